Background: an optimization exercise with open tools, aiming at small area, a short achievable clock period and few clock cycles. Do not read the settings as production practice. RTL that was checked went through simulation tests only; none was proved equivalent to the original. Runs are listed by start time; runs that overlapped did not see each other's results, and the first one shown may already differ from the original design. Not every run is shown, and edits may drop behaviour that the tests do not exercise. No functional check of the RTL was part of runs 3 and 4. Power figures rest on the tool's default switching activity, not on a simulated workload.

<file path="design/flow/run.sh">
#!/bin/bash
# synth_recipe.tcl (not shown) runs the flow's synth.tcl, then flattens the netlist and writes it again
# the make line also repeats each setting of config.mk as NAME=value (left out here)
make -C /OpenROAD-flow-scripts/flow DESIGN_CONFIG=/design/flow/config.mk WORK_HOME=/design/flow/orfs CLKGATE_MAP_FILE= SYNTH_SCRIPT=/design/flow/synth_recipe.tcl finish
</file>
<file path="design/flow/config.mk">
export PLATFORM = sky130hd
export DESIGN_NAME = FemtoRV32
export DESIGN_NICKNAME = FemtoRV32
export VERILOG_FILES = /design/flow/design.v
export SDC_FILE = /design/flow/constraint.sdc
export NUM_CORES = 4
export LEC_CHECK = 0
export CAP_MARGIN = 20
export CORE_MARGIN = 2
export CORE_UTILIZATION = 30
export PLACE_DENSITY = 0.5
export SLEW_MARGIN = 20
</file>
<file path="design/flow/constraint.sdc">
create_clock -name core_clock -period 10.0 [get_ports {clk}]
set_input_delay 2.0000 -clock core_clock [delete_from_list [all_inputs] [get_ports {clk}]]
set_output_delay 2.0000 -clock core_clock [all_outputs]
set_load 0.01 [all_outputs]
</file>
<file path="design/flow/design.v">
module FemtoRV32(
   input 	 clk,
   output [31:0] mem_addr,   
   output [31:0] mem_wdata,  
   output [3:0]  mem_wmask,  
   input [31:0]  mem_rdata,  
   output 	 mem_rstrb,  
   input 	 mem_rbusy,  
   input 	 mem_wbusy,  
   input 	 reset       
);
   parameter RESET_ADDR       = 32'h00000000;
   parameter ADDR_WIDTH       = 32;
 wire [4:0] rdId = instr[11:7];
 (* onehot *)
 wire [7:0] funct3Is = 8'b00000001 << instr[14:12];
 wire [31:0] Uimm = {    instr[31],   instr[30:12], {12{1'b0}}};
 wire [31:0] Iimm = {{21{instr[31]}}, instr[30:20]};
 /*verilator lint_off UNUSED*/  
 wire [31:0] Simm = {{21{instr[31]}}, instr[30:25],instr[11:7]};
 wire [31:0] Bimm = {{20{instr[31]}}, instr[7],instr[30:25],instr[11:8],1'b0};
 wire [31:0] Jimm = {{12{instr[31]}}, instr[19:12],instr[20],instr[30:21],1'b0};
 /*verilator lint_on UNUSED*/
   wire isLoad    =  (instr[6:2] == 5'b00000);  
   wire isALUimm  =  (instr[6:2] == 5'b00100);  
   wire isStore   =  (instr[6:2] == 5'b01000);  
   wire isALUreg  =  (instr[6:2] == 5'b01100);  
   wire isSYSTEM  =  (instr[6:2] == 5'b11100);  
   wire isJAL     =  instr[3];  
   wire isJALR    =  (instr[6:2] == 5'b11001);  
   wire isLUI     =  (instr[6:2] == 5'b01101);  
   wire isAUIPC   =  (instr[6:2] == 5'b00101);  
   wire isBranch  =  (instr[6:2] == 5'b11000);  
   wire isALU = isALUimm | isALUreg;
   reg [31:0] rs1;
   reg [31:0] rs2;
   (* no_rw_check *)
   reg [31:0] registerFile [31:0];
   always @(posedge clk) begin
     if (writeBack)
       if (rdId != 0)
         registerFile[rdId] <= writeBackData;
   end
   wire [31:0] aluIn1 = rs1;
   wire [31:0] aluIn2 = isALUreg | isBranch ? rs2 : Iimm;
   reg  [31:0] aluReg;        
   reg  [4:0]  aluShamt;      
   wire aluBusy = |aluShamt;  
   wire aluWr;                
   wire [31:0] aluPlus = aluIn1 + aluIn2;
   wire [32:0] aluMinus = {1'b1, ~aluIn2} + {1'b0,aluIn1} + 33'b1;
   wire        LT  = (aluIn1[31] ^ aluIn2[31]) ? aluIn1[31] : aluMinus[32];
   wire        LTU = aluMinus[32];
   wire        EQ  = (aluMinus[31:0] == 0);
   wire [31:0] aluOut =
     (funct3Is[0]  ? instr[30] & instr[5] ? aluMinus[31:0] : aluPlus : 32'b0) |
     (funct3Is[2]  ? {31'b0, LT}                                     : 32'b0) |
     (funct3Is[3]  ? {31'b0, LTU}                                    : 32'b0) |
     (funct3Is[4]  ? aluIn1 ^ aluIn2                                 : 32'b0) |
     (funct3Is[6]  ? aluIn1 | aluIn2                                 : 32'b0) |
     (funct3Is[7]  ? aluIn1 & aluIn2                                 : 32'b0) |
     (funct3IsShift ? aluReg                                         : 32'b0) ;
   wire funct3IsShift = funct3Is[1] | funct3Is[5];
   always @(posedge clk) begin
      if(aluWr) begin
         if (funct3IsShift) begin   
	    aluReg <= aluIn1;
	    aluShamt <= aluIn2[4:0];
	 end
      end
      if (|aluShamt) begin
         aluShamt <= aluShamt - 1;
	 aluReg <= funct3Is[1] ? aluReg << 1 :               
		   {instr[30] & aluReg[31], aluReg[31:1]};   
      end
      if(!reset) aluShamt <= 5'b0;
   end
   wire predicate =
        funct3Is[0] &  EQ  |  
        funct3Is[1] & !EQ  |  
        funct3Is[4] &  LT  |  
        funct3Is[5] & !LT  |  
        funct3Is[6] &  LTU |  
        funct3Is[7] & !LTU ;  
   reg  [ADDR_WIDTH-1:0] PC;  
   reg  [31:2] instr;         
   wire [ADDR_WIDTH-1:0] PCplus4 = PC + 4;
   wire [ADDR_WIDTH-1:0] PCplusImm = PC + ( instr[3] ? Jimm[ADDR_WIDTH-1:0] :
					    instr[4] ? Uimm[ADDR_WIDTH-1:0] :
					               Bimm[ADDR_WIDTH-1:0] );
   wire [ADDR_WIDTH-1:0] loadstore_addr = rs1[ADDR_WIDTH-1:0] +
		   (instr[5] ? Simm[ADDR_WIDTH-1:0] : Iimm[ADDR_WIDTH-1:0]);
   /*verilator lint_off WIDTH*/
   assign mem_addr = state[WAIT_INSTR_bit] | state[FETCH_INSTR_bit] ?
		     PC : loadstore_addr ;
   wire [31:0] writeBackData  =
      (isSYSTEM            ? cycles     : 32'b0) |   
      (isLUI               ? Uimm       : 32'b0) |   
      (isALU               ? aluOut     : 32'b0) |   
      (isAUIPC             ? PCplusImm  : 32'b0) |   
      (isJALR   | isJAL    ? PCplus4    : 32'b0) |   
      (isLoad              ? LOAD_data  : 32'b0) ;   
   /*verilator lint_on WIDTH*/
   wire mem_byteAccess     = instr[13:12] == 2'b00;  
   wire mem_halfwordAccess = instr[13:12] == 2'b01;  
   wire LOAD_sign =
	!instr[14] & (mem_byteAccess ? LOAD_byte[7] : LOAD_halfword[15]);
   wire [31:0] LOAD_data =
         mem_byteAccess ? {{24{LOAD_sign}},     LOAD_byte} :
     mem_halfwordAccess ? {{16{LOAD_sign}}, LOAD_halfword} :
                          mem_rdata ;
   wire [15:0] LOAD_halfword =
	       loadstore_addr[1] ? mem_rdata[31:16] : mem_rdata[15:0];
   wire  [7:0] LOAD_byte =
	       loadstore_addr[0] ? LOAD_halfword[15:8] : LOAD_halfword[7:0];
   assign mem_wdata[ 7: 0] = rs2[7:0];
   assign mem_wdata[15: 8] = loadstore_addr[0] ? rs2[7:0]  : rs2[15: 8];
   assign mem_wdata[23:16] = loadstore_addr[1] ? rs2[7:0]  : rs2[23:16];
   assign mem_wdata[31:24] = loadstore_addr[0] ? rs2[7:0]  :
			     loadstore_addr[1] ? rs2[15:8] : rs2[31:24];
   wire [3:0] STORE_wmask =
	      mem_byteAccess      ?
	            (loadstore_addr[1] ?
		          (loadstore_addr[0] ? 4'b1000 : 4'b0100) :
		          (loadstore_addr[0] ? 4'b0010 : 4'b0001)
                    ) :
	      mem_halfwordAccess ?
	            (loadstore_addr[1] ? 4'b1100 : 4'b0011) :
              4'b1111;
   localparam FETCH_INSTR_bit     = 0;
   localparam WAIT_INSTR_bit      = 1;
   localparam EXECUTE_bit         = 2;
   localparam WAIT_ALU_OR_MEM_bit = 3;
   localparam NB_STATES           = 4;
   localparam FETCH_INSTR     = 1 << FETCH_INSTR_bit;
   localparam WAIT_INSTR      = 1 << WAIT_INSTR_bit;
   localparam EXECUTE         = 1 << EXECUTE_bit;
   localparam WAIT_ALU_OR_MEM = 1 << WAIT_ALU_OR_MEM_bit;
   (* onehot *)
   reg [NB_STATES-1:0] state;
   wire writeBack = ~(isBranch | isStore ) &
	            (state[EXECUTE_bit] | state[WAIT_ALU_OR_MEM_bit]);
   assign mem_rstrb = state[EXECUTE_bit] & isLoad | state[FETCH_INSTR_bit];
   assign mem_wmask = {4{state[EXECUTE_bit] & isStore}} & STORE_wmask;
   assign aluWr = state[EXECUTE_bit] & isALU;
   wire jumpToPCplusImm = isJAL | (isBranch & predicate);
   wire needToWait = isLoad | isStore | isALU & funct3IsShift;
   always @(posedge clk) begin
      if(!reset) begin
         state      <= WAIT_ALU_OR_MEM;  
         PC         <= RESET_ADDR[ADDR_WIDTH-1:0];
      end else
      case(1'b1)
        state[WAIT_INSTR_bit]: begin
           if(!mem_rbusy) begin  
              rs1 <= (mem_rdata[19:15] == 5'd0) ? 32'b0 : registerFile[mem_rdata[19:15]];
              rs2 <= (mem_rdata[24:20] == 5'd0) ? 32'b0 : registerFile[mem_rdata[24:20]];
              instr <= mem_rdata[31:2];  
              state <= EXECUTE;          
           end
        end
        state[EXECUTE_bit]: begin
           PC <= isJALR          ? {aluPlus[ADDR_WIDTH-1:1],1'b0} :
                 jumpToPCplusImm ? PCplusImm :
                 PCplus4;
	   state <= needToWait ? WAIT_ALU_OR_MEM : FETCH_INSTR;
        end
        state[WAIT_ALU_OR_MEM_bit]: begin
           if(!aluBusy & !mem_rbusy & !mem_wbusy) state <= FETCH_INSTR;
        end
        default: begin  
          state <= WAIT_INSTR;
        end
      endcase
   end
   reg [31:0]  cycles;
   always @(posedge clk) cycles <= !reset ? 0 : cycles + 1;
endmodule
</file>
==> results of run 1 <==
-- critical path: cells and delay by family (launching register included) --
family	cells	cell delay (ns)
compound gates	11	3.14
simple gates	1	0.11
flops	1	0.78
mux	1	0.41
buf+inv	1	0.57
fa+ha+maj	2	0.59
xor+xnor	1	0.08
-- layout make-up --
class                           count  area (um2)
Sequential cell                  1222       36000
Multi-Input combinational cell   2798       29400
Tap cell                         2958        3700
Clock buffer                      182        3700
Inverter                          116         435
Antenna cell                        2        5.00
Fill cell                       21263      144000
Clock inverter                     63         614
Timing Repair Buffer              221        2020
-- path summary, 6_finish.rpt --
check / from / slack [ns] / to / depth (start not counted)
worst min register to register: aluShamt[0] / 0.50 / aluShamt[0] / 1
worst max-delay path: instr[5] / 1.49 / mem_addr[26] / 17
worst max register to register: instr[5] / 2.60 / PC[11] / 20
worst min-delay path: aluShamt[0] / 0.50 / aluShamt[0] / 1
-- Yosys cell counts, types with 18 or more instances --
cell type | count | share of area [%]
a21oi_1 | 135 | 1.0
edfxtp_1 | 1150 | 52
nand4_1 | 23 | 0.22
mux2i_1 | 107 | 1.6
buf_1 | 71 | 0.40
and2_1 | 56 | 0.53
xor2_1 | 49 | 0.65
o21bai_1 | 20 | 0.23
a211oi_1 | 18 | 0.20
nand3_1 | 47 | 0.35
nand2b_1 | 27 | 0.25
a31oi_1 | 47 | 0.44
o21ai_0 | 178 | 1.3
inv_1 | 112 | 0.63
mux4_2 | 641 | 22
clkbuf_1 | 206 | 1.2
ha_1 | 160 | 3.0
dfxtp_1 | 72 | 2.2
a221oi_1 | 29 | 0.38
nor2b_1 | 25 | 0.24
nand2_1 | 290 | 1.6
nor2_1 | 284 | 1.6
xnor2_1 | 131 | 1.7
a221o_1 | 25 | 0.38
a21o_1 | 89 | 1.0
o221ai_1 | 26 | 0.34
o211ai_1 | 18 | 0.20
nor3_1 | 41 | 0.31
mux2_2 | 38 | 0.64
a22oi_1 | 24 | 0.27
-- metrics by stage --
| stage | utilization (%) | power, mW | cells | hold slack, ns |
|---|---|---|---|---|
| finish | 34.5 | 12.7 | 7562 | 0.497 |
| global route | 34.5 | 13.1 | 7560 | 0.509 |
| CTS | 34.5 | 12.8 | 7560 | 0.491 |
| detailed placement | 32.5 | 7.85 | 7315 | 0.478 |
| global placement | 32.5 | 7.84 | 7315 | 0.467 |
| floorplan | - | 7.10 | 4441 | 0.444 |
-- flip-flops by register name (all words and copies together), names as in the netlist --
signal,flops
rs2,32
aluReg,32
cycles,32
instr,30
registerFile,1024
PC,31
state,4
rs1,32
aluShamt,5
-- metal layers --
metal  vias to the layer above  wire length [um]  GRT usage [%]  share of wire [%]
li1                      17959                 -              -                  -
met5                         -                27              0              0.011
met2                      1826            114000           34.3                 46
met4                         2             10700           8.63                4.3
met3                       361             17200           3.06                7.0
met1                     22904            104000           29.8                 42
-- cell families (layout without fill, tap and decap cells) --
family                     after synthesis  after routing  synth area share [%]
other                                    1             34               0.00565
DFF                                   1222           1222                  54.2
buffers and inverters                  421            582                  2.55
AOI/OAI and AO/OA                      759            759                  7.72
muxes                                  787            787                  24.0
and+or+nand+nor                        876            876                  6.05
xor gates and xnor gates               180            180                  2.37
adders and majority gates              164            164                  3.13
-- where the power goes --
group,internal (mW),leakage (nW),switching [mW],total (mW)
Clock,2.80,2.08,2.16,4.97
Combinational,0.715,12.0,1.09,1.81
Sequential,5.79,11.3,0.150,5.94
Total,9.31,25.3,3.40,12.7
==> flow_summary.json, run 1 <==
{
  "fin_crit_ns": 8.51,
  "drt_drc_violations_left": 0,
  "core_um2": 220000,
  "critPathLaunchType": "register",
  "clkLatencyLatePin_ns": 0.82,
  "start_util_pct": 30.2,
  "dp_slack_ns": 2.33,
  "firstDrtPassIters": 6,
  "drt-total-wl_um": 246000,
  "ioPinCount": 105,
  "grt.total_usage_pct": 21.6,
  "crit_fanout": 19,
  "run_status": "complete, no violations",
  "tns_ns": 0,
  "finClkSkew_ns": 0.0409,
  "yosysWarnings": 1,
  "cts_buffer_depth": 3,
  "postLayoutSetupSlackWorst_ns": 1.49,
  "ys_ff_latch": 1222,
  "post-cts-setup-buffers": 0,
  "gr-total-overflow": 0,
  "vias": 43052,
  "placementRows": 172,
  "antenna_found_initial": 7,
  "grt_pass1_vias": 42947,
  "io_buffers": 104,
  "power_density_nw_per_um2": 168,
  "netlist_area_um2": 66400,
  "async_flop_share_pct": 0,
  "finalInstanceArea_um2": 75800,
  "synth_seq_area_share_pct": 54.2,
  "cts_root_buf": "clkbuf_16",
  "cp.required_ns": 8.00,
  "clock.fmax_ghz": 0.118,
  "cts_buffers": 140,
  "clkTransAtPathRegs_ns": 0.06,
  "hpwl_um": 157000,
  "critical_path.max_stage_delay_ns": 0.78,
  "crit_top_cell": "a21o_1",
  "p_leak_nw": 25.3,
  "final_nets": 4699,
  "crit_chain": "mux2_2, ha_1, fa_2, a21o_1, a21o_1, a2111oi_0, o21bai_1, a41oi_1, o21ai_0, a21oi_1, nor2_1, o41a_1, a21o_1, a21oi_1, xor2_1, o21ai_0, clkdlybuf4s50_1",
  "synth_ff_type": "edfxtp_1",
  "netlist_instances": 4410,
  "die_h_um": 475,
  "rsz0062_at_grt": "false",
  "synth.distinct_cells": 96,
  "dieArea_um2": 225000,
  "slew_violations": 0,
  "drt_iter0_drc": 4908,
  "post_dp_cell_area_um2": 71500,
  "htreeDepth": 4,
  "cp_slowest_cell": "edfxtp_1",
  "cts-resized-gates": 0,
  "peakVddDrop_mv": 0.125,
  "final_common_cell": "edfxtp_1",
  "vias_per_cell": 5.69,
  "hp-class": "register to register",
  "cp.arrival_ns": 6.51,
  "wire_per_inst_um": 32.5,
  "synth_edf_count": 1150,
  "critical_path_class": "register to output pin",
  "finalSetupViolations": 0,
  "fin_crit_sh_pct": 85.1,
  "grt_max_degree": 108,
  "cts.sinks": 1222,
  "holdBufCountCts": 0,
  "max_cap_viol_count": 0,
  "area_growth_pct": 14.1,
  "layout-drive-gt1-share_pct": 24.0,
  "cts_tree": "done",
  "endpoint_kind": "output pin",
  "ant_nets": 0,
  "gp_routability_congestion": 0.990,
  "die_x_um": 475,
  "hold_viol": 0,
  "tightest_slew_ns": 1.20,
  "avgSynthCellArea_um2": 15.1,
  "grt_first_pass_wirelength_um": 343000,
  "worst_slew_margin_rel_pct": 19.8,
  "final_cell_mix": "edfxtp_1, mux4_2, nand2_1"
}
Testbench counts, summed over its fixed seeds: cycles 269,672.
==> run 2, diff against run 1 <==
==> design/flow/design.v (replaced) <==
module FemtoRV32(
   input         clk,
   output [31:0] mem_addr,   
   output [31:0] mem_wdata,  
   output [3:0]  mem_wmask,  
   input  [31:0] mem_rdata,  
   output        mem_rstrb,  
   input         mem_rbusy,  
   input         mem_wbusy,  
   input         reset       
);
   wire stall = mem_rbusy | mem_wbusy;
   reg        D_valid;       
   reg [31:0] PC_D;          
   reg        E_valid;
   reg [31:0] E_rs1;         
   reg [31:0] E_op2;         
   reg [31:0] E_aux;         
   reg [4:0]  E_rd;
   reg [4:0]  E_rs1id;       
   reg [4:0]  E_rs2id;
   reg [2:0]  E_f3;
   reg        E_wr;          
   reg        E_isLoad, E_isStore, E_isBranch, E_isJAL, E_isJALR;
   reg        E_sub, E_arith;
   reg        E_selAdd, E_selSlt, E_selSltu, E_selXor, E_selOr, E_selAnd;
   reg        E_selShift, E_selLink, E_selCyc;
   reg        W_valid;       
   reg        W_wr;          
   reg [4:0]  W_rd;
   reg [2:0]  W_f3;
   reg [1:0]  W_a;
   reg [31:0] cycles;
   reg [31:0] registerFile [1:31];
   wire        rf_we;
   wire [4:0]  rf_wa;
   wire [31:0] rf_wd;
   always @(posedge clk) begin
      if (rf_we)
         registerFile[rf_wa] <= rf_wd;
   end
   wire [31:0] I = mem_rdata;
   wire [4:0] D_rs1 = I[19:15];
   wire [4:0] D_rs2 = I[24:20];
   wire [4:0] D_rd  = I[11:7];
   wire D_isLoad   = (I[6:2] == 5'b00000);
   wire D_isALUimm = (I[6:2] == 5'b00100);
   wire D_isAUIPC  = (I[6:2] == 5'b00101);
   wire D_isStore  = (I[6:2] == 5'b01000);
   wire D_isALUreg = (I[6:2] == 5'b01100);
   wire D_isLUI    = (I[6:2] == 5'b01101);
   wire D_isBranch = (I[6:2] == 5'b11000);
   wire D_isJALR   = (I[6:2] == 5'b11001);
   wire D_isJAL    = (I[6:2] == 5'b11011);
   wire D_isSYSTEM = (I[6:2] == 5'b11100);
   wire [31:0] Iimm = {{21{I[31]}}, I[30:20]};
   wire [31:0] Simm = {{21{I[31]}}, I[30:25], I[11:7]};
   wire [31:0] Bimm = {{20{I[31]}}, I[7], I[30:25], I[11:8], 1'b0};
   wire [31:0] Uimm = {I[31:12], 12'b0};
   wire [31:0] Jimm = {{12{I[31]}}, I[19:12], I[20], I[30:21], 1'b0};
   wire D_usesRs1 = !(D_isLUI | D_isAUIPC | D_isJAL);
   wire D_usesRs2 = D_isALUreg | D_isBranch | D_isStore;
   wire D_isALU   = D_isALUimm | D_isALUreg;
   wire [2:0] D_f3 = I[14:12];
   wire        E_fwd;
   wire [31:0] E_result;
   wire [31:0] rf_r1 = (D_rs1 == 5'd0) ? 32'b0 : registerFile[D_rs1];
   wire [31:0] rf_r2 = (D_rs2 == 5'd0) ? 32'b0 : registerFile[D_rs2];
   wire [31:0] D_r1 = (E_fwd && E_rd == D_rs1) ? E_result : rf_r1;
   wire [31:0] D_r2 = (E_fwd && E_rd == D_rs2) ? E_result : rf_r2;
   wire [31:0] D_imm = D_isStore           ? Simm :
                       (D_isLUI|D_isAUIPC) ? Uimm :
                       D_isJAL             ? Jimm :
                                             Iimm;
   wire [31:0] D_target = PC_D + Bimm;
   wire Eexec = E_valid & !W_valid;
   wire [31:0] op2x = E_sub ? ~E_op2 : E_op2;
   wire [32:0] X = {1'b0, E_rs1} + {1'b0, op2x} + {32'b0, E_sub};
   wire        LTU = !X[32];
   wire        LT  = (E_rs1[31] ^ E_op2[31]) ? E_rs1[31] : X[31];
   wire        EQ  = (E_rs1 == E_op2);
   wire taken = (E_f3[2:1] == 2'b00) ? (EQ  ^ E_f3[0]) :
                (E_f3[2:1] == 2'b10) ? (LT  ^ E_f3[0]) :
                                       (LTU ^ E_f3[0]);
   wire        shLeft = !E_f3[2];
   wire [31:0] rs1rev;
   genvar gi;
   generate
      for (gi = 0; gi < 32; gi = gi + 1) begin : rev1
         assign rs1rev[gi] = E_rs1[31-gi];
      end
   endgenerate
   wire [31:0] shIn = shLeft ? rs1rev : E_rs1;
   wire        shFill = E_arith & E_rs1[31];
   wire [63:0] shExt = {{32{shFill}}, shIn} >> E_op2[4:0];
   wire [31:0] shR = shExt[31:0];
   wire [31:0] shRrev;
   generate
      for (gi = 0; gi < 32; gi = gi + 1) begin : rev2
         assign shRrev[gi] = shR[31-gi];
      end
   endgenerate
   wire [31:0] shOut = shLeft ? shRrev : shR;
   wire [31:0] incPC = PC_D + 32'd4;
   wire [31:0] link  = D_valid ? PC_D : incPC;
   assign E_result =
      (E_selAdd   ? X[31:0]         : 32'b0) |
      (E_selSlt   ? {31'b0, LT}     : 32'b0) |
      (E_selSltu  ? {31'b0, LTU}    : 32'b0) |
      (E_selXor   ? E_rs1 ^ E_op2   : 32'b0) |
      (E_selOr    ? E_rs1 | E_op2   : 32'b0) |
      (E_selAnd   ? E_rs1 & E_op2   : 32'b0) |
      (E_selShift ? shOut           : 32'b0) |
      (E_selLink  ? link            : 32'b0) |
      (E_selCyc   ? cycles          : 32'b0);
   assign E_fwd = E_valid & E_wr;
   wire E_ld = Eexec & E_isLoad;
   wire E_st = Eexec & E_isStore;
   wire E_useX = Eexec & (E_isLoad | E_isStore | E_isJAL | E_isJALR);
   wire E_br   = Eexec & E_isBranch & taken;
   wire E_redirect = Eexec & (E_isJAL | E_isJALR | (E_isBranch & taken));
   wire fetch = !(E_ld | E_st);
   assign mem_addr = E_useX ? {X[31:1], X[0] & !E_isJALR} :
                     E_br   ? E_aux :
                              incPC;
   assign mem_rstrb = !stall & !E_st;
   wire [3:0] st_mask =
      E_f3[1] ? 4'b1111 :
      E_f3[0] ? (X[1] ? 4'b1100 : 4'b0011) :
                (4'b0001 << X[1:0]);
   assign mem_wmask = (!stall & E_st) ? st_mask : 4'b0000;
   assign mem_wdata = E_f3[1] ? E_aux :
                      E_f3[0] ? {2{E_aux[15:0]}} :
                                {4{E_aux[7:0]}};
   wire [15:0] ld_half = W_a[1] ? mem_rdata[31:16] : mem_rdata[15:0];
   wire  [7:0] ld_byte = W_a[0] ? ld_half[15:8] : ld_half[7:0];
   wire        ld_sign = !W_f3[2] & (W_f3[0] ? ld_half[15] : ld_byte[7]);
   wire [31:0] ld_data = W_f3[1] ? mem_rdata :
                         W_f3[0] ? {{16{ld_sign}}, ld_half} :
                                   {{24{ld_sign}}, ld_byte};
   assign rf_we = !stall & ((Eexec & E_wr) | (W_valid & W_wr));
   assign rf_wa = W_valid ? W_rd : E_rd;
   assign rf_wd = W_valid ? ld_data : E_result;
   always @(posedge clk) begin
      if (!reset) begin
         D_valid <= 1'b0;
         E_valid <= 1'b0;
         W_valid <= 1'b0;
         PC_D    <= 32'hFFFFFFFC;
      end else if (!stall) begin
         D_valid <= fetch;
         if (fetch) PC_D <= mem_addr;
         W_valid <= E_ld;
         if (!W_valid) E_valid <= D_valid & !E_redirect;
      end
   end
   always @(posedge clk) begin
      if (!stall) begin
         if (W_valid) begin
            if (W_wr && E_rs1id == W_rd) E_rs1 <= ld_data;
            if (W_wr && E_rs2id == W_rd) begin
               if (E_isStore) E_aux <= ld_data;
               else           E_op2 <= ld_data;
            end
         end else begin
            E_rs1   <= (D_isAUIPC | D_isJAL) ? PC_D : D_isLUI ? 32'b0 : D_r1;
            E_op2   <= (D_isALUreg | D_isBranch) ? D_r2 : D_imm;
            E_aux   <= D_isStore ? D_r2 : D_target;
            E_rd    <= D_rd;
            E_rs1id <= D_usesRs1 ? D_rs1 : 5'd0;
            E_rs2id <= D_usesRs2 ? D_rs2 : 5'd0;
            E_f3    <= D_f3;
            E_wr    <= !(D_isBranch | D_isStore | D_isLoad) & (D_rd != 5'd0);
            E_isLoad   <= D_isLoad;
            E_isStore  <= D_isStore;
            E_isBranch <= D_isBranch;
            E_isJAL    <= D_isJAL;
            E_isJALR   <= D_isJALR;
            E_sub      <= D_isBranch | (D_isALU & (D_f3 == 3'b010 | D_f3 == 3'b011)) |
                          (D_isALUreg & D_f3 == 3'b000 & I[30]);
            E_arith    <= I[30];
            E_selAdd   <= (D_isALU & D_f3 == 3'b000) | D_isLUI | D_isAUIPC;
            E_selSlt   <= D_isALU & D_f3 == 3'b010;
            E_selSltu  <= D_isALU & D_f3 == 3'b011;
            E_selXor   <= D_isALU & D_f3 == 3'b100;
            E_selOr    <= D_isALU & D_f3 == 3'b110;
            E_selAnd   <= D_isALU & D_f3 == 3'b111;
            E_selShift <= D_isALU & D_f3[1:0] == 2'b01;
            E_selLink  <= D_isJAL | D_isJALR;
            E_selCyc   <= D_isSYSTEM;
         end
         if (E_ld) begin
            W_wr  <= E_rd != 5'd0;
            W_rd  <= E_rd;
            W_f3  <= E_f3;
            W_a   <= X[1:0];
         end
      end
   end
   always @(posedge clk) cycles <= !reset ? 32'b0 : cycles + 1;
endmodule
==> run 2 against run 1 <==
Worst hold slack gained 0.023 ns; design area grew 0.77%; global-route usage grew 1.9 points; final cell count grew 3.2%; worst setup slack gained 0.41 ns; combinational power grew 54%; total power grew 5.8%; synthesized area grew 0.96%; largest power group unchanged; sequential power shrank 2%; still clean.
==> flow_summary.json, run 2 <==
{
  "crit_fanout": 39,
  "clock.fmax_ghz": 0.123,
  "die_x_um": 477,
  "grt_max_degree": 102,
  "die_h_um": 477,
  "cts_root_buf": "clkbuf_16",
  "fin_crit_sh_pct": 81.0,
  "final_cell_mix": "edfxtp_1, mux4_2, nand2_1",
  "crit_family": "compound AO/OA/AOI/OAI gates",
  "synth.distinct_cells": 88,
  "finalInstanceArea_um2": 76400,
  "r2r_slack_ns": 4.42,
  "worst_slew_margin_rel_pct": 14.2,
  "peakVddDrop_mv": 0.132,
  "cts_buffer_depth": 3,
  "r2r_cells": 14,
  "firstDrtPassIters": 6,
  "drt_drc_violations_left": 0,
  "synth_most_common_cell": "edfxtp_1",
  "postLayoutSetupSlackWorst_ns": 1.90,
  "core_um2": 222000,
  "crit_cells": 15,
  "run_status": "complete, no violations",
  "io_buffers": 104,
  "finalSetupViolations": 0,
  "max_cap_viol_count": 0,
  "final_common_cell": "edfxtp_1",
  "hpwl_um": 182000,
  "grt.total_usage_pct": 23.5,
  "finClkSkew_ns": 0.0365,
  "hold_viol": 0,
  "path_buf_inv": 3,
  "dieArea_um2": 227000,
  "synth_seq_area_share_pct": 52.8,
  "post-cts-setup-buffers": 0,
  "clkTransAtPathRegs_ns": 0.06,
  "vias_per_cell": 6.06,
  "p_total_mw": 13.4,
  "ioPinCount": 105,
  "largest_reg_flops": 992,
  "hp-class": "register to register",
  "p_leak_nw": 26.1,
  "drt_iter0_drc": 6745,
  "dp_slack_ns": 2.85,
  "fin_crit_ns": 8.10,
  "rr_startpoint": "E_op2[2]",
  "critical_path.max_stage_delay_ns": 0.67,
  "wire_per_inst_um": 35.2,
  "critPathLaunch": "E_op2[2]",
  "vias": 47249,
  "area_growth_pct": 13.9,
  "placementRows": 173,
  "antenna_found_initial": 28,
  "cp.arrival_ns": 6.10,
  "cp_slowest_cell": "edfxtp_1",
  "yosysWarnings": 1,
  "endpoint_kind": "output pin",
  "gr-total-overflow": 0,
  "crit_chain": "buf_4, xor2_1, ha_1, a211oi_1, o21ai_1, o2111ai_1, nand3_1, a211oi_1, o32ai_1, o21a_1, o211ai_1, buf_4, mux2i_1, o21ai_1, clkdlybuf4s50_1",
  "endpoint": "mem_addr[25]",
  "avgSynthCellArea_um2": 14.3,
  "tns_ns": 0,
  "synth_commonest_cells": "edfxtp_1, mux4_2, nand2_1",
  "synth_top_area_share_pct": 50.8,
  "grt_first_pass_wirelength_um": 376000,
  "holdBufCountCts": 0,
  "async_flop_share_pct": 0,
  "rr_endpoint": "E_aux[31]",
  "synth_edf_count": 1134,
  "netlist_area_um2": 67100,
  "yosysTopAreaCell": "edfxtp_1",
  "critPathLaunchType": "register",
  "htreeDepth": 4,
  "drt-total-wl_um": 274000,
  "grt_pass1_vias": 45368,
  "cts-resized-gates": 0,
  "top_register": "registerFile",
  "start_util_pct": 30.2,
  "ant_nets": 0,
  "ys_top_cells_by_area": "edfxtp_1, mux4_2, mux2i_1",
  "cts.sinks": 1201,
  "cts_buffers": 133,
  "post_dp_cell_area_um2": 72100,
  "final_nets": 4877,
  "rsz0062_at_grt": "false",
  "cts_tree": "done",
  "cp.required_ns": 8.00,
  "ys_ff_latch": 1201,
  "netlist_instances": 4674,
  "power_density_nw_per_um2": 176,
  "slew_violations": 0,
  "critical_path_class": "register to output pin",
  "clkLatencyLatePin_ns": 0.81,
  "gp_routability_congestion": 1.04,
  "tightest_slew_ns": 1.27,
  "layout-drive-gt1-share_pct": 23.7,
  "synth_ff_type": "edfxtp_1"
}
run 2: cell types whose count changed in the layout (fill, tap and decap cells not counted), sizes merged, moves of 31 or more:
cell / previous run / this run
a21o: 89 / 29
a21oi: 139 / 249
a31oi: 47 / 16
buf: 127 / 165
conb: 32 / 0
ha: 160 / 127
mux2: 38 / 86
mux2i: 108 / 199
mux4: 641 / 602
o21ai: 197 / 229
xnor2: 131 / 69
xor2: 49 / 123
run 2: layout make-up:
type                            count  area, um2
Timing Repair Buffer              259       2270
Antenna cell                        6       15.0
Clock buffer                      169       3530
Sequential cell                  1201      35400
Fill cell                       21448     146000
Tap cell                         2975       3720
Clock inverter                     75        674
Multi-Input combinational cell   3008      30400
Inverter                          109        409
run 2: logic make-up (layout without fill, tap and decap cells):
group	after synthesis	in the layout	share of synthesized area, %
multiplexers	887	887	24.6
buffers and inverters	465	612	2.78
XOR/XNOR	192	192	2.51
AO/OA/AOI/OAI	912	912	8.89
flip-flops	1201	1201	52.8
other	0	6	0
AND/OR/NAND/NOR	888	888	5.99
adder cells (fa/ha/maj)	129	129	2.43
run 2: worst min path at each step:
stage	from	depth (start not counted)	to	slack, ns
finish	E_f3[0]	0	W_f3[0]	0.52
global route	E_f3[0]	0	W_f3[0]	0.53
CTS	E_f3[0]	0	W_f3[0]	0.52
detailed placement	E_f3[0]	0	W_f3[0]	0.51
global placement	E_f3[0]	0	W_f3[0]	0.50
floorplan	E_f3[0]	0	W_f3[0]	0.42
run 2: where the power goes:
part | switching (mW) | internal, mW
Clock | 2.17 | 2.69
Sequential | 0.153 | 5.65
Combinational | 1.79 | 0.999
run 2: per-layer routing:
layer	GRT usage (%)	wire length, um
met1	32.5	113000
met5	0	63
met3	4.84	25200
met2	35.3	121000
met4	11.1	15000
run 2: worst reg2reg max path, cell delays in order, from the launching register on:
cell and delay (ns):
edfxtp_1 0.67, buf_4 0.48, xor2_1 0.13, ha_1 0.38
and3_1 0.21, and3_1 0.21, o211ai_1 0.40, o21ai_1 0.29
a31oi_1 0.26, xnor2_1 0.18, buf_4 0.23, a2111oi_1 0.99
nor2_1 0.13, o31ai_1 0.64, a31oi_1 0.10
run 2: stage by stage:
| step | std cells | util (%) | hold WS [ns] |
|---|---|---|---|
| floorplan | 4674 | - | 0.424 |
| finish | 7802 | 34.4 | 0.520 |
| global route | 7800 | 34.4 | 0.534 |
| global placement | 7550 | 32.4 | 0.501 |
| detailed placement | 7551 | 32.4 | 0.509 |
| CTS | 7795 | 34.3 | 0.524 |
Testbench counts for the RTL of run 2, summed over its fixed seeds: cycles 87,634.
==> run 3, diff against run 2 <==
==> design/flow/design.v (replaced) <==
module FemtoRV32(
   input         clk,
   output [31:0] mem_addr,   
   output [31:0] mem_wdata,  
   output [3:0]  mem_wmask,  
   input  [31:0] mem_rdata,  
   output        mem_rstrb,  
   input         mem_rbusy,  
   input         mem_wbusy,  
   input         reset       
);
   wire stall = mem_rbusy | mem_wbusy;
   reg [31:0] B_addr;
   reg [31:0] B_wdata;
   reg [3:0]  B_wmask;
   reg        B_rd;          
   reg        B_fetch;       
   reg        pend;          
   reg        D_valid;       
   reg [31:0] PC_D;          
   reg        E_valid;
   reg [31:0] E_rs1;         
   reg [31:0] E_op2;         
   reg [31:0] E_aux;         
   reg [4:0]  E_rd;
   reg [4:0]  E_rs1id;       
   reg [4:0]  E_rs2id;
   reg [2:0]  E_f3;
   reg        E_wr;          
   reg        E_isLoad, E_isStore, E_isBranch, E_isJALR, E_pred;
   reg        E_sub, E_arith;
   reg        E_selAdd, E_selSlt, E_selSltu, E_selXor, E_selOr, E_selAnd;
   reg        E_selShift, E_selAux, E_selCyc;
   reg        M_valid;       
   reg        M_isLoad;
   reg        M_wr;
   reg [4:0]  M_rd;
   reg [2:0]  M_f3;
   reg [1:0]  M_a;
   reg        W_valid;       
   reg        W_wr;
   reg [4:0]  W_rd;
   reg [2:0]  W_f3;
   reg [1:0]  W_a;
   reg [31:0] cycles;
   assign mem_addr  = B_addr;
   assign mem_wdata = B_wdata;
   assign mem_wmask = stall ? 4'b0000 : B_wmask;
   assign mem_rstrb = B_rd & !stall;
   reg [31:0] registerFile [1:31];
   wire        rf_we;
   wire [4:0]  rf_wa;
   wire [31:0] rf_wd;
   always @(posedge clk) begin
      if (rf_we)
         registerFile[rf_wa] <= rf_wd;
   end
   wire [31:0] I = mem_rdata;
   wire [4:0] D_rs1 = I[19:15];
   wire [4:0] D_rs2 = I[24:20];
   wire [4:0] D_rd  = I[11:7];
   wire [2:0] D_f3  = I[14:12];
   wire D_isLoad   = (I[6:2] == 5'b00000);
   wire D_isALUimm = (I[6:2] == 5'b00100);
   wire D_isAUIPC  = (I[6:2] == 5'b00101);
   wire D_isStore  = (I[6:2] == 5'b01000);
   wire D_isALUreg = (I[6:2] == 5'b01100);
   wire D_isLUI    = (I[6:2] == 5'b01101);
   wire D_isBranch = (I[6:2] == 5'b11000);
   wire D_isJALR   = (I[6:2] == 5'b11001);
   wire D_isJAL    = (I[6:2] == 5'b11011);
   wire D_isSYSTEM = (I[6:2] == 5'b11100);
   wire [31:0] Iimm = {{21{I[31]}}, I[30:20]};
   wire [31:0] Simm = {{21{I[31]}}, I[30:25], I[11:7]};
   wire [31:0] Bimm = {{20{I[31]}}, I[7], I[30:25], I[11:8], 1'b0};
   wire [31:0] Uimm = {I[31:12], 12'b0};
   wire [31:0] Jimm = {{12{I[31]}}, I[19:12], I[20], I[30:21], 1'b0};
   wire D_usesRs1 = !(D_isLUI | D_isAUIPC | D_isJAL);
   wire D_usesRs2 = D_isALUreg | D_isBranch | D_isStore;
   wire D_isALU   = D_isALUimm | D_isALUreg;
   wire D_pred    = D_isJAL | (D_isBranch & I[31]);    
   reg [31:0] rf_r1, rf_r2;
   integer ri;
   always @(*) begin
      rf_r1 = 32'b0;
      rf_r2 = 32'b0;
      for (ri = 1; ri < 32; ri = ri + 1) begin
         rf_r1 = rf_r1 | ({32{D_rs1 == ri}} & registerFile[ri]);
         rf_r2 = rf_r2 | ({32{D_rs2 == ri}} & registerFile[ri]);
      end
   end
   wire        E_fwd = E_valid & E_wr;
   wire [31:0] E_result;
   wire [31:0] D_r1 = (E_fwd && E_rd == D_rs1) ? E_result : rf_r1;
   wire [31:0] D_r2 = (E_fwd && E_rd == D_rs2) ? E_result : rf_r2;
   wire [31:0] D_imm = D_isStore           ? Simm :
                       (D_isLUI|D_isAUIPC) ? Uimm :
                                             Iimm;
   wire D_sub = D_isBranch | (D_isALU & (D_f3 == 3'b010 | D_f3 == 3'b011)) |
                (D_isALUreg & D_f3 == 3'b000 & I[30]);
   wire [31:0] D_op2 = (D_isALUreg | D_isBranch) ? D_r2 : D_imm;
   wire [31:0] D_target = PC_D + (I[3] ? Jimm : Bimm);    
   wire [31:0] D_pc4    = PC_D + 32'd4;
   wire E_stall = E_valid & (W_valid |
                  (M_valid & M_isLoad & M_wr &
                   (M_rd == E_rs1id | M_rd == E_rs2id | (E_wr & M_rd == E_rd))));
   wire E_exec  = E_valid & !E_stall;
   wire [32:0] X = {1'b0, E_rs1} + {1'b0, E_op2} + {32'b0, E_sub};
   wire        LTU = !X[32];
   wire        LT  = (E_rs1[31] ^ !E_op2[31]) ? E_rs1[31] : X[31];
   wire        EQ  = &(E_rs1 ^ E_op2);
   wire taken = (E_f3[2:1] == 2'b00) ? (EQ  ^ E_f3[0]) :
                (E_f3[2:1] == 2'b10) ? (LT  ^ E_f3[0]) :
                                       (LTU ^ E_f3[0]);
   wire        shLeft = !E_f3[2];
   wire [31:0] rs1rev;
   genvar gi;
   generate
      for (gi = 0; gi < 32; gi = gi + 1) begin : rev1
         assign rs1rev[gi] = E_rs1[31-gi];
      end
   endgenerate
   wire [31:0] shIn = shLeft ? rs1rev : E_rs1;
   wire        shFill = E_arith & E_rs1[31];
   wire [63:0] shExt = {{32{shFill}}, shIn} >> E_op2[4:0];
   wire [31:0] shR = shExt[31:0];
   wire [31:0] shRrev;
   generate
      for (gi = 0; gi < 32; gi = gi + 1) begin : rev2
         assign shRrev[gi] = shR[31-gi];
      end
   endgenerate
   wire [31:0] shOut = shLeft ? shRrev : shR;
   assign E_result =
      (E_selAdd   ? X[31:0]         : 32'b0) |
      (E_selSlt   ? {31'b0, LT}     : 32'b0) |
      (E_selSltu  ? {31'b0, LTU}    : 32'b0) |
      (E_selXor   ? E_rs1 ^ E_op2   : 32'b0) |
      (E_selOr    ? E_rs1 | E_op2   : 32'b0) |
      (E_selAnd   ? E_rs1 & E_op2   : 32'b0) |
      (E_selShift ? shOut           : 32'b0) |
      (E_selAux   ? E_aux           : 32'b0) |
      (E_selCyc   ? cycles_inc      : 32'b0);
   wire        E_redirect = E_exec & (E_isJALR | (E_isBranch & (taken ^ E_pred)));
   wire [31:0] E_newpc    = E_isJALR ? {X[31:1], 1'b0} : E_aux;
   wire        E_mem      = E_exec & (E_isLoad | E_isStore);
   wire [3:0] st_mask =
      E_f3[1] ? 4'b1111 :
      E_f3[0] ? (X[1] ? 4'b1100 : 4'b0011) :
                (4'b0001 << X[1:0]);
   wire [31:0] st_data = E_f3[1] ? E_aux :
                         E_f3[0] ? {2{E_aux[15:0]}} :
                                   {4{E_aux[7:0]}};
   wire D_enter    = D_valid & !E_stall & !E_redirect;
   wire D_refetch  = D_valid & E_stall;
   wire D_redirect = D_enter & D_pred;
   wire [15:0] ld_half = W_a[1] ? mem_rdata[31:16] : mem_rdata[15:0];
   wire  [7:0] ld_byte = W_a[0] ? ld_half[15:8] : ld_half[7:0];
   wire        ld_sign = !W_f3[2] & (W_f3[0] ? ld_half[15] : ld_byte[7]);
   wire [31:0] ld_data = W_f3[1] ? mem_rdata :
                         W_f3[0] ? {{16{ld_sign}}, ld_half} :
                                   {{24{ld_sign}}, ld_byte};
   assign rf_we = !stall & ((E_exec & E_wr) | (W_valid & W_wr));
   assign rf_wa = W_valid ? W_rd : E_rd;
   assign rf_wd = W_valid ? ld_data : E_result;
   wire [31:0] seq = pend ? PC_D : (B_fetch ? B_addr : PC_D) + 32'd4;
   always @(posedge clk) begin
      if (!reset) begin
         B_addr  <= 32'b0;
         B_rd    <= 1'b1;
         B_fetch <= 1'b1;
         B_wmask <= 4'b0000;
         pend    <= 1'b0;
         D_valid <= 1'b0;
         E_valid <= 1'b0;
         M_valid <= 1'b0;
         W_valid <= 1'b0;
      end else if (!stall) begin
         B_wmask <= 4'b0000;
         B_fetch <= !E_mem;
         B_rd    <= !(E_exec & E_isStore);
         if (E_mem) begin
            B_addr <= X[31:0];
            if (E_isStore) B_wmask <= st_mask;
            if (D_redirect) pend <= 1'b1;
         end else begin
            pend <= 1'b0;
            if (E_redirect)      B_addr <= E_newpc;
            else if (D_refetch)  B_addr <= PC_D;
            else if (D_redirect) B_addr <= D_target;
            else                 B_addr <= seq;
         end
         D_valid <= B_fetch & !E_redirect & !D_redirect & !D_refetch;
         if (!E_stall) E_valid <= D_enter;
         M_valid <= E_mem;
         W_valid <= M_valid & M_isLoad;
      end
   end
   always @(posedge clk) begin
      if (!stall) begin
         if (E_mem & D_redirect) PC_D <= D_target;
         else if (B_fetch)       PC_D <= B_addr;
         if (E_exec & E_isStore) B_wdata <= st_data;
         if (E_stall) begin
            if (W_valid & W_wr & E_rs1id == W_rd) E_rs1 <= ld_data;
            if (W_valid & W_wr & E_rs2id == W_rd) begin
               if (E_isStore) E_aux <= ld_data;
               else           E_op2 <= E_sub ? ~ld_data : ld_data;
            end
         end else begin
            E_rs1   <= (D_isAUIPC) ? PC_D : D_isLUI ? 32'b0 : D_r1;
            E_op2   <= D_sub ? ~D_op2 : D_op2;
            E_aux   <= D_isStore ? D_r2 :
                       (D_isBranch & !I[31]) ? D_target : D_pc4;
            E_rd    <= D_rd;
            E_rs1id <= D_usesRs1 ? D_rs1 : 5'd0;
            E_rs2id <= D_usesRs2 ? D_rs2 : 5'd0;
            E_f3    <= D_f3;
            E_wr    <= !(D_isBranch | D_isStore | D_isLoad) & (D_rd != 5'd0);
            E_isLoad   <= D_isLoad;
            E_isStore  <= D_isStore;
            E_isBranch <= D_isBranch;
            E_isJALR   <= D_isJALR;
            E_pred     <= I[31];
            E_sub      <= D_sub;
            E_arith    <= I[30];
            E_selAdd   <= (D_isALU & D_f3 == 3'b000) | D_isLUI | D_isAUIPC;
            E_selSlt   <= D_isALU & D_f3 == 3'b010;
            E_selSltu  <= D_isALU & D_f3 == 3'b011;
            E_selXor   <= D_isALU & D_f3 == 3'b100;
            E_selOr    <= D_isALU & D_f3 == 3'b110;
            E_selAnd   <= D_isALU & D_f3 == 3'b111;
            E_selShift <= D_isALU & D_f3[1:0] == 2'b01;
            E_selAux   <= D_isJAL | D_isJALR;
            E_selCyc   <= D_isSYSTEM;
         end
         if (E_mem) begin
            M_isLoad <= E_isLoad;
            M_wr  <= E_rd != 5'd0;
            M_rd  <= E_rd;
            M_f3  <= E_f3;
            M_a   <= X[1:0];
         end
         W_wr  <= M_wr;
         W_rd  <= M_rd;
         W_f3  <= M_f3;
         W_a   <= M_a;
      end
   end
   wire [31:0] cycles_inc = cycles + 1;
   always @(posedge clk) cycles <= !reset ? 32'b0 : cycles_inc;
endmodule
--- a/design/flow/config.mk
+++ b/design/flow/config.mk
@@ -9,4 +9,5 @@
 export CORE_MARGIN = 2
 export CORE_UTILIZATION = 30
 export PLACE_DENSITY = 0.5
+export SETUP_SLACK_MARGIN = 5
 export SLEW_MARGIN = 20
==> run 3 against run 2 <==
The layout now fails its checks (capacitance limit, slew limit); clock power increased by 13%; maximum frequency increased by 55%; register-to-register slack improved by 0.35 ns; die area increased by 2.5%; worst setup slack improved by 2.9 ns; utilization increased by 2.2 points; clock skew increased by 0.039 ns; combinational power decreased by 32%; highest routed layer unchanged.
==> flow_summary.json, run 3 <==
{
  "crit_fanout": 6,
  "dieArea_um2": 233000,
  "htreeDepth": 4,
  "largest_reg_flops": 992,
  "final_common_cell": "edfxtp_1",
  "drt-total-wl_um": 389000,
  "drt-met1-wl_um": 136000,
  "gr-total-overflow": 0,
  "holdBufCountCts": 0,
  "post_dp_cell_area_um2": 74500,
  "cts_buffers": 141,
  "r2r_cells": 20,
  "yosysTopAreaCell": "edfxtp_1",
  "hold_ws_ns": 0.423,
  "route.met3.wl_um": 60900,
  "antenna_found_initial": 31,
  "hpwl_um": 236000,
  "grt_first_pass_wirelength_um": 513000,
  "top_layer": "met5",
  "cts_buffer_depth": 3,
  "cts_root_buf": "clkbuf_16",
  "fin_crit_sh_pct": 52.3,
  "synth_ff_type": "edfxtp_1",
  "wire_per_inst_um": 41.6,
  "hold_depth": 0,
  "hold_end": "W_f3[2]",
  "die_x_um": 483,
  "synth_top_area_share_pct": 52.9,
  "layout-drive-gt1-share_pct": 18.5,
  "clkLatencyLatePin_ns": 0.86,
  "finalInstanceArea_um2": 83100,
  "hold_viol": 0,
  "r2r_slack_ns": 4.77,
  "peakVddDrop_mv": 0.132,
  "cts.sinks": 1285,
  "synth_commonest_cells": "edfxtp_1, a22oi_1, nand2_1",
  "synth.distinct_cells": 100,
  "yosysWarnings": 1,
  "vias": 64729,
  "wl_met2_um": 159000,
  "netlist_area_um2": 68700,
  "max_cap_viol_count": 1,
  "tns_ns": 0,
  "ant_nets": 0,
  "vias_per_cell": 6.93,
  "firstDrtPassIters": 13,
  "synth_seq_area_share_pct": 55.0,
  "finalSetupViolations": 0,
  "cp.required_ns": 10.70,
  "placementRows": 175,
  "final_nets": 6336,
  "ys_ff_latch": 1285,
  "worst_slew_margin_rel_pct": -5.23,
  "grt_max_degree": 75,
  "synth_most_common_cell": "edfxtp_1",
  "clock.fmax_ghz": 0.191,
  "grt_pass1_vias": 59301,
  "tightest_slew_ns": 1.58,
  "hp-class": "register to register",
  "avgSynthCellArea_um2": 11.5,
  "rr_startpoint": "E_rs1[0]",
  "core_um2": 227000,
  "run_status": "finished with violations",
  "clkTransAtPathRegs_ns": 0.07,
  "cts_tree": "done",
  "drt_iter0_drc": 14598,
  "ioPinCount": 105,
  "start_util_pct": 30.2,
  "netlist_instances": 5960,
  "async_flop_share_pct": 0,
  "endpoint_kind": "register",
  "hp-start": "M_f3[2]",
  "power_density_nw_per_um2": 162,
  "final_cell_mix": "edfxtp_1, a22oi_1, nand2_1",
  "critPathLaunchType": "register",
  "top_register": "registerFile",
  "gp_routability_congestion": 0.993,
  "slew_violations": 6,
  "finClkSkew_ns": 0.0755,
  "area_growth_pct": 20.9,
  "rr_endpoint": "B_addr[24]",
  "io_buffers": 104,
  "violations": "capacitance limit, slew limit",
  "p_leak_nw": 28.2,
  "drt_drc_violations_left": 0,
  "ys_top_cells_by_area": "edfxtp_1, a22oi_1, nand2_1",
  "grt.total_usage_pct": 31.9,
  "synth_edf_count": 1210,
  "die_h_um": 483,
  "rsz0062_at_grt": "true",
  "fin_crit_ns": 5.23,
  "cp.arrival_ns": 5.93,
  "critical_path_class": "register to register"
}
run 3: layout make-up:
class	count	area (um2)
multi-input cells	4086	30800
diodes	16	40.0
fillers	21969	144000
clock inverters	81	1090
repair buffers	554	5340
clock buffers	173	3670
inverters	129	533
repair inverters	2	16.3
well taps	3009	3760
flip-flops and latches	1285	37800
run 3: per-stage QoR:
step	worst slack, ns	instances	utilization [%]	power, mW
floorplan	4.83	5960	-	7.02
global placement	2.91	8834	32.7	7.77
detailed placement	2.90	8836	32.8	7.78
CTS	4.85	9258	36.0	13.3
global route	4.68	9325	36.5	13.7
finish	4.77	9335	36.5	13.5
run 3: how the worst max path moves through the flow:
stage / start / end / slack [ns] / cells past startpoint
finish: E_rs1[0] / B_addr[24] / 4.77 / 20
global route: E_rs1[0] / PC_D[30] / 4.68 / 21
CTS: E_rs1[0] / B_addr[6] / 4.85 / 21
detailed placement: mem_rdata[24] / E_op2[3] / 2.90 / 13
global placement: mem_rdata[20] / E_op2[3] / 2.91 / 13
floorplan: E_op2[2] / PC_D[14] / 4.83 / 24
run 3: report_power, final:
group	leakage (nW)	internal [mW]	switching, mW
sequential	11.7	5.96	0.0988
combinational	14.2	0.604	1.29
clock	2.29	3.06	2.45
run 3: layer usage:
metal	vias up	track usage [%]
li1	24395	-
met1	31675	39.4
met2	6802	45.7
met3	1833	12.9
met4	24	20.8
met5	-	0.960
run 3: kinds of logic after synthesis:
group	count (synthesis)	share of synthesized area (%)
mux	263	5.16
flops	1285	55.0
xor+xnor	209	2.66
simple gates	1512	10.6
fa+ha+maj	101	1.88
buf+inv	593	3.38
compound gates	1997	21.3
run 3: timing repair:
action / 4_1_cts / 5_1_grt
pin swaps: 87 / 76
buffers inserted: 160 / 51
gates cloned: 8 / 10
resized for setup: 250 / 169
endpoints found under the setup margin: 430 / 257
run 3: worst max-delay path, cell delays in order, from the launching register on:
cell      delay (ns)
edfxtp_1        0.53
fa_2            0.52
a211oi_2        0.26
o21ai_1         0.09
o211ai_1        0.19
a21oi_2         0.14
o2111a_1        0.29
or4_4           0.43
and3_4          0.19
o21ai_2         0.11
nand2b_1        0.10
fa_2            0.38
nor3_2          0.14
a31oi_2         0.09
mux2i_1         0.21
o21ai_2         0.11
o41a_1          0.46
buf_12          0.20
o211ai_1        0.30
o211a_1         0.26
o32ai_2         0.10
==> run 4, diff against run 3 <==
--- a/design/flow/config.mk
+++ b/design/flow/config.mk
@@ -9,5 +9,5 @@
 export CORE_MARGIN = 2
 export CORE_UTILIZATION = 30
 export PLACE_DENSITY = 0.5
-export SETUP_SLACK_MARGIN = 5
+export SETUP_SLACK_MARGIN = 4
 export SLEW_MARGIN = 20
==> run 4 against run 3 <==
The run now finishes clean; combinational power fell by 9%; clock power barely moved; clock-buffer cell count fell by 10; final cell count fell by 1.8%; non-clock buffer count fell by 158; clock skew fell by 0.024 ns; worst hold slack got worse by 0.0014 ns; wire length fell by 1.7%; sequential power barely moved; critical path type is now input pin to register; highest routed layer unchanged.
==> flow_summary.json, run 4 <==
{
  "run_status": "complete, no violations",
  "yosysWarnings": 1,
  "rr_endpoint": "registerFile[26][31]",
  "power_frac_comb_pct": 13.0,
  "gp_routability_congestion": 0.985,
  "start_util_pct": 30.2,
  "drt_iter0_drc": 12986,
  "cts_buffer_depth": 3,
  "tightest_slew_ns": 1.22,
  "endpoint_kind": "register",
  "hold_ws_ns": 0.421,
  "crit_fanout": 20,
  "top_usage_layer": "met2",
  "synth_most_common_cell": "edfxtp_1",
  "io_buffers": 104,
  "clkTransAtPathRegs_ns": 0.06,
  "cp_slowest_cell": "clkdlybuf4s50_1",
  "met2_usage_pct": 46.4,
  "holdBufCountCts": 0,
  "crit_top_cell": "a21oi_1",
  "async_flop_share_pct": 0,
  "critPathLaunchType": "input pin",
  "worst_slew_margin_rel_pct": 18.0,
  "grt_pass1_vias": 57710,
  "antenna_found_initial": 21,
  "die_h_um": 483,
  "power_density_nw_per_um2": 166,
  "ant_nets": 0,
  "rsz0062_at_grt": "true",
  "slew_violations": 0,
  "final_common_cell": "edfxtp_1",
  "r2r_slack_ns": 4.08,
  "synth.distinct_cells": 100,
  "largest_reg_flops": 992,
  "hpwl_um": 239000,
  "grt_first_pass_wirelength_um": 507000,
  "seq_power_share_pct": 45.6,
  "rr_startpoint": "E_op2[3]",
  "crit_family": "compound AO/OA/AOI/OAI gates",
  "avgSynthCellArea_um2": 11.5,
  "hold_viol": 0,
  "drt_drc_violations_left": 0,
  "vias_per_cell": 6.89,
  "netlist_area_um2": 68700,
  "tns_ns": 0,
  "synth_top_area_share_pct": 52.9,
  "finClkSkew_ns": 0.0513,
  "clock.fmax_ghz": 0.156,
  "met3_usage_pct": 10.8,
  "switching_power_mw": 3.70,
  "p_leak_nw": 26.9,
  "max_cap_viol_count": 0,
  "ys_ff_latch": 1285,
  "layout-drive-gt1-share_pct": 13.4,
  "cts_buffers": 138,
  "synth_ff_type": "edfxtp_1",
  "final_nets": 6170,
  "drt-total-wl_um": 382000,
  "dieArea_um2": 233000,
  "htreeDepth": 4,
  "synth_commonest_cells": "edfxtp_1, a22oi_1, nand2_1",
  "cts_root_buf": "clkbuf_16",
  "die_x_um": 483,
  "finalSetupViolations": 0,
  "fin_crit_ns": 6.40,
  "cts.sinks": 1285,
  "critical_path_class": "input pin to register",
  "clkLatencyLatePin_ns": 0.84,
  "swShare_pct": 27.8,
  "power_frac_clock_pct": 41.4,
  "hp-class": "register to register",
  "firstDrtPassIters": 13,
  "crit_cells": 10,
  "wire_per_inst_um": 41.7,
  "gr-total-overflow": 0,
  "ioPinCount": 105,
  "cp.arrival_ns": 6.95,
  "ys_top_cells_by_area": "edfxtp_1, a22oi_1, nand2_1",
  "r2r_cells": 18,
  "peakVddDrop_mv": 0.132,
  "use_met1_pct": 40.0,
  "endpoint": "E_rs1[6]",
  "final_cell_mix": "edfxtp_1, a22oi_1, nand2_1",
  "yosysTopAreaCell": "edfxtp_1",
  "area_growth_pct": 16.3,
  "cts_tree": "done",
  "netlist_instances": 5960,
  "fin_crit_sh_pct": 64.0,
  "core_um2": 227000,
  "placementRows": 175,
  "path_buf_inv": 2,
  "p_int_mw": 9.60,
  "crit_chain": "clkdlybuf4s50_1, or2_2, nor2_4, buf_4, a221oi_1, nand3_1, nor4_1, a21oi_1, o21ai_0, a21oi_1",
  "critical_path.max_stage_delay_ns": 0.89,
  "grt.total_usage_pct": 31.6,
  "top_register": "registerFile",
  "vias": 63176,
  "synth_edf_count": 1210,
  "synth_seq_area_share_pct": 55.0,
  "grt_max_degree": 83,
  "cp.required_ns": 10.55,
  "critPathLaunch": "mem_rdata[18]"
}
## run 4: cell count changes in the layout (fill, tap and decap cells not counted), moves of 23 or more
| cell | previous run | this run |
|---|---|---|
| a21oi_1 | 255 | 278 |
| buf_12 | 42 | 11 |
| buf_4 | 345 | 275 |
| buf_6 | 45 | 2 |
| o21ai_0 | 147 | 186 |
## run 4: final cells by class
type / instances / area [um2]
inverters: 129 / 498
repair buffers: 396 / 3430
multi-input cells: 4082 / 29600
flip-flops and latches: 1285 / 37800
clock buffers: 163 / 3610
clock inverters: 89 / 1160
diodes: 14 / 35.0
repair inverters: 1 / 5.00
fillers: 22128 / 148000
well taps: 3009 / 3760
## run 4: stage by stage
| step | instance area, um2 | std cells | util, % | setup WS (ns) | total power, mW |
|---|---|---|---|---|---|
| after CTS | 79600 | 9134 | 35.0 | 4.00 | 13.2 |
| after floorplan | 68700 | 5960 | - | 4.19 | 7.01 |
| after detailed placement | 74600 | 8857 | 32.8 | 2.80 | 7.79 |
| after global placement | 74500 | 8854 | 32.7 | 2.84 | 7.79 |
| final | 80000 | 9168 | 35.1 | 3.60 | 13.3 |
| after global routing | 79900 | 9160 | 35.1 | 3.98 | 13.5 |
## run 4: what timing repair did
| action | CTS | global route |
|---|---|---|
| resized for setup | 36 | 19 |
| pin swaps | 7 | 4 |
| gates cloned | 1 | 2 |
| endpoints found under the setup margin | 147 | 128 |
| buffers inserted | 24 | 18 |
## run 4: worst min-delay path by stage
stage	start	end	slack, ns	depth (start not counted)
final	M_f3[1]	W_f3[1]	0.42	0
after global routing	M_f3[1]	W_f3[1]	0.44	0
after CTS	M_f3[1]	W_f3[1]	0.42	0
after detailed placement	M_a[0]	W_a[0]	0.40	0
after global placement	M_f3[2]	W_f3[2]	0.41	0
after floorplan	M_a[0]	W_a[0]	0.40	0
## run 4: kinds of logic (layout without fill, tap and decap cells)
logic type | Yosys count | after routing | share of synthesized area (%)
AND/OR/NAND/NOR | 1512 | 1512 | 10.6
other | 0 | 14 | 0
AO/OA/AOI/OAI | 1997 | 1997 | 21.3
flip-flops | 1285 | 1285 | 55.0
multiplexers | 263 | 263 | 5.16
buffers and inverters | 593 | 778 | 3.38
XOR/XNOR | 209 | 209 | 2.66
adder cells (fa/ha/maj) | 101 | 101 | 1.88
## run 4: routing by layer
metal / part of all wire (%) / vias up
met5: 0.055 / -
met4: 7.8 / 24
met3: 14 / 1609
met2: 42 / 6278
met1: 36 / 31183
li1: - / 24082
## run 4: worst register-to-register path, delay by kind of cell (launching register included)
kind / cells / cell delay (ns)
DFF: 1 / 0.59
AOI/OAI and AO/OA: 9 / 2.58
adders and majority gates: 2 / 0.98
and+or+nand+nor: 5 / 0.96
buffers and inverters: 2 / 0.48
## run 4: power groups by stage
stage	clock network, mW	logic [mW]	registers [mW]
floorplan	0	0.897	6.11
global placement	0	1.60	6.18
detailed placement	0	1.61	6.18
CTS	5.50	1.64	6.06
global route	5.71	1.77	6.06
finish	5.51	1.73	6.06
==> run 5, diff against run 4 <==
--- a/design/flow/design.v
+++ b/design/flow/design.v
@@ -153,7 +153,7 @@
                                    {4{E_aux[7:0]}};
    wire D_enter    = D_valid & !E_stall & !E_redirect;
    wire D_refetch  = D_valid & E_stall;
-   wire D_redirect = D_enter & D_pred;
+   wire D_redirect = D_valid & !E_stall & D_pred;
    wire [15:0] ld_half = W_a[1] ? mem_rdata[31:16] : mem_rdata[15:0];
    wire  [7:0] ld_byte = W_a[0] ? ld_half[15:8] : ld_half[7:0];
    wire        ld_sign = !W_f3[2] & (W_f3[0] ? ld_half[15] : ld_byte[7]);
@@ -164,6 +164,10 @@
    assign rf_wa = W_valid ? W_rd : E_rd;
    assign rf_wd = W_valid ? ld_data : E_result;
    wire [31:0] seq = pend ? PC_D : (B_fetch ? B_addr : PC_D) + 32'd4;
+   wire [31:0] B_next = E_mem      ? X[31:0] :
+                        D_refetch  ? PC_D :
+                        D_redirect ? D_target :
+                                     seq;
    always @(posedge clk) begin
       if (!reset) begin
          B_addr  <= 32'b0;
@@ -179,17 +183,9 @@
          B_wmask <= 4'b0000;
          B_fetch <= !E_mem;
          B_rd    <= !(E_exec & E_isStore);
-         if (E_mem) begin
-            B_addr <= X[31:0];
-            if (E_isStore) B_wmask <= st_mask;
-            if (D_redirect) pend <= 1'b1;
-         end else begin
-            pend <= 1'b0;
-            if (E_redirect)      B_addr <= E_newpc;
-            else if (D_refetch)  B_addr <= PC_D;
-            else if (D_redirect) B_addr <= D_target;
-            else                 B_addr <= seq;
-         end
+         if (E_isStore & E_exec) B_wmask <= st_mask;
+         pend   <= E_mem & D_redirect;
+         B_addr <= E_redirect ? E_newpc : B_next;
          D_valid <= B_fetch & !E_redirect & !D_redirect & !D_refetch;
          if (!E_stall) E_valid <= D_enter;
          M_valid <= E_mem;
==> design/flow/config.mk (replaced) <==
export PLATFORM = sky130hd
export DESIGN_NAME = FemtoRV32
export DESIGN_NICKNAME = FemtoRV32
export VERILOG_FILES = /design/flow/design.v
export SDC_FILE = /design/flow/constraint.sdc
export NUM_CORES = 4
export LEC_CHECK = 0
export CAP_MARGIN = 30
export CORE_MARGIN = 2
export CORE_UTILIZATION = 40
export PLACE_DENSITY = 0.6
export SETUP_SLACK_MARGIN = 5
export SLEW_MARGIN = 30
==> run 5 against run 4 <==
Still clean; via count increased by 6.9%; maximum frequency increased by 24%; sequential power about the same; sequential share of layout area decreased by 1.5 points; wire length increased by 3.2%; synthesized cell count increased by 7.0%; register-to-register slack improved by 0.75 ns; clock power decreased by 1%; die area decreased by 24%; clock-buffer cell count increased by 9; sequential cell count unchanged.
==> flow_summary.json, run 5 <==
{
  "run_status": "complete, no violations",
  "grt_max_degree": 69,
  "cp.arrival_ns": 5.74,
  "tightest_slew_ns": 1.19,
  "synth_top_area_share_pct": 52.0,
  "cp.required_ns": 10.57,
  "critical_path_class": "register to register",
  "cts_buffer_depth": 3,
  "die_x_um": 422,
  "yosysWarnings": 1,
  "synth_ff_type": "edfxtp_1",
  "p_total_mw": 13.3,
  "tns_ns": 0,
  "async_flop_share_pct": 0,
  "crit_fanout": 3,
  "r2r_cells": 21,
  "crit_chain": "buf_12, clkinvlp_4, ha_4, and3_4, a221oi_4, a211oi_4, o211ai_1, nand2_1, o21ai_4, a21oi_2, nor3_2, o21bai_2, fa_2, nand2_1, o211ai_1, a221oi_4, nand3_4, o31ai_4, nor2_2, a21o_1, a31o_2",
  "gp_routability_congestion": 1.03,
  "cts_tree": "done",
  "antenna_found_initial": 19,
  "area_growth_pct": 18.2,
  "holdBufCountCts": 0,
  "synth_edf_count": 1210,
  "top_register": "registerFile",
  "hpwl_um": 247000,
  "vias_per_cell": 7.50,
  "drt-total-wl_um": 394000,
  "finalInstanceArea_um2": 82600,
  "clkTransAtPathRegs_ns": 0.07,
  "cts.sinks": 1285,
  "rr_endpoint": "E_op2[31]",
  "drt_drc_violations_left": 0,
  "firstDrtPassIters": 11,
  "cts_root_buf": "clkbuf_16",
  "slew_violations": 0,
  "synth_seq_area_share_pct": 54.1,
  "hold_end": "W_a[0]",
  "synth_commonest_cells": "edfxtp_1, a22oi_1, nand2_1",
  "htreeDepth": 4,
  "grt.total_usage_pct": 42.7,
  "netlist_instances": 6380,
  "clock.fmax_ghz": 0.193,
  "grt_pass1_vias": 61547,
  "avgSynthCellArea_um2": 11.0,
  "ant_nets": 0,
  "p_leak_nw": 29.3,
  "finalSetupViolations": 0,
  "critical_path.max_stage_delay_ns": 0.49,
  "rsz0062_at_grt": "true",
  "ioPinCount": 105,
  "rr_startpoint": "E_op2[2]",
  "cp_slowest_cell": "edfxtp_1",
  "ys_ff_latch": 1285,
  "critPathLaunchType": "register",
  "io_buffers": 104,
  "vias": 67525,
  "netlist_area_um2": 69900,
  "power_density_nw_per_um2": 161,
  "dieArea_um2": 178000,
  "final_cell_mix": "edfxtp_1, a22oi_1, nand2_1",
  "path_buf_inv": 2,
  "hp-start": "M_a[0]",
  "grt_first_pass_wirelength_um": 527000,
  "yosysTopAreaCell": "edfxtp_1",
  "core_um2": 174000,
  "largest_reg_flops": 992,
  "hp-class": "register to register",
  "finClkSkew_ns": 0.0716,
  "hold_depth": 0,
  "endpoint_kind": "register",
  "cts_buffers": 141,
  "post_dp_cell_area_um2": 74700,
  "placementRows": 153,
  "final_common_cell": "edfxtp_1",
  "drt_iter0_drc": 14659,
  "crit_family": "compound AO/OA/AOI/OAI gates",
  "ys_top_cells_by_area": "edfxtp_1, a22oi_1, nand2_1",
  "clkLatencyLatePin_ns": 0.83,
  "synth.distinct_cells": 94,
  "synth_most_common_cell": "edfxtp_1",
  "fin_util_pct": 47.5,
  "die_h_um": 422,
  "wire_per_inst_um": 43.8,
  "layout-drive-gt1-share_pct": 16.5,
  "hold_ws_ns": 0.396,
  "fin_crit_sh_pct": 51.7,
  "hold_viol": 0,
  "start_util_pct": 40.2,
  "max_cap_viol_count": 0,
  "final_nets": 6676,
  "peakVddDrop_mv": 0.134,
  "r2r_slack_ns": 4.83,
  "fin_crit_ns": 5.17,
  "gr-total-overflow": 0,
  "worst_slew_margin_rel_pct": 20.4
}
[run 5: cell count changes in the layout (fill, tap and decap cells not counted), moves of 30 or more]
cell,previous run,this run
and3_1,46,91
nor2_4,95,65
nand3_1,221,298
nor4_1,40,70
a22o_1,165,27
a22oi_1,632,817
buf_6,2,41
buf_4,275,333
nand2_1,414,639
a221oi_1,175,31
[run 5: per-stage QoR]
step                setup slack (ns)  instances
floorplan                       5.00       6380
global placement                2.67       8563
detailed placement              2.60       8565
CTS                             4.90       8918
global route                    4.72       8982
finish                          4.83       9003
[run 5: cell families after synthesis]
logic type / synth area share [%]
AOI/OAI and AO/OA: 20.5
xor gates and xnor gates: 2.43
adders and majority gates: 1.85
buffers and inverters: 3.55
DFF: 54.1
muxes: 4.35
and+or+nand+nor: 13.2
[run 5: power by group]
part           internal [mW]  total (mW)  switching [mW]
Sequential              5.93        6.03          0.0991
Combinational          0.567        1.81            1.24
Clock                   3.02        5.43            2.40
[run 5: worst max path at each step]
stage	cells past startpoint	slack [ns]	start	end
finish	21	4.83	E_op2[2]	E_op2[31]
global route	22	4.72	E_op2[1]	E_op2[31]
CTS	21	4.90	E_op2[2]	E_op2[31]
detailed placement	20	2.60	E_op2[2]	B_addr[18]
global placement	20	2.67	E_op2[2]	B_addr[18]
floorplan	5	5.00	mem_wbusy	E_op2[0]
[run 5: final cells by class]
type	count	area, um2
fill	15820	91200
sequential	1285	37800
multi-input combinational	4465	31600
timing repair buffer	521	4930
clock buffer	172	3700
tap	2325	2910
clock inverter	88	1060
inverter	125	497
antenna	22	55.1
[run 5: worst register-to-register path, delay by kind of cell, from the launching register on]
kind,cells,cell delay [ns]
adder cells (fa/ha/maj),2,0.74
flip-flops,1,0.49
buffers and inverters,2,0.35
AO/OA/AOI/OAI,11,2.51
AND/OR/NAND/NOR,6,0.82
[run 5: routing by layer]
layer | GRT usage [%] | routed length [um]
met2 | 61.9 | 162000
met1 | 50.8 | 130000
met3 | 15.4 | 59300
met5 | 0.430 | 245
met4 | 34.4 | 42800
[run 5: timing repair]
action                     in CTS  in global routing
pin swaps                      54                 58
resized for setup             268                126
setup endpoints to repair     462                316
buffers inserted               79                 54
cloned                         14                  6
Testbench counts for the RTL of run 5, summed over its fixed seeds: cycles 90,074.
==> run 6, diff against run 5 <==
--- a/design/flow/design.v
+++ b/design/flow/design.v
@@ -10,6 +10,24 @@
    input         reset       
 );
    wire stall = mem_rbusy | mem_wbusy;
+   function [32:0] fast_add(input [31:0] a, input [31:0] b, input cin);
+      reg [31:0] g, p, G, P;
+      integer lvl, i;
+      begin
+         g = a & b;
+         p = a ^ b;
+         G = g;
+         P = p;
+         G[0] = g[0] | (p[0] & cin);
+         for (lvl = 0; lvl < 5; lvl = lvl + 1)
+            for (i = 0; i < 32; i = i + 1)
+               if (i[lvl]) begin
+                  G[i] = G[i] | (P[i] & G[((i >> lvl) << lvl) - 1]);
+                  P[i] = P[i] & P[((i >> lvl) << lvl) - 1];
+               end
+         fast_add = {G[31], p ^ {G[30:0], cin}};
+      end
+   endfunction
    reg [31:0] B_addr;
    reg [31:0] B_wdata;
    reg [3:0]  B_wmask;
@@ -99,13 +117,13 @@
    wire D_sub = D_isBranch | (D_isALU & (D_f3 == 3'b010 | D_f3 == 3'b011)) |
                 (D_isALUreg & D_f3 == 3'b000 & I[30]);
    wire [31:0] D_op2 = (D_isALUreg | D_isBranch) ? D_r2 : D_imm;
-   wire [31:0] D_target = PC_D + (I[3] ? Jimm : Bimm);    
-   wire [31:0] D_pc4    = PC_D + 32'd4;
+   wire [31:0] D_target = fast_add(PC_D, I[3] ? Jimm : Bimm, 1'b0);    
+   wire [31:0] D_pc4    = fast_add(PC_D, 32'd4, 1'b0);
    wire E_stall = E_valid & (W_valid |
                   (M_valid & M_isLoad & M_wr &
                    (M_rd == E_rs1id | M_rd == E_rs2id | (E_wr & M_rd == E_rd))));
    wire E_exec  = E_valid & !E_stall;
-   wire [32:0] X = {1'b0, E_rs1} + {1'b0, E_op2} + {32'b0, E_sub};
+   wire [32:0] X = fast_add(E_rs1, E_op2, E_sub);
    wire        LTU = !X[32];
    wire        LT  = (E_rs1[31] ^ !E_op2[31]) ? E_rs1[31] : X[31];
    wire        EQ  = &(E_rs1 ^ E_op2);
@@ -163,7 +181,7 @@
    assign rf_we = !stall & ((E_exec & E_wr) | (W_valid & W_wr));
    assign rf_wa = W_valid ? W_rd : E_rd;
    assign rf_wd = W_valid ? ld_data : E_result;
-   wire [31:0] seq = pend ? PC_D : (B_fetch ? B_addr : PC_D) + 32'd4;
+   wire [31:0] seq = pend ? PC_D : fast_add(B_fetch ? B_addr : PC_D, 32'd4, 1'b0);
    wire [31:0] B_next = E_mem      ? X[31:0] :
                         D_refetch  ? PC_D :
                         D_redirect ? D_target :
@@ -243,6 +261,6 @@
          W_a   <= M_a;
       end
    end
-   wire [31:0] cycles_inc = cycles + 1;
+   wire [31:0] cycles_inc = fast_add(cycles, 32'd1, 1'b0);
    always @(posedge clk) cycles <= !reset ? 32'b0 : cycles_inc;
 endmodule
--- a/design/flow/config.mk
+++ b/design/flow/config.mk
@@ -7,7 +7,7 @@
 export LEC_CHECK = 0
 export CAP_MARGIN = 30
 export CORE_MARGIN = 2
-export CORE_UTILIZATION = 40
-export PLACE_DENSITY = 0.6
+export CORE_UTILIZATION = 30
+export PLACE_DENSITY = 0.45
 export SETUP_SLACK_MARGIN = 5
 export SLEW_MARGIN = 30
==> run 6 against run 5 <==
Still clean; via count is 4.7% lower; sequential cell count stayed put; first-iteration DRC count is 17% lower; utilization is 11 points lower; maximum frequency is 1.1% lower; global-route usage is 9.2 points lower; total power is 3.4% higher; wire length is 3.6% higher; die area is 31% higher; critical path type is now input pin to register; largest cell class unchanged.
==> flow_summary.json, run 6 <==
{
  "firstDrtPassIters": 11,
  "synth_ff_type": "edfxtp_1",
  "vias": 64351,
  "synth_most_common_cell": "edfxtp_1",
  "wire_per_inst_um": 43.0,
  "ys_top_cells_by_area": "edfxtp_1, a22oi_1, nand2_1",
  "power_density_nw_per_um2": 166,
  "top_register": "registerFile",
  "drt-total-wl_um": 409000,
  "die_x_um": 483,
  "fin_crit_ns": 5.23,
  "die_h_um": 483,
  "synth_seq_area_share_pct": 54.9,
  "rsz0062_at_grt": "true",
  "clkTransAtPathRegs_ns": 0.07,
  "netlist_instances": 6182,
  "gr-total-overflow": 0,
  "fin_crit_sh_pct": 52.3,
  "drt_iter0_drc": 12098,
  "ioPinCount": 105,
  "core_um2": 228000,
  "p_leak_nw": 28.0,
  "critical_path.max_stage_delay_ns": 0.62,
  "largest_reg_flops": 992,
  "cts_root_buf": "clkbuf_16",
  "cp.required_ns": 10.62,
  "p_total_mw": 13.7,
  "r2r_slack_ns": 4.89,
  "slew_violations": 0,
  "final_common_cell": "edfxtp_1",
  "cts.sinks": 1285,
  "ys_ff_latch": 1285,
  "finalSetupViolations": 0,
  "grt_pass1_vias": 59134,
  "tightest_slew_ns": 1.17,
  "grt_max_degree": 94,
  "io_buffers": 104,
  "critPathLaunchType": "input pin",
  "holdBufCountCts": 0,
  "layout.cells.non_filler": 9511,
  "worst_slew_margin_rel_pct": 22.0,
  "drt_drc_violations_left": 0,
  "vias_per_cell": 6.77,
  "ant_nets": 0,
  "cts_tree": "done",
  "hold_viol": 0,
  "synth_top_area_share_pct": 52.7,
  "tns_ns": 0,
  "clkLatencyLatePin_ns": 0.85,
  "peakVddDrop_mv": 0.160,
  "synth.distinct_cells": 91,
  "antenna_found_initial": 26,
  "run_status": "complete, no violations",
  "htreeDepth": 4,
  "endpoint_kind": "register",
  "cts_buffer_depth": 3,
  "start_util_pct": 30.2,
  "finClkSkew_ns": 0.0535,
  "cp.arrival_ns": 5.85,
  "grt.total_usage_pct": 33.5,
  "crit_top_cell": "a22oi_1",
  "layout-drive-gt1-share_pct": 16.5,
  "hpwl_um": 260000,
  "place_inst": 9088,
  "synth_commonest_cells": "edfxtp_1, a22oi_1, nand2_1",
  "grt_first_pass_wirelength_um": 539000,
  "avgSynthCellArea_um2": 11.1,
  "yosysTopAreaCell": "edfxtp_1",
  "gp_routability_congestion": 0.988,
  "clock.fmax_ghz": 0.191,
  "placementRows": 175,
  "crit_fanout": 22,
  "max_cap_viol_count": 0,
  "area_growth_pct": 19.9,
  "critical_path_class": "input pin to register",
  "async_flop_share_pct": 0,
  "cts_buffers": 149,
  "final_cell_mix": "edfxtp_1, a22oi_1, nand2_1",
  "netlist_area_um2": 68900,
  "dieArea_um2": 234000,
  "hp-class": "register to register",
  "cp_slowest_cell": "or3b_2",
  "yosysWarnings": 1,
  "crit_chain": "clkdlybuf4s50_1, buf_4, or3b_2, nor2_4, buf_6, a22oi_1, nand2_1, nor4_1, a31oi_2, o21ai_0, a22oi_1",
  "final_nets": 6522,
  "synth_edf_count": 1210
}
## run 6: cell types whose count changed in the layout (fill, tap and decap cells not counted), sizes merged, moves of 15 or more
cell / change
a21oi: -65
a22oi: -45
mux2i: -24
nand2: -44
nand3: +93
nand4: +22
nor2: -34
nor3: -15
o21ai: -21
## run 6: cells by family (layout without fill, tap and decap cells)
kind of cell	count (synthesis)	in the layout	share of synthesized area, %
DFF	1285	1285	54.9
other	0	9	0
buffers and inverters	606	913	3.39
and+or+nand+nor	1949	1951	13.8
muxes	210	210	4.23
AOI/OAI and AO/OA	1829	1831	19.1
adders and majority gates	118	118	2.26
xor gates and xnor gates	185	185	2.35
## run 6: repair_timing
item | 4_1_cts | 5_1_grt
pin swaps | 45 | 49
gates resized for setup | 235 | 115
endpoints found under the setup margin | 423 | 204
buffers inserted | 78 | 44
cloned | 10 | 3
## run 6: per-layer routing
metal | track usage (%) | wire [um]
met2 | 49.8 | 173000
met4 | 22.6 | 34300
met3 | 10.5 | 52300
met1 | 41.5 | 149000
met5 | 0 | 185
## run 6: final timing paths
| kind | start | to | cells after the start |
|---|---|---|---|
| min reg2reg | M_a[0] | W_a[0] | 0 |
| min | M_a[0] | W_a[0] | 0 |
| max | mem_rdata[15] | E_rs1[16] | 11 |
| max reg2reg | E_rs1[0] | E_rs1[31] | 18 |
## run 6: final cells by class
cell class,count,area [um2]
Antenna cell,9,22.5
Clock inverter,101,1110
Timing Repair inverter,1,8.76
Fill cell,22148,145000
Tap cell,3009,3760
Clock buffer,175,3930
Sequential cell,1285,37800
Inverter,131,508
Multi-Input combinational cell,4295,30600
Timing Repair Buffer,505,4800
## run 6: power by group
part / leakage (nW) / switching [mW] / internal (mW)
clock network: 2.43 / 2.49 / 3.28
registers: 11.0 / 0.104 / 5.96
logic: 14.6 / 1.31 / 0.579
## run 6: worst max-delay path: cells and delay by family
family / cells / cell delay [ns]
buf+inv: 3 / 1.28
compound gates: 4 / 1.19
simple gates: 4 / 1.29
## run 6: stage by stage
step                      utilization [%]  worst slack [ns]  area [um2]  hold WS [ns]
after floorplan                         -              5.00       69000         0.400
after global placement               32.7              2.73       74600         0.402
after detailed placement             32.9              2.97       75000         0.418
after CTS                            35.8              4.93       81600         0.421
after global routing                 36.2              4.88       82600         0.428
final                                36.2              4.77       82600         0.423
Testbench counts for the RTL of run 6, summed over its fixed seeds: cycles 90,074.
==> run 7, diff against run 6 <==
--- a/design/flow/config.mk
+++ b/design/flow/config.mk
@@ -7,7 +7,7 @@
 export LEC_CHECK = 0
 export CAP_MARGIN = 30
 export CORE_MARGIN = 2
-export CORE_UTILIZATION = 30
-export PLACE_DENSITY = 0.45
+export CORE_UTILIZATION = 40
+export PLACE_DENSITY = 0.6
 export SETUP_SLACK_MARGIN = 5
 export SLEW_MARGIN = 30
==> run 7 against run 6 <==
Sequential cell count unchanged; combinational power down 3%; die area down 25%; critical endpoint is now E_op2[3].
==> flow_summary.json, run 7 <==
{
  "run_status": "complete, no violations",
  "cts.sinks": 1285,
  "grt.total_usage_pct": 40.3,
  "path_buf_inv": 4,
  "fin_crit_ns": 5.16,
  "rsz0062_at_grt": "true",
  "rr_startpoint": "E_op2[0]",
  "crit_fanout": 28,
  "hp-start": "M_f3[0]",
  "critical_path_class": "input pin to register",
  "firstDrtPassIters": 11,
  "vias": 65829,
  "cts_buffers": 143,
  "ys_top_cells_by_area": "edfxtp_1, a22oi_1, nand2_1",
  "fin_crit_sh_pct": 51.6,
  "clkTransAtPathRegs_ns": 0.07,
  "drt_iter0_drc": 15697,
  "netlist_instances": 6182,
  "p_total_mw": 13.6,
  "io_buffers": 104,
  "critPathLaunchType": "input pin",
  "synth.distinct_cells": 91,
  "start_util_pct": 40.2,
  "clkLatencyLatePin_ns": 0.85,
  "power_density_nw_per_um2": 167,
  "area_growth_pct": 17.6,
  "crit_cells": 13,
  "die_h_um": 419,
  "crit_family": "simple AND/OR/NAND/NOR gates",
  "crit_chain": "dlymetal6s2s_1, buf_12, and3b_4, buf_6, and2_1, buf_4, a22oi_1, nand2_1, nor4_1, nand3_1, o21a_1, mux2i_1, or3_1",
  "hp-class": "register to register",
  "tightest_slew_ns": 1.17,
  "grt_first_pass_wirelength_um": 490000,
  "hpwl_um": 222000,
  "placementRows": 152,
  "largest_reg_flops": 992,
  "hold_end": "W_f3[0]",
  "hold_viol": 0,
  "avgSynthCellArea_um2": 11.1,
  "grt_pass1_vias": 59010,
  "synth_most_common_cell": "edfxtp_1",
  "ant_nets": 0,
  "cp_slowest_cell": "buf_4",
  "yosysTopAreaCell": "edfxtp_1",
  "holdBufCountCts": 0,
  "slew_violations": 0,
  "cp.required_ns": 10.58,
  "synth_edf_count": 1210,
  "drt-total-wl_um": 368000,
  "ioPinCount": 105,
  "cts_root_buf": "clkbuf_16",
  "clock.fmax_ghz": 0.194,
  "endpoint_kind": "register",
  "finalSetupViolations": 0,
  "worst_slew_margin_rel_pct": 21.9,
  "synth_top_area_share_pct": 52.7,
  "r2r_cells": 19,
  "postLayoutSetupSlackWorst_ns": 4.84,
  "wire_per_inst_um": 42.1,
  "dieArea_um2": 176000,
  "gr-total-overflow": 0,
  "synth_seq_area_share_pct": 54.9,
  "die_x_um": 419,
  "async_flop_share_pct": 0,
  "ys_ff_latch": 1285,
  "vias_per_cell": 7.52,
  "dp_slack_ns": 2.99,
  "core_um2": 171000,
  "layout-drive-gt1-share_pct": 15.5,
  "cts_buffer_depth": 3,
  "hold_depth": 0,
  "top_register": "registerFile",
  "tns_ns": 0,
  "cp.arrival_ns": 5.73,
  "peakVddDrop_mv": 0.167,
  "finClkSkew_ns": 0.0718,
  "cts_tree": "done",
  "critical_path.max_stage_delay_ns": 0.49,
  "grt_max_degree": 66,
  "p_leak_nw": 27.7,
  "drt_drc_violations_left": 0,
  "final_common_cell": "edfxtp_1",
  "rr_endpoint": "registerFile[4][31]",
  "netlist_area_um2": 68900,
  "final_nets": 6474,
  "synth_commonest_cells": "edfxtp_1, a22oi_1, nand2_1",
  "htreeDepth": 4,
  "max_cap_viol_count": 0,
  "final_cell_mix": "edfxtp_1, a22oi_1, nand2_1",
  "r2r_slack_ns": 4.88,
  "synth_ff_type": "edfxtp_1",
  "yosysWarnings": 1,
  "gp_routability_congestion": 1.04,
  "critPathLaunch": "mem_rdata[22]",
  "antenna_found_initial": 19
}
-- run 7: cell counts after synthesis --
No cell type changed its count.
-- run 7: per-stage QoR --
step	instance area, um2	std cells	hold WS [ns]	utilization (%)
finish	81100	8759	0.420	47.3
global route	81000	8748	0.442	47.3
CTS	80000	8698	0.422	46.7
detailed placement	73600	8356	0.408	43.0
global placement	73500	8351	0.406	42.9
floorplan	69000	6182	0.400	-
-- run 7: what timing repair did --
action                     CTS  global route
setup buffers               69            40
setup endpoints to repair  362           161
cloned                      10             7
gates resized for setup    202           131
pin swaps                   32            41
-- run 7: worst max path at each step --
stage	to	slack, ns
global route	B_addr[1]	4.84
CTS	E_aux[31]	4.96
finish	E_op2[3]	4.84
global placement	E_op2[10]	3.01
detailed placement	E_op2[10]	2.99
floorplan	E_aux[16]	5.00
-- run 7: area by class of cell --
cell class | instances | area [um2]
Clock buffer | 173 | 3780
Timing Repair Buffer | 461 | 4270
Clock inverter | 90 | 1190
Inverter | 131 | 512
Multi-Input combinational cell | 4296 | 30500
Fill cell | 15320 | 90300
Sequential cell | 1285 | 37800
Tap cell | 2310 | 2890
Antenna cell | 11 | 27.5
Timing Repair inverter | 2 | 13.8
-- run 7: per-layer routing --
layer	routed length, um	GRT usage [%]	up-vias	part of all wire, %
met3	62200	16.5	2129	17
met4	38000	30.8	12	10
met2	147000	56.6	7362	40
met5	104	0	-	0.028
li1	-	-	24757	-
met1	121000	49.0	31569	33
-- run 7: logic make-up (layout without fill, tap and decap cells) --
kind of cell | count (synthesis) | after routing | share of synthesized area, %
buffers and inverters | 606 | 857 | 3.39
multiplexers | 210 | 210 | 4.23
AO/OA/AOI/OAI | 1829 | 1834 | 19.1
AND/OR/NAND/NOR | 1949 | 1949 | 13.8
adder cells (fa/ha/maj) | 118 | 118 | 2.26
XOR/XNOR | 185 | 185 | 2.35
flip-flops | 1285 | 1285 | 54.9
other | 0 | 11 | 0
-- run 7: power by group --
group	switching, mW	internal, mW
Sequential	0.104	5.96
Clock	2.44	3.23
Combinational	1.26	0.565
-- run 7: worst register-to-register path, delay by kind of cell (launching register included) --
kind | cells | cell delay [ns]
simple gates | 3 | 0.66
fa+ha+maj | 3 | 0.99
buf+inv | 4 | 0.68
compound gates | 9 | 1.96
flops | 1 | 0.51
==> run 8, diff against run 7 <==
--- a/design/flow/config.mk
+++ b/design/flow/config.mk
@@ -7,7 +7,9 @@
 export LEC_CHECK = 0
 export CAP_MARGIN = 30
 export CORE_MARGIN = 2
-export CORE_UTILIZATION = 40
-export PLACE_DENSITY = 0.6
+export CORE_UTILIZATION = 30
+export CTS_BUF_LIST = sky130_fd_sc_hd__clkbuf_8
+export CTS_CLUSTER_SIZE = 25
+export PLACE_DENSITY = 0.45
 export SETUP_SLACK_MARGIN = 5
 export SLEW_MARGIN = 30
==> run 8 against run 7 <==
Sequential share of layout area down 0.37 points; synthesized area unchanged; clock power down 9.9%; register-to-register slack worse by 0.04 ns; non-clock buffer count up 21; clock skew up 0.032 ns.
==> flow_summary.json, run 8 <==
{
  "largest_reg_flops": 992,
  "swShare_pct": 29.9,
  "wl_met2_um": 174000,
  "ys_ff_latch": 1285,
  "synth_commonest_cells": "edfxtp_1, a22oi_1, nand2_1",
  "crit_top_cell": "buf_4",
  "fin_crit_ns": 5.22,
  "critPathLaunchType": "input pin",
  "area_growth_pct": 18.6,
  "avgSynthCellArea_um2": 11.1,
  "drt_iter0_drc": 12008,
  "max_cap_viol_count": 0,
  "worst_slew_margin_rel_pct": 24.1,
  "top_register": "registerFile",
  "slew_violations": 0,
  "rsz0062_at_grt": "true",
  "finalSetupViolations": 0,
  "wire_per_inst_um": 42.5,
  "clkLatencyLatePin_ns": 1.08,
  "ys_top_cells_by_area": "edfxtp_1, a22oi_1, nand2_1",
  "grt_max_degree": 94,
  "firstDrtPassIters": 11,
  "gp_routability_congestion": 0.988,
  "place_inst": 9088,
  "vias": 64834,
  "peakVddDrop_mv": 0.111,
  "yosysTopAreaCell": "edfxtp_1",
  "cts_tree": "done",
  "dp_slack_ns": 2.97,
  "final_common_cell": "edfxtp_1",
  "cts.sinks": 1285,
  "power_frac_clock_pct": 39.2,
  "hpwl_um": 260000,
  "synth_ff_type": "edfxtp_1",
  "die_h_um": 483,
  "netlist_area_um2": 68900,
  "power_frac_comb_pct": 14.3,
  "start_util_pct": 30.2,
  "holdBufCountCts": 0,
  "vias_per_cell": 6.73,
  "postLayoutSetupSlackWorst_ns": 4.78,
  "final_cell_mix": "edfxtp_1, a22oi_1, nand2_1",
  "crit_chain": "clkdlybuf4s18_2, and2_2, buf_4, and2_4, buf_4, a222oi_1, nand4_1, nand2_1, a221o_1, a32o_1, a31o_2",
  "drt-total-wl_um": 409000,
  "netlist_instances": 6182,
  "tightest_slew_ns": 1.13,
  "die_x_um": 483,
  "seq_power_share_pct": 46.5,
  "switching_power_mw": 3.90,
  "synth.distinct_cells": 91,
  "hold_viol": 0,
  "antenna_found_initial": 20,
  "critical_path_class": "input pin to register",
  "ioPinCount": 105,
  "crit_fanout": 33,
  "grt_pass1_vias": 59795,
  "synth_seq_area_share_pct": 54.9,
  "layout-drive-gt1-share_pct": 16.5,
  "synth_edf_count": 1210,
  "finClkSkew_ns": 0.104,
  "drt-met1-wl_um": 149000,
  "final_nets": 6573,
  "route.met3.wl_um": 52100,
  "grt.total_usage_pct": 33.5,
  "endpoint_kind": "register",
  "layout.cells.non_filler": 9629,
  "hold_ws_ns": 0.426,
  "cp.arrival_ns": 6.01,
  "cts_buffer_depth": 3,
  "top_layer": "met5",
  "cts_buffers": 222,
  "hp-class": "register to register",
  "core_um2": 228000,
  "dieArea_um2": 234000,
  "cp_slowest_cell": "clkdlybuf4s18_2",
  "cp.required_ns": 10.79,
  "placementRows": 175,
  "p_total_mw": 13.0,
  "clock.fmax_ghz": 0.191,
  "hp-start": "M_f3[1]",
  "synth_top_area_share_pct": 52.7,
  "synth_most_common_cell": "edfxtp_1",
  "run_status": "complete, no violations",
  "io_buffers": 104,
  "fin_crit_sh_pct": 52.2,
  "rr_startpoint": "E_op2[0]",
  "power_density_nw_per_um2": 160,
  "htreeDepth": 4,
  "yosysWarnings": 1,
  "gr-total-overflow": 0,
  "p_leak_nw": 28.0,
  "grt_first_pass_wirelength_um": 540000,
  "critPathLaunch": "mem_rdata[20]",
  "clkTransAtPathRegs_ns": 0.08,
  "async_flop_share_pct": 0,
  "drt_drc_violations_left": 0,
  "critical_path.max_stage_delay_ns": 0.54,
  "tns_ns": 0,
  "p_int_mw": 9.15,
  "ant_nets": 0,
  "cts_root_buf": "clkbuf_8"
}
==> run 8: path summary, 6_finish.rpt <==
| check | endpoint | depth (start not counted) | slack [ns] |
|---|---|---|---|
| setup / recovery | E_op2[10] | 11 | 4.78 |
| hold reg to reg | W_f3[1] | 0 | 0.43 |
| hold / removal | W_f3[1] | 0 | 0.43 |
| setup reg to reg | E_rs1[31] | 19 | 4.84 |
==> run 8: cells by family after synthesis <==
family	count (synthesis)	synth area share [%]
fa+ha+maj	118	2.26
simple gates	1949	13.8
mux	210	4.23
compound gates	1829	19.1
flops	1285	54.9
xor+xnor	185	2.35
buf+inv	606	3.39
==> run 8: metrics by stage <==
stage	utilization, %	area, um2
floorplan	-	69000
global placement	32.7	74600
detailed placement	32.9	75000
CTS	35.5	81000
global route	35.8	81700
finish	35.8	81700
==> run 8: power groups by stage <==
| stage | Sequential [mW] | Clock (mW) | Combinational (mW) |
|---|---|---|---|
| global placement | 6.19 | 0 | 1.62 |
| floorplan | 6.11 | 0 | 0.883 |
| global route | 6.06 | 5.37 | 1.89 |
| detailed placement | 6.19 | 0 | 1.63 |
| finish | 6.06 | 5.11 | 1.87 |
| CTS | 6.06 | 5.16 | 1.73 |
==> run 8: what timing repair did <==
action                                  CTS  global route
resized for setup                       189            84
buffers inserted                         73            26
endpoints found under the setup margin  390           147
pin swaps                                41            35
gates cloned                             11             2
==> run 8: routing by layer <==
layer	vias to the layer above	GRT usage, %
met2	5925	49.9
met3	1582	10.3
met4	18	22.6
li1	24959	-
met5	-	0
met1	32350	41.7
==> run 8: area by class of cell <==
cell class,instances,area (um2)
Timing Repair inverter,1,8.76
Timing Repair Buffer,482,4520
Sequential cell,1285,37800
Multi-Input combinational cell,4296,30500
Antenna cell,12,30.0
Clock buffer,228,3140
Inverter,131,508
Clock inverter,185,1420
Fill cell,22408,146000
Tap cell,3009,3760
==> run 8: critical path: cells and delay by family <==
kind / cells / cell delay (ns)
buf+inv: 3 / 1.50
simple gates: 4 / 1.41
compound gates: 4 / 1.00
==> run 9, diff against run 8 <==
--- a/design/flow/design.v
+++ b/design/flow/design.v
@@ -48,7 +48,7 @@
    reg        E_isLoad, E_isStore, E_isBranch, E_isJALR, E_pred;
    reg        E_sub, E_arith;
    reg        E_selAdd, E_selSlt, E_selSltu, E_selXor, E_selOr, E_selAnd;
-   reg        E_selShift, E_selAux, E_selCyc;
+   reg        E_selShift, E_selAux, E_selCyc, E_selImm;
    reg        M_valid;       
    reg        M_isLoad;
    reg        M_wr;
@@ -93,7 +93,7 @@
    wire [31:0] Bimm = {{20{I[31]}}, I[7], I[30:25], I[11:8], 1'b0};
    wire [31:0] Uimm = {I[31:12], 12'b0};
    wire [31:0] Jimm = {{12{I[31]}}, I[19:12], I[20], I[30:21], 1'b0};
-   wire D_usesRs1 = !(D_isLUI | D_isAUIPC | D_isJAL);
+   wire D_usesRs1 = !(D_isLUI | D_isAUIPC | D_isJAL);    
    wire D_usesRs2 = D_isALUreg | D_isBranch | D_isStore;
    wire D_isALU   = D_isALUimm | D_isALUreg;
    wire D_pred    = D_isJAL | (D_isBranch & I[31]);    
@@ -117,7 +117,7 @@
    wire D_sub = D_isBranch | (D_isALU & (D_f3 == 3'b010 | D_f3 == 3'b011)) |
                 (D_isALUreg & D_f3 == 3'b000 & I[30]);
    wire [31:0] D_op2 = (D_isALUreg | D_isBranch) ? D_r2 : D_imm;
-   wire [31:0] D_target = fast_add(PC_D, I[3] ? Jimm : Bimm, 1'b0);    
+   wire [31:0] D_target = fast_add(PC_D, I[3] ? Jimm : I[2] ? Uimm : Bimm, 1'b0);
    wire [31:0] D_pc4    = fast_add(PC_D, 32'd4, 1'b0);
    wire E_stall = E_valid & (W_valid |
                   (M_valid & M_isLoad & M_wr &
@@ -158,6 +158,7 @@
       (E_selAnd   ? E_rs1 & E_op2   : 32'b0) |
       (E_selShift ? shOut           : 32'b0) |
       (E_selAux   ? E_aux           : 32'b0) |
+      (E_selImm   ? E_op2           : 32'b0) |
       (E_selCyc   ? cycles_inc      : 32'b0);
    wire        E_redirect = E_exec & (E_isJALR | (E_isBranch & (taken ^ E_pred)));
    wire [31:0] E_newpc    = E_isJALR ? {X[31:1], 1'b0} : E_aux;
@@ -222,10 +223,10 @@
                else           E_op2 <= E_sub ? ~ld_data : ld_data;
             end
          end else begin
-            E_rs1   <= (D_isAUIPC) ? PC_D : D_isLUI ? 32'b0 : D_r1;
+            E_rs1   <= D_r1;
             E_op2   <= D_sub ? ~D_op2 : D_op2;
             E_aux   <= D_isStore ? D_r2 :
-                       (D_isBranch & !I[31]) ? D_target : D_pc4;
+                       ((D_isBranch & !I[31]) | D_isAUIPC) ? D_target : D_pc4;
             E_rd    <= D_rd;
             E_rs1id <= D_usesRs1 ? D_rs1 : 5'd0;
             E_rs2id <= D_usesRs2 ? D_rs2 : 5'd0;
@@ -238,14 +239,15 @@
             E_pred     <= I[31];
             E_sub      <= D_sub;
             E_arith    <= I[30];
-            E_selAdd   <= (D_isALU & D_f3 == 3'b000) | D_isLUI | D_isAUIPC;
+            E_selAdd   <= D_isALU & D_f3 == 3'b000;
+            E_selImm   <= D_isLUI;
             E_selSlt   <= D_isALU & D_f3 == 3'b010;
             E_selSltu  <= D_isALU & D_f3 == 3'b011;
             E_selXor   <= D_isALU & D_f3 == 3'b100;
             E_selOr    <= D_isALU & D_f3 == 3'b110;
             E_selAnd   <= D_isALU & D_f3 == 3'b111;
             E_selShift <= D_isALU & D_f3[1:0] == 2'b01;
-            E_selAux   <= D_isJAL | D_isJALR;
+            E_selAux   <= D_isJAL | D_isJALR | D_isAUIPC;
             E_selCyc   <= D_isSYSTEM;
          end
          if (E_mem) begin
--- a/design/flow/config.mk
+++ b/design/flow/config.mk
@@ -7,9 +7,9 @@
 export LEC_CHECK = 0
 export CAP_MARGIN = 30
 export CORE_MARGIN = 2
-export CORE_UTILIZATION = 30
+export CORE_UTILIZATION = 40
 export CTS_BUF_LIST = sky130_fd_sc_hd__clkbuf_8
 export CTS_CLUSTER_SIZE = 25
-export PLACE_DENSITY = 0.45
+export PLACE_DENSITY = 0.6
 export SETUP_SLACK_MARGIN = 5
 export SLEW_MARGIN = 30
==> run 9 against run 8 <==
Via count decreased by 3.5%; non-clock buffer count decreased by 52; critical endpoint is now E_op2[3]; global-route usage increased by 6.5 points.
==> flow_summary.json, run 9 <==
{
  "tightest_slew_ns": 1.24,
  "synth-simple-area-share_pct": 10.5,
  "p_leak_nw": 27.3,
  "hold_viol": 0,
  "clkTransAtPathRegs_ns": 0.06,
  "grt_max_degree": 99,
  "synth_most_common_cell": "edfxtp_1",
  "async_flop_share_pct": 0,
  "synth.mux.area_fraction_pct": 4.04,
  "dieArea_um2": 172000,
  "crit_fanout": 20,
  "synth.distinct_cells": 93,
  "hpwl_um": 220000,
  "hp-class": "register to register",
  "synth_top_area_share_pct": 53.8,
  "layout-drive-gt1-share_pct": 15.8,
  "wire_per_inst_um": 42.5,
  "grt_pass1_vias": 58015,
  "area_growth_pct": 15.8,
  "regArea_um2": 37900,
  "yosys.area_share.xor_xnor_pct": 2.50,
  "rsz0062_at_grt": "true",
  "firstDrtPassIters": 11,
  "postLayoutSetupSlackWorst_ns": 4.80,
  "use_met1_pct": 48.2,
  "drt_drc_violations_left": 0,
  "ant_nets": 0,
  "avgSynthCellArea_um2": 11.6,
  "n_fill_cell": 15066,
  "synth-compound-area-share_pct": 21.4,
  "netlist_instances": 5817,
  "finClkSkew_ns": 0.0632,
  "netlist_area_um2": 67600,
  "run_status": "complete, no violations",
  "fin_util_pct": 46.7,
  "core_um2": 167000,
  "grt_first_pass_wirelength_um": 481000,
  "endpoint_kind": "register",
  "yosysWarnings": 1,
  "tns_ns": 0,
  "cts_tree": "done",
  "synth_edf_count": 1211,
  "finalInstanceArea_um2": 78200,
  "power_density_nw_per_um2": 158,
  "critPathLaunchType": "input pin",
  "largest_reg_flops": 992,
  "met2_usage_pct": 56.0,
  "fin_crit_sh_pct": 52.0,
  "io_buffers": 104,
  "dp_slack_ns": 3.10,
  "synth_top_family_by_area": "compound AO/OA/AOI/OAI gates",
  "ys_ff_latch": 1286,
  "ioPinCount": 105,
  "die_h_um": 415,
  "grt.total_usage_pct": 40.0,
  "max_cap_viol_count": 0,
  "ys_top_cells_by_area": "edfxtp_1, a22oi_1, nand2_1",
  "holdBufCountCts": 0,
  "final_nets": 6170,
  "final_cell_mix": "edfxtp_1, a22oi_1, nand2_1",
  "met3_usage_pct": 18.1,
  "die_x_um": 415,
  "synth_ff_type": "edfxtp_1",
  "cp.arrival_ns": 5.93,
  "peakVddDrop_mv": 0.152,
  "top_usage_layer": "met2",
  "synth_commonest_cells": "edfxtp_1, a22oi_1, nand2_1",
  "cts.sinks": 1286,
  "multi_input_area_um2": 29000,
  "fin_crit_ns": 5.20,
  "r2r_slack_ns": 5.06,
  "start_util_pct": 40.4,
  "synth_seq_area_share_pct": 56.0,
  "drt-total-wl_um": 357000,
  "antenna_found_initial": 23,
  "cp.required_ns": 10.73,
  "vias": 62557,
  "gr-total-overflow": 0,
  "post_dp_cell_area_um2": 72600,
  "worst_slew_margin_rel_pct": 17.3,
  "placementRows": 150,
  "top_register": "registerFile",
  "clock.fmax_ghz": 0.192,
  "yosysTopAreaCell": "edfxtp_1",
  "final_common_cell": "edfxtp_1",
  "slew_violations": 0,
  "synthAdderAreaFrac_pct": 2.31,
  "cts_buffer_depth": 3,
  "finalSetupViolations": 0,
  "cts_root_buf": "clkbuf_8",
  "vias_per_cell": 7.45,
  "htreeDepth": 4,
  "drt_iter0_drc": 14790,
  "clkLatencyLatePin_ns": 1.01,
  "critical_path_class": "input pin to register",
  "cts_buffers": 213,
  "gp_routability_congestion": 1.00
}
## run 9: final cells by class
class | instances | share of cell area, %
inverters | 116 | 0.585
clock inverters | 164 | 1.52
multi-input cells | 3968 | 37.1
repair buffers | 430 | 5.03
diodes | 14 | 0.0448
clock buffers | 215 | 3.78
well taps | 2204 | 3.53
flip-flops and latches | 1286 | 48.4
repair inverters | 1 | 0.0112
## run 9: worst max-delay path: stages
cell,delay [ns]
clkdlybuf4s50_1,0.47
buf_6,0.28
nor3b_2,0.38
and2_4,0.46
buf_6,0.45
a22oi_1,0.16
nand2_1,0.09
nor4_1,0.05
nand3_1,0.17
o21ai_0,0.19
o21ai_0,0.40
mux2_2,0.40
a21oi_2,0.36
## run 9: cells by family after synthesis
family,after synthesis
compound gates,1974
xor+xnor,193
mux,202
buf+inv,563
fa+ha+maj,118
flops,1286
simple gates,1481
## run 9: metal layers
metal	vias to the layer above	wire length (um)	part of all wire, %
met5	-	453	0.13
met4	26	34900	9.8
met3	1950	59000	17
met2	6737	142000	40
met1	30083	121000	34
li1	23761	-	-
## run 9: worst paths after layout
| path | start | endpoint | cells past startpoint |
|---|---|---|---|
| setup / recovery | mem_rdata[20] | E_op2[3] | 13 |
| hold / removal | M_a[1] | W_a[1] | 0 |
| setup reg to reg | E_rs1[13] | registerFile[23][16] | 16 |
| hold reg to reg | M_a[1] | W_a[1] | 0 |
## run 9: stage by stage
step / cells / power (mW) / hold WS [ns]
3_3_place_gp: 7918 / 7.61 / 0.404
2_1_floorplan: 5817 / 6.92 / 0.400
3_5_place_dp: 7920 / 7.62 / 0.407
5_1_grt: 8388 / 12.6 / 0.441
6_report: 8398 / 12.4 / 0.426
4_1_cts: 8357 / 12.2 / 0.421
## run 9: repair_timing
action                                  CTS  global route
gates cloned                              5             0
resized for setup                       108            62
buffers inserted                         53            26
pin swaps                                22            25
endpoints found under the setup margin  283           115
## run 9: where the power goes
group | total [mW] | internal, mW | switching [mW]
Combinational | 1.64 | 0.515 | 1.13
Clock | 4.70 | 2.32 | 2.38
Sequential | 6.05 | 5.94 | 0.105
Testbench counts for the RTL of run 9, summed over its fixed seeds: cycles 90,074.
==> run 10, diff against run 9 <==
--- a/design/flow/config.mk
+++ b/design/flow/config.mk
@@ -7,9 +7,9 @@
 export LEC_CHECK = 0
 export CAP_MARGIN = 30
 export CORE_MARGIN = 2
-export CORE_UTILIZATION = 40
+export CORE_UTILIZATION = 30
 export CTS_BUF_LIST = sky130_fd_sc_hd__clkbuf_8
 export CTS_CLUSTER_SIZE = 25
-export PLACE_DENSITY = 0.6
+export PLACE_DENSITY = 0.45
 export SETUP_SLACK_MARGIN = 5
 export SLEW_MARGIN = 30
==> run 10 against run 9 <==
Worst setup slack gained 0.020 ns; total power up 3.7%; still clean on timing, DRC and antenna; maximum frequency increased by 0.38%; via count shrank 0.84%; first-iteration DRC count is 14% lower; global-route usage shrank 7.0 points; design area is 2.3% higher; combinational power is 2% higher; sequential cell count unchanged; sequential power is essentially flat.
==> flow_summary.json, run 10 <==
{
  "cts_buffer_depth": 3,
  "final_common_cell": "edfxtp_1",
  "yosysWarnings": 1,
  "area_growth_pct": 18.5,
  "clock.fmax_ghz": 0.193,
  "cts_tree": "done",
  "drt-met1-wl_um": 144000,
  "power_density_nw_per_um2": 161,
  "cp.required_ns": 10.78,
  "slew_violations": 0,
  "core_um2": 224000,
  "htreeDepth": 4,
  "fin_util_pct": 35.7,
  "finClkSkew_ns": 0.0993,
  "start_util_pct": 30.1,
  "cp.arrival_ns": 5.96,
  "fin_crit_ns": 5.18,
  "drt_iter0_drc": 12705,
  "n_fill_cell": 21998,
  "grt_max_degree": 68,
  "final_cell_mix": "edfxtp_1, a22oi_1, nand2_1",
  "cts_root_buf": "clkbuf_8",
  "placementRows": 174,
  "async_flop_share_pct": 0,
  "synth_seq_area_share_pct": 56.0,
  "route.met3.wl_um": 51100,
  "vias_per_cell": 6.71,
  "largest_reg_flops": 992,
  "dieArea_um2": 229000,
  "max_cap_viol_count": 0,
  "critical_path_class": "register to register",
  "worst_slew_margin_rel_pct": 21.4,
  "synth_ff_type": "edfxtp_1",
  "drt_drc_violations_left": 0,
  "avgSynthCellArea_um2": 11.6,
  "layout-drive-gt1-share_pct": 16.4,
  "die_x_um": 479,
  "grt.total_usage_pct": 33.0,
  "hold_viol": 0,
  "endpoint_kind": "register",
  "rsz0062_at_grt": "true",
  "synth_edf_count": 1211,
  "synth_top_area_share_pct": 53.8,
  "fin_crit_sh_pct": 51.8,
  "synth_most_common_cell": "edfxtp_1",
  "die_h_um": 479,
  "cp_slowest_cell": "o21ai_1",
  "crit_family": "compound AO/OA/AOI/OAI gates",
  "netlist_instances": 5817,
  "ant_nets": 0,
  "holdBufCountCts": 0,
  "crit_fanout": 18,
  "vias": 62032,
  "peakVddDrop_mv": 0.129,
  "hp-class": "register to register",
  "tns_ns": 0,
  "io_buffers": 104,
  "ioPinCount": 105,
  "yosysTopAreaCell": "edfxtp_1",
  "critPathLaunchType": "register",
  "cts_buffers": 222,
  "top_register": "registerFile",
  "firstDrtPassIters": 12,
  "wire_per_inst_um": 42.6,
  "drt-total-wl_um": 393000,
  "run_status": "complete, no violations",
  "critical_path.max_stage_delay_ns": 0.77,
  "synth_commonest_cells": "edfxtp_1, a22oi_1, nand2_1",
  "clkTransAtPathRegs_ns": 0.07,
  "gr-total-overflow": 0,
  "final_nets": 6196,
  "grt_first_pass_wirelength_um": 521000,
  "path_buf_inv": 5,
  "grt_pass1_vias": 57838,
  "tightest_slew_ns": 1.18,
  "synth.distinct_cells": 93,
  "ys_ff_latch": 1286,
  "top_layer": "met5",
  "p_leak_nw": 27.6,
  "netlist_area_um2": 67600,
  "gp_routability_congestion": 0.992,
  "antenna_found_initial": 21,
  "hold_ws_ns": 0.424,
  "cts.sinks": 1286,
  "finalSetupViolations": 0,
  "hpwl_um": 246000,
  "clkLatencyLatePin_ns": 1.07,
  "ys_top_cells_by_area": "edfxtp_1, a22oi_1, nand2_1",
  "crit_chain": "clkinv_1, buf_6, ha_1, nand3_1, o21bai_2, nand3_2, a221oi_4, inv_2, buf_4, buf_4, a21o_1, xnor2_1, o21ai_1, o21ai_1, mux2i_1, nand2_1",
  "wl_met2_um": 167000
}
## run 10: what timing repair did
action | 4_1_cts | 5_1_grt
pin swaps | 19 | 32
setup endpoints to repair | 440 | 154
setup buffers | 44 | 29
gates cloned | 6 | 1
resized for setup | 143 | 84
## run 10: per-layer routing
| metal | vias up | global-route usage (%) |
|---|---|---|
| li1 | 23841 | - |
| met1 | 30914 | 41.6 |
| met2 | 5741 | 49.2 |
| met3 | 1512 | 10.1 |
| met4 | 24 | 21.0 |
| met5 | - | 0.0829 |
## run 10: logic make-up after synthesis
logic type,share of synthesized area (%)
DFF,56.0
adders and majority gates,2.31
buffers and inverters,3.25
xor gates and xnor gates,2.50
AOI/OAI and AO/OA,21.4
muxes,4.04
and+or+nand+nor,10.5
## run 10: layout make-up
| type | count | area (um2) | area share (%) |
|---|---|---|---|
| multi-input combinational | 3969 | 29100 | 36.4 |
| inverter | 116 | 454 | 0.567 |
| timing repair buffer | 447 | 4240 | 5.30 |
| sequential | 1286 | 37900 | 47.3 |
| antenna | 16 | 40.0 | 0.0500 |
| clock inverter | 191 | 1520 | 1.90 |
| clock buffer | 223 | 3070 | 3.83 |
| tap | 2992 | 3740 | 4.68 |
## run 10: worst reg2reg max path, delay by kind of cell, from the launching register on
kind	cells	cell delay, ns
fa+ha+maj	1	0.38
flops	1	0.55
simple gates	3	0.41
buf+inv	5	0.70
compound gates	5	1.92
mux	1	0.26
xor+xnor	1	0.70
## run 10: worst paths after layout
check | slack [ns] | depth (start not counted) | endpoint | startpoint
max reg2reg | 4.82 | 16 | E_op2[24] | E_op2[3]
max | 4.82 | 16 | E_op2[24] | E_op2[3]
min reg2reg | 0.42 | 0 | W_f3[1] | M_f3[1]
min | 0.42 | 0 | W_f3[1] | M_f3[1]
## run 10: where the power goes
part	leakage, nW	switching, mW	internal (mW)
clock network	2.53	2.50	2.62
registers	11.9	0.105	5.94
logic	13.2	1.16	0.523
## run 10: metrics by stage
step	setup slack (ns)	total power, mW	instance area [um2]	cells
floorplan	4.92	6.92	67900	5817
global placement	2.83	7.66	73800	8724
global route	4.90	13.2	80000	9227
finish	4.82	12.9	80100	9240
detailed placement	2.80	7.66	73900	8728
CTS	4.99	12.8	79400	9192
==> run 11, diff against run 10 <==
--- a/design/flow/config.mk
+++ b/design/flow/config.mk
@@ -8,8 +8,8 @@
 export CAP_MARGIN = 30
 export CORE_MARGIN = 2
 export CORE_UTILIZATION = 30
-export CTS_BUF_LIST = sky130_fd_sc_hd__clkbuf_8
-export CTS_CLUSTER_SIZE = 25
+export CTS_BUF_LIST = sky130_fd_sc_hd__clkbuf_4 sky130_fd_sc_hd__clkbuf_8
+export CTS_CLUSTER_SIZE = 20
 export PLACE_DENSITY = 0.45
 export SETUP_SLACK_MARGIN = 5
 export SLEW_MARGIN = 30
==> run 11 against run 10 <==
Design area increased by 0.14%; critical path depth decreased by 4; total power is 1.6% higher; worst setup slack got worse by 0.060 ns; clock-buffer cell count rose by 55; synthesized cell count stayed put; combinational power is essentially flat; first-iteration DRC count decreased by 0.89%; worst hold slack worse by 0.0037 ns; critical path type is now input pin to register; largest cell class unchanged; highest routed layer unchanged.
==> flow_summary.json, run 11 <==
{
  "drt_drc_violations_left": 0,
  "grt_pass1_vias": 57794,
  "wire_per_inst_um": 42.6,
  "synth_commonest_cells": "edfxtp_1, a22oi_1, nand2_1",
  "yosysWarnings": 1,
  "cts_buffers": 222,
  "antenna_found_initial": 20,
  "async_flop_share_pct": 0,
  "p_int_mw": 9.29,
  "placementRows": 174,
  "clock.fmax_ghz": 0.191,
  "crit_chain": "clkdlybuf4s15_1, nand3b_1, nor2_4, buf_4, buf_4, a22o_1, a221oi_1, nand4_1, nor3_2, a21oi_1, nor2_1, nor2_1",
  "power_density_nw_per_um2": 163,
  "final_cell_mix": "edfxtp_1, a22oi_1, nand2_1",
  "cts.sinks": 1286,
  "run_status": "complete, no violations",
  "htreeDepth": 4,
  "layout-drive-gt1-share_pct": 17.1,
  "cp.required_ns": 10.68,
  "netlist_instances": 5817,
  "clkTransAtPathRegs_ns": 0.06,
  "gr-total-overflow": 0,
  "crit_fanout": 18,
  "die_h_um": 479,
  "synth.distinct_cells": 93,
  "place_inst": 8728,
  "critical_path.max_stage_delay_ns": 0.74,
  "cts_root_buf": "clkbuf_8",
  "ant_nets": 0,
  "p_leak_nw": 27.5,
  "core_um2": 224000,
  "switching_power_mw": 3.76,
  "final_nets": 6191,
  "avgSynthCellArea_um2": 11.6,
  "drt-total-wl_um": 393000,
  "grt_first_pass_wirelength_um": 521000,
  "hold_ws_ns": 0.420,
  "cp_slowest_cell": "clkdlybuf4s15_1",
  "layout.cells.non_filler": 9233,
  "finClkSkew_ns": 0.107,
  "swShare_pct": 28.8,
  "synth_top_area_share_pct": 53.8,
  "cts_buffer_depth": 3,
  "hpwl_um": 246000,
  "cts_tree": "done",
  "peakVddDrop_mv": 0.130,
  "hp-class": "register to register",
  "tightest_slew_ns": 1.19,
  "clkLatencyLatePin_ns": 1.07,
  "netlist_area_um2": 67600,
  "ys_ff_latch": 1286,
  "fin_crit_ns": 5.24,
  "path_buf_inv": 3,
  "power_frac_comb_pct": 12.8,
  "start_util_pct": 30.1,
  "top_register": "registerFile",
  "synth_most_common_cell": "edfxtp_1",
  "hold_viol": 0,
  "finalSetupViolations": 0,
  "firstDrtPassIters": 11,
  "tns_ns": 0,
  "io_buffers": 104,
  "drt_iter0_drc": 12592,
  "yosysTopAreaCell": "edfxtp_1",
  "dieArea_um2": 229000,
  "power_frac_clock_pct": 40.9,
  "worst_slew_margin_rel_pct": 20.7,
  "holdBufCountCts": 0,
  "area_growth_pct": 18.6,
  "critical_path_class": "input pin to register",
  "seq_power_share_pct": 46.3,
  "crit_family": "buffers and inverters",
  "grt.total_usage_pct": 33.0,
  "gp_routability_congestion": 0.992,
  "slew_violations": 0,
  "synth_edf_count": 1211,
  "largest_reg_flops": 992,
  "ys_top_cells_by_area": "edfxtp_1, a22oi_1, nand2_1",
  "final_common_cell": "edfxtp_1",
  "n_fill_cell": 21995,
  "endpoint_kind": "register",
  "synth_ff_type": "edfxtp_1",
  "vias": 61973,
  "ioPinCount": 105,
  "max_cap_viol_count": 0,
  "die_x_um": 479,
  "vias_per_cell": 6.71,
  "critPathLaunchType": "input pin",
  "rsz0062_at_grt": "true",
  "grt_max_degree": 68,
  "synth_seq_area_share_pct": 56.0,
  "fin_crit_sh_pct": 52.4,
  "cp.arrival_ns": 5.92
}
run 11: area by class of cell:
class | count | area (um2) | area share (%)
clock buffers | 278 | 3480 | 4.34
diodes | 14 | 35.0 | 0.0437
well taps | 2992 | 3740 | 4.67
clock inverters | 136 | 1320 | 1.64
repair buffers | 443 | 4210 | 5.25
flip-flops and latches | 1286 | 37900 | 47.2
inverters | 116 | 454 | 0.567
multi-input cells | 3968 | 29100 | 36.2
run 11: worst paths after layout:
check | start | endpoint | slack (ns) | cells after the start
worst max-delay path | mem_rdata[15] | E_rs1[0] | 4.76 | 12
worst min-delay path | M_a[0] | W_a[0] | 0.42 | 0
worst max register to register | E_op2[3] | B_addr[16] | 4.89 | 20
worst min register to register | M_a[0] | W_a[0] | 0.42 | 0
run 11: worst reg2reg max path: stages, from the launching register on:
cell	delay, ns
edfxtp_1	0.54
clkinv_1	0.14
buf_6	0.20
ha_1	0.37
nand3_1	0.13
o21bai_2	0.15
nand3_2	0.16
a221oi_4	0.38
inv_2	0.10
a21oi_4	0.17
o31ai_4	0.08
a21o_1	0.19
fa_2	0.37
o32a_1	0.23
xnor2_1	0.15
a32o_2	0.30
or2_4	0.28
buf_4	0.15
o21a_4	0.26
o221ai_1	0.51
o21ai_0	0.14
run 11: layer usage:
layer  GRT usage (%)  part of all wire (%)
met2            49.1                    42
met3            10.1                    13
met1            41.6                    37
met4            21.1                   8.0
met5          0.0829                 0.042
run 11: power by group through the flow:
stage	Sequential, mW	Combinational, mW	Clock (mW)
finish	6.05	1.67	5.33
global route	6.04	1.71	5.61
CTS	6.04	1.56	5.37
detailed placement	6.16	1.50	0
global placement	6.16	1.50	0
floorplan	6.09	0.830	0
run 11: cell families after synthesis:
| group | share of synthesized area [%] |
|---|---|
| XOR/XNOR | 2.50 |
| flip-flops | 56.0 |
| buffers and inverters | 3.25 |
| AND/OR/NAND/NOR | 10.5 |
| AO/OA/AOI/OAI | 21.4 |
| adder cells (fa/ha/maj) | 2.31 |
| multiplexers | 4.04 |
run 11: per-stage QoR:
step	setup WS, ns	util, %	power [mW]	cell area, um2
3_5_place_dp	2.80	32.9	7.66	73900
4_1_cts	5.00	35.5	13.0	79600
2_1_floorplan	4.92	-	6.92	67900
3_3_place_gp	2.83	32.9	7.66	73800
6_report	4.76	35.7	13.1	80200
5_1_grt	4.90	35.7	13.4	80100
run 11: repair_timing:
| action | CTS | global route |
|---|---|---|
| cloned | 6 | 0 |
| gates resized for setup | 145 | 72 |
| pin swaps | 19 | 29 |
| endpoints found under the setup margin | 440 | 161 |
| buffers inserted | 44 | 24 |

[port drivers added, routing unchanged]
The flow's constraints put no driver on any port. The routed layouts listed below were extracted and timed again, unchanged, in two steps. Step 1, drivers: a clkbuf_16 drives clk and a buf_2 each remaining input, both assumed. Step 2, shift: input delay + t, output delay - t, t = (earliest + latest rising clock arrival at the registers) / 2. This alone moves slack from input paths to output paths. Three values: no drivers, after step 1, after step 2; two values: the first two.
| run | t, ns | slack for setup (ns) | worst hold slack (ns) | worst setup path at the end | worst register clock-pin slew, ns |
|---|---|---|---|---|---|
| run 1 | 0.881 | 1.491 / 1.411 / 2.292 | 0.497 / 0.497 / 0.497 | register to output | 0.07 / 0.07 |
| run 2 | 0.870 | 1.899 / 1.820 / 2.690 | 0.520 / 0.520 / 0.520 | register to output | 0.07 / 0.07 |
| run 3 | 0.914 | 4.772 / 4.772 / 3.873 | 0.423 / 0.423 / 0.423 | input to register | 0.08 / 0.08 |
| run 4 | 0.908 | 3.598 / 3.524 / 2.616 | 0.421 / 0.421 / 0.421 | input to register | 0.07 / 0.07 |
| run 5 | 0.879 | 4.832 / 4.832 / 4.025 | 0.396 / 0.396 / 0.396 | input to register | 0.07 / 0.07 |
| run 6 | 0.918 | 4.775 / 4.838 / 3.920 | 0.423 / 0.423 / 0.423 | input to register | 0.07 / 0.07 |
| run 7 | 0.894 | 4.845 / 4.879 / 3.992 | 0.420 / 0.420 / 0.420 | input to register | 0.07 / 0.07 |
| run 8 | 1.128 | 4.778 / 4.838 / 3.718 | 0.426 / 0.426 / 0.426 | input to register | 0.08 / 0.08 |
| run 9 | 1.061 | 4.802 / 4.853 / 3.792 | 0.426 / 0.426 / 0.426 | input to register | 0.08 / 0.08 |
| run 10 | 1.111 | 4.822 / 4.822 / 3.811 | 0.424 / 0.424 / 0.424 | input to register | 0.08 / 0.08 |
| run 11 | 1.108 | 4.761 / 4.823 / 3.715 | 0.420 / 0.420 / 0.420 | input to register | 0.08 / 0.08 |
The setup slack of run 8, which loses most, moves by +0.060 ns with the drivers and by -1.060 ns with both steps.
